Source: an optimization exercise on an open RTL-to-GDS flow (aim: small area, a short achievable clock period and few clock cycles per item). Production flows keep margins and buffers that such runs may drop.
At most, simulation tests tie the RTL to the original design; equivalence was not proved.
Order is by start time. A run may have started before the one above it ended, and the first run may already hold edits.
The series may have gaps, and a smaller design here may also do less where the tests do not look.
The RTL of run 1 was laid out without a check of its function.

`flow/config.mk`:
```
export PLATFORM = sky130hd
export DESIGN_NAME = Sha3512
export DESIGN_NICKNAME = Sha3512
export VERILOG_FILES = /design/flow/design.v
export SDC_FILE = /design/flow/constraint.sdc
export NUM_CORES = 4
export LEC_CHECK = 0
export CAP_MARGIN = 30
export CORE_MARGIN = 2
export CORE_UTILIZATION = 30
export PLACE_DENSITY = 0.5
export SLEW_MARGIN = 30
```
`flow/constraint.sdc`:
```
create_clock -name core_clock -period 5.0 [get_ports {inClk}]
set_input_delay 1.0000 -clock core_clock [delete_from_list [all_inputs] [get_ports {inClk}]]
set_output_delay 1.0000 -clock core_clock [all_outputs]
set_load 0.01 [all_outputs]
```
`flow/design.v`:
```
module RCfun(
	input wire	[7:0]  inRoundNumber,
	output wire	[63:0] outData
);
assign outData = (inRoundNumber == 8'd1) ? 64'h0000000000000001 :
					  (inRoundNumber == 8'd2) ? 64'h0000000000008082 :
					  (inRoundNumber == 8'd3) ? 64'h800000000000808A :
					  (inRoundNumber == 8'd4) ? 64'h8000000080008000 :
					  (inRoundNumber == 8'd5) ? 64'h000000000000808B :
					  (inRoundNumber == 8'd6) ? 64'h0000000080000001 :
					  (inRoundNumber == 8'd7) ? 64'h8000000080008081 :
					  (inRoundNumber == 8'd8) ? 64'h8000000000008009 :
					  (inRoundNumber == 8'd9) ? 64'h000000000000008A :
					  (inRoundNumber == 8'd10) ? 64'h0000000000000088 :
					  (inRoundNumber == 8'd11) ? 64'h0000000080008009 :
					  (inRoundNumber == 8'd12) ? 64'h000000008000000A :
					  (inRoundNumber == 8'd13) ? 64'h000000008000808B :
					  (inRoundNumber == 8'd14) ? 64'h800000000000008B :
				     (inRoundNumber == 8'd15) ? 64'h8000000000008089 :
					  (inRoundNumber == 8'd16) ? 64'h8000000000008003 :
					  (inRoundNumber == 8'd17) ? 64'h8000000000008002 :
					  (inRoundNumber == 8'd18) ? 64'h8000000000000080 :
					  (inRoundNumber == 8'd19) ? 64'h000000000000800A :
					  (inRoundNumber == 8'd20) ? 64'h800000008000000A :
					  (inRoundNumber == 8'd21) ? 64'h8000000080008081 :
					  (inRoundNumber == 8'd22) ? 64'h8000000000008080 :
					  (inRoundNumber == 8'd23) ? 64'h0000000080000001 : 64'h8000000080008008;  
endmodule
module lotaFun(
	input wire  [7:0]    inRoundNumber,  
	input wire  [1599:0] inData,			 
	output wire [1599:0] outData			 
);
wire [63:0] rcNumber;  
RCfun rcfun(.inRoundNumber(inRoundNumber), .outData(rcNumber));
assign outData[1599:64] = inData[1599:64];
assign outData[63:0] = inData[63:0] ^ rcNumber[63:0];
endmodule
module chiFun (
	input wire  [1599:0] inData,
	output wire [1599:0] outData
);
assign outData[1599:1536] =   inData[1599:1536] ^ ((~inData[1343:1280]) & inData[1407:1344]);
assign outData[1535:1472] =   inData[1535:1472] ^ ((~inData[1599:1536]) & inData[1343:1280]);
assign outData[1471:1408] =   inData[1471:1408] ^ ((~inData[1535:1472]) & inData[1599:1536]);
assign outData[1407:1344] =   inData[1407:1344] ^ ((~inData[1471:1408]) & inData[1535:1472]);
assign outData[1343:1280] =   inData[1343:1280] ^ ((~inData[1407:1344]) & inData[1471:1408]);
assign outData[1279:1216] =   inData[1279:1216] ^ ((~inData[1023:960]) & inData[1087:1024]);
assign outData[1215:1152] =   inData[1215:1152] ^ ((~inData[1279:1216]) & inData[1023:960]);
assign outData[1151:1088] =   inData[1151:1088] ^ ((~inData[1215:1152]) & inData[1279:1216]);
assign outData[1087:1024] =   inData[1087:1024] ^ ((~inData[1151:1088]) & inData[1215:1152]);
assign outData[1023:960]  =   inData[1023:960]  ^ ((~inData[1087:1024]) & inData[1151:1088]);
assign outData[959:896]   =   inData[959:896] ^ ((~inData[703:640]) & inData[767:704]);
assign outData[895:832]   =   inData[895:832] ^ ((~inData[959:896]) & inData[703:640]);
assign outData[831:768]   =   inData[831:768] ^ ((~inData[895:832]) & inData[959:896]);
assign outData[767:704]   =   inData[767:704] ^ ((~inData[831:768]) & inData[895:832]);
assign outData[703:640]   =   inData[703:640] ^ ((~inData[767:704]) & inData[831:768]);
assign outData[639:576]   =   inData[639:576] ^ ((~inData[383:320]) & inData[447:384]);
assign outData[575:512]   =   inData[575:512] ^ ((~inData[639:576]) & inData[383:320]);
assign outData[511:448]   =   inData[511:448] ^ ((~inData[575:512]) & inData[639:576]);
assign outData[447:384]   =   inData[447:384] ^ ((~inData[511:448]) & inData[575:512]);
assign outData[383:320]   =   inData[383:320] ^ ((~inData[447:384]) & inData[511:448]);
assign outData[319:256]   =   inData[319:256] ^ ((~inData[63:0]) & inData[127:64]);
assign outData[255:192]   =   inData[255:192] ^ ((~inData[319:256]) & inData[63:0]);
assign outData[191:128]   =   inData[191:128] ^ ((~inData[255:192]) & inData[319:256]);
assign outData[127:64]    =   inData[127:64]  ^ ((~inData[191:128]) & inData[255:192]);
assign outData[63:0]      =   inData[63:0]    ^ ((~inData[127:64]) & inData[191:128]); 
endmodule
module phiFun (
	input  wire [1599:0] inData,  
	output wire [1599:0] outData  
);
assign outData[1599:1280] = {inData[1407:1344], inData[1023:960], inData[959:896],
									  inData[575:512], inData[191:128]};
assign outData[1279:960]  = {inData[1535:1472], inData[1151:1088], inData[767:704],
									  inData[383:320], inData[319:256]};
assign outData[959:640]   = {inData[1343:1280], inData[1279:1216], inData[895:832],
									  inData[511:448], inData[127:64]};
assign outData[639:320]   = {inData[1471:1408], inData[1087:1024], inData[703:640],
									  inData[639:576], inData[255:192]};
assign outData[319:64]    = {inData[1599:1536], inData[1215:1152], inData[831:768],
								     inData[447:384]};
assign outData[63:0]      =  inData[63:0];
endmodule
module rhoFun (
	input wire  [1599:0]  inData,  
	output wire [1599:0]  outData   
);
assign outData[1599:1536] = {inData[1585:1536], inData[1599:1586]};        
assign outData[1535:1472] = {inData[1479:1472], inData[1535:1480]};        
assign outData[1471:1408] = {inData[1410:1408], inData[1471:1411]};        
assign outData[1407:1344] = {inData[1405:1344], inData[1407:1406]};        
assign outData[1343:1280] = {inData[1325:1280], inData[1343:1326]};        
assign outData[1279:1216] = {inData[1271:1216], inData[1279:1272]};        
assign outData[1215:1152] = {inData[1194:1152], inData[1215:1195]};        
assign outData[1151:1088] = {inData[1136:1088], inData[1151:1137]};        
assign outData[1087:1024] = {inData[1042:1024], inData[1087:1043]};        
assign outData[1023:960] = {inData[982:960], inData[1023:983]};            
assign outData[959:896] = {inData[920:896], inData[959:921]};              
assign outData[895:832] = {inData[870:832], inData[895:871]};              
assign outData[831:768] = {inData[788:768], inData[831:789]};              
assign outData[767:704] = {inData[757:704], inData[767:758]};              
assign outData[703:640] = {inData[700:640], inData[703:701]};              
assign outData[639:576] = {inData[619:576], inData[639:620]};              
assign outData[575:512] = {inData[520:512], inData[575:521]};              
assign outData[511:448] = {inData[505:448], inData[511:506]};              
assign outData[447:384] = {inData[403:384], inData[447:404]};              
assign outData[383:320] = {inData[347:320], inData[383:348]};              
assign outData[319:256] = {inData[292:256], inData[319:293]};              
assign outData[255:192] = {inData[227:192], inData[255:228]};              
assign outData[191:128] = {inData[129:128], inData[191:130]};              
assign outData[127:64] = {inData[126:64], inData[127]}; 
assign outData[63:0] = inData[63:0];   
endmodule
module dFun (
	input wire [319:0] inData,
	output wire [319:0] outData
);
assign outData[319:257] = inData[255:193] ^ inData[62:0];
assign outData[256] = inData[192] ^ inData[63];
assign outData[255:193] = inData[191:129] ^ inData[318:256];
assign outData[192] = inData[128] ^ inData[319];
assign outData[191:129] = inData[127:65] ^ inData[254:192];
assign outData[128] = inData[64] ^ inData[255];
assign outData[127:65] = inData[63:1] ^ inData[190:128];
assign outData[64] = inData[0] ^ inData[191];
assign outData[63:1] = inData[319:257] ^ inData[126:64];
assign outData[0] = inData[256] ^ inData[127];
endmodule
module cFun (                
	input wire [1599:0] inData,  
	output wire [319:0] outData
	);
assign outData = { inData[319:256] ^ inData[639:576] ^ inData[959:896] ^ inData[1279:1216] ^ inData[1599:1536],	 
						 inData[255:192] ^ inData[575:512] ^ inData[895:832] ^ inData[1215:1152] ^ inData[1535:1472],	 
						 inData[191:128] ^ inData[511:448] ^ inData[831:768] ^ inData[1151:1088] ^ inData[1471:1408],	 
						 inData[127:64]  ^ inData[447:384] ^ inData[767:704] ^ inData[1087:1024] ^ inData[1407:1344],    
						 inData[63:0] 	  ^ inData[383:320] ^ inData[703:640] ^ inData[1023:960]  ^ inData[1343:1280] };  
endmodule
module thetaFun (
	input wire [1599:0] inData,   
	output wire [1599:0] outData  
);
wire[319:0] outCData;  
wire[319:0] outDData;  
cFun cfun (.inData(inData), .outData(outCData));
dFun dfun (.inData(outCData), .outData(outDData));
assign outData[1599:1280] = inData[1599:1280] ^ outDData;
assign outData[1279:960]  = inData[1279:960]  ^ outDData;
assign outData[959:640]   = inData[959:640]   ^ outDData;
assign outData[639:320]   = inData[639:320]   ^ outDData;
assign outData[319:0]     = inData[319:0]     ^ outDData;
endmodule
module keccakP (
	input wire  [1599:0]   inData,  
	input wire  [7:0] 	  inRoundNumber,  
	output wire [1599:0]   outData	 
);
wire[1599:0] outTheta;
wire[1599:0] outRho;
wire[1599:0] outPhi;
wire[1599:0] outChi;
thetaFun Thetafun (.inData(inData), .outData(outTheta));
rhoFun Rhofun (.inData(outTheta), .outData(outRho));
phiFun Phifun (.inData(outRho), .outData(outPhi));
chiFun Chifun (.inData(outPhi), .outData(outChi));
lotaFun Lotafun (.inData(outChi), .inRoundNumber(inRoundNumber), .outData(outData));
endmodule
module Sha3512RoundReg(
	input wire 					inClk,
	input wire					inInit,		 
	input wire 					inExtWr,		 
	input wire		[575:0]	inExtData,	 
	input wire 					inIntWr,		 
	input wire		[1599:0] inIntData,	 
   output wire		[1599:0] outData		
);
reg [1599:0] regData;
always @ (posedge(inClk))
begin
    if (inExtWr == 1'b1) begin
		regData[575:0] <=  (regData[575:0] ^ inExtData[575:0]);  
		regData[1599:576] <= regData[1599:576];  
    end
    if (inIntWr == 1'b1) begin										   
        regData <= inIntData[1599:0];
    end
	 if (inInit == 1'b1) begin											   
		  regData <= 1600'b0;
	 end
end
assign outData = regData;
endmodule
module Sha3512DataOutReg(
	input wire 				inClk, 	 
	input wire				inInit,
	input wire 				inWr,		 
	input wire	[1599:0] inData,	 
	output wire	[575:0] 	outData	 
);
reg [575:0] regData;
always @ (posedge(inClk))
begin
    if (inWr == 1'b1) begin
        regData <= {64'b0, inData[511:0]};  
    end												  
	 if (inInit == 1'b1) begin  
		  regData <= 576'b0;
	 end
end
assign outData = regData;
endmodule
module Sha3512Control(
	input wire 			inClk, 				 
	input wire			inInit,				 
	input wire 			inExtDataWr,		 
	output wire 		outIntStateExtWr,	 
	output wire 		outIntStateIntWr,	 
	output wire 		outIntDataOutWr,	 
	output wire 		outBusy,				 
	output wire	[7:0] outRoundNumber,	 
	output wire			outInInit			 
);
reg [7:0] regCounter;
always @ (posedge(inClk))
begin
    if (inInit == 1'b1) begin
        regCounter <= 8'b0;  
    end else if ((inExtDataWr == 1'b1) || (regCounter != 8'b0)) begin
        if (regCounter == 8'd24) begin
            regCounter <= 8'b0;
        end else begin
            regCounter <= regCounter + 8'd1;
        end
    end
end
assign outIntStateExtWr = (regCounter == 8'd0) ? inExtDataWr : 1'b0;
assign outIntStateIntWr = (regCounter == 8'd0) ? 1'b0 : 1'b1;
assign outIntDataOutWr = (regCounter == 8'd24) ? 1'b1 : 1'b0;
assign outBusy = (regCounter == 8'd0) ? 1'b0 : 1'b1;
assign outRoundNumber = regCounter;
assign outInInit = inInit;
endmodule
module Sha3512(
		input wire 				inClk, 		 
		input wire				inInit,		 
		input wire				inDataWr,	 
		input wire	[575:0] 	inData,		 
		output wire	[575:0] 	outData,		 
		output wire 			outBusy		 
);
wire wireControloutIntStateExtWr;
wire wireControloutIntStateIntWr;
wire wireControloutIntDataOutWr;
wire wireControloutInInit;
wire[1599:0] wireKeccakPoutData;
wire[1599:0] wireStateRegoutData;
wire[7:0] wireRoundNumber;
Sha3512Control Sha3512Control(
					.inClk(inClk),
					.inInit(inInit),
					.inExtDataWr(inDataWr),
					.outIntStateExtWr(wireControloutIntStateExtWr),
					.outIntStateIntWr(wireControloutIntStateIntWr),
					.outIntDataOutWr(wireControloutIntDataOutWr),
					.outBusy(outBusy),
					.outRoundNumber(wireRoundNumber),
					.outInInit(wireControloutInInit)
					);
keccakP keccakp(
            .inData(wireStateRegoutData),
				.inRoundNumber(wireRoundNumber),
            .outData(wireKeccakPoutData)
				);
Sha3512RoundReg Sha3512RoundReg(
                .inClk(inClk),
					 .inInit(wireControloutInInit),
                .inExtWr(wireControloutIntStateExtWr),
                .inExtData(inData),
                .inIntWr(wireControloutIntStateIntWr),
                .inIntData(wireKeccakPoutData),
                .outData(wireStateRegoutData)
				);
Sha3512DataOutReg Sha3512DataOutReg(
                .inClk(inClk),
					 .inInit(wireControloutInInit),
                .inWr(wireControloutIntDataOutWr),
                .inData(wireKeccakPoutData),
                .outData(outData)
				);
endmodule
```
`flow/run.sh`:
```
#!/bin/bash
# synth_recipe.tcl (not shown) runs the flow's synth.tcl, then flattens the netlist and writes it again
# the make line also repeats each setting of config.mk as NAME=value (left out here)
make -C /OpenROAD-flow-scripts/flow DESIGN_CONFIG=/design/flow/config.mk WORK_HOME=/design/flow/orfs CLKGATE_MAP_FILE= SYNTH_SCRIPT=/design/flow/synth_recipe.tcl finish
```
==> results of run 1 <==
cell families after synthesis:
family | synth area share [%]
buffers and inverters | 2.621
other | 0.002845
muxes | 0.02373
and+or+nand+nor | 13.40
DFF | 32.20
adders and majority gates | 0.03797
AOI/OAI and AO/OA | 12.27
xor gates and xnor gates | 39.45
final timing paths:
kind / from / end / slack [ps] / depth (start not counted)
setup reg to reg: Sha3512Control.regCounter[4]$_SDFFE_PP0P_ / Sha3512RoundReg.regData[310]$_SDFFE_PP0P_ / 720 / 9
hold / removal: Sha3512DataOutReg.regData[3]$_SDFFE_PP0N_ / Sha3512DataOutReg.regData[3]$_SDFFE_PP0N_ / 450 / 2
setup / recovery: Sha3512Control.regCounter[4]$_SDFFE_PP0P_ / outBusy / 290 / 6
hold reg to reg: Sha3512DataOutReg.regData[3]$_SDFFE_PP0N_ / Sha3512DataOutReg.regData[3]$_SDFFE_PP0N_ / 450 / 2
worst reg2reg max path, delay by kind of cell, from the launching register on:
family	cells	cell delay, ps
buffers and inverters	3	1900
and+or+nand+nor	5	890
DFF	1	690
AOI/OAI and AO/OA	1	660
stage by stage:
| stage | worst slack, ps | hold WS [ps] | util (%) | cells |
|---|---|---|---|---|
| 5_1_grt | 28.83 | 474.1 | 39.40 | 22119 |
| 6_report | 290.7 | 453.5 | 39.44 | 22192 |
| 4_1_cts | 258.9 | 457.2 | 39.34 | 22117 |
| 3_3_place_gp | 649.8 | 444.7 | 36.49 | 21581 |
| 3_5_place_dp | 686.5 | 445.9 | 37.06 | 21597 |
| 2_1_floorplan | 2061 | 464.8 | - | 14632 |
Yosys cell counts (4+ instances only):
| library cell | instances | share of area, % |
|---|---|---|
| xnor2_1 | 3032 | 20 |
| nor2_1 | 2690 | 7.7 |
| dfxtp_1 | 2120 | 32 |
| a211oi_1 | 2103 | 12 |
| xor2_1 | 1309 | 8.7 |
| nand2_1 | 1155 | 3.3 |
| clkbuf_1 | 775 | 2.2 |
| xnor3_1 | 325 | 5.6 |
| nor2b_1 | 310 | 1.5 |
| xnor2_2 | 272 | 3.4 |
| nand2b_1 | 149 | 0.71 |
| xor2_2 | 123 | 1.5 |
| buf_4 | 64 | 0.36 |
| a21oi_1 | 16 | 0.061 |
| and2b_1 | 15 | 0.085 |
| nor3_1 | 15 | 0.057 |
| o21ai_0 | 7 | 0.027 |
| inv_1 | 6 | 0.017 |
| nand3_1 | 6 | 0.023 |
| buf_1 | 5 | 0.014 |
| xor2_4 | 5 | 0.10 |
| buf_2 | 4 | 0.015 |
| ha_1 | 4 | 0.038 |
| xor3_1 | 4 | 0.072 |
registers in the layout, summed over array words and instances (netlist names):
signal	count
Sha3512RoundReg.regData	1600
Sha3512DataOutReg.regData	512
Sha3512Control.regCounter	8
per-layer routing:
layer  wire [um]  global-route usage, %  vias to the layer above
li1            -                      -                    51312
met1      420700                  56.78                    59505
met2      411100                  62.88                     6005
met3      105400                  15.45                     1439
met4       92560                  33.20                       42
met5         284                      0                        -
cell type report:
class	instances	area [um2]	area share (%)
timing repair buffer	2057	18810	10.89
sequential	2120	42440	24.58
tap	5757	7203	4.172
multi-input combinational	11657	94040	54.46
clock buffer	406	8402	4.866
antenna	74	185.2	0.1072
clock inverter	114	1556	0.9014
inverter	7	33.78	0.01956
==> flow_summary.toml, run 1 <==
[cts]
tritoncts = "yes"
post_cts_buffers = 0
cts_hold_buf = 0
clk-insertion-delay-late_ps = 1010
cts_root_buf = "clkbuf_16"
ctsResizeCount = 0
htree_levels = 5
cts_max_path_buffers = 4
clk_pin_slew_ps = 60
cts_buffers = 290
cts_sinks = 2120

[timing]
finalCritPeriodShare_pct = 94.19
period_minus_slack_ps = 4709
finalHoldViolCount = 0
fin_skew_ps = 51.78
rsz0062_at_grt = "false"
maxSlewViolCount = 0
slew_headroom_pct = 15.59
setup_tns_ps = 0
setup_viol = 0
timing.fmax_ghz = 0.2123
worst_slew_pin_slew_ps = 1260

[setup_path]
critPathArrivalTime_ps = 3710
cp_slowest_stage_delay_ps = 570
path_max_fanout = 40
crit_slowest_cell = "clkdlybuf4s50_1"
cp_top_family = "simple AND/OR/NAND/NOR gates"
critPathLaunchType = "register"
crit_required_ps = 4000
worstPathCellList = "nor3_1 > and2_1 > nand2_1 > nor2_1 > inv_8 > clkdlybuf4s50_1"
crit_buf_inv = 2
endpoint_kind = "primary output"
worstSetupPathType = "register to primary output"

[routing]
via_count = 118303
drtAntennaViolNets = 0
viasPerCell = 5.331
avgRoutedWirePerCell_um = 46.42
drc = 0
drt-total-wl_um = 1030000
first_pass_iters = 5
drt_iter0_markers = 15253

[die]
dieHeight_um = 666.8
die_area_um2 = 444700
io_pins = 1156
die_x_um = 666.8
coreArea_um2 = 437800
core.rowCount = 243
start_util_pct = 30.10

[status]
outcome = "complete, no violations"

[logic_synthesis]
synth_flop_cell = "dfxtp_1"
yosysWarnings = 3
async_flop_share_pct = 0
synth.cell_area_um2 = 131800
synth_edf_count = 0
synth.distinct_cells = 59
synthesis.instances = 14569
ys_seq_elements = 2120
synth_area_per_cell_um2 = 9.047
ys_seq_area_share_pct = 32.20

[global_routing]
gr-total-overflow = 0
grt_pass1_wl_um = 1267000
grtUsageTotal_pct = 44.94
grt_start_max_net_pins = 211
grt_pass1_vias = 107724
antenna_found_initial = 124

[worst_hold_path]
hold_path_class = "register to register"

[place]
place_hpwl_um = 902600
port_buffers = 1091
dpl_cell_area_um2 = 162300
place.gp.congestion = 1.130

[layout]
area_delta_synth_final_pct = 31.01
nFillCells = 44048
nets = 16716
stdcell_area_um2 = 172700
final_cell_mix = "nor2_1, xnor2_1, dfxtp_1, a211oi_1, nand2_1"
layout_commonest_cell = "nor2_1"
drive_above_1_share_pct = 16.21

[run]
max_cap_viol_count = 0
Power of run 1 is not shown: default switching activity piles up to over one toggle a cycle in this logic, so the estimate is an artifact.
==> inputs of run 2 (changes only) <==
==> flow/design.v (replaced) <==
module keccakP (
	input  wire [1599:0] inData,
	input  wire [63:0]   inRc,
	output wire [1599:0] outData
);
function integer rhoOff(input integer i);
	case (i)
		0: rhoOff = 0;   1: rhoOff = 1;   2: rhoOff = 62;  3: rhoOff = 28;  4: rhoOff = 27;
		5: rhoOff = 36;  6: rhoOff = 44;  7: rhoOff = 6;   8: rhoOff = 55;  9: rhoOff = 20;
		10: rhoOff = 3;  11: rhoOff = 10; 12: rhoOff = 43; 13: rhoOff = 25; 14: rhoOff = 39;
		15: rhoOff = 41; 16: rhoOff = 45; 17: rhoOff = 15; 18: rhoOff = 21; 19: rhoOff = 8;
		20: rhoOff = 18; 21: rhoOff = 2;  22: rhoOff = 61; 23: rhoOff = 56; default: rhoOff = 14;
	endcase
endfunction
wire [63:0] c [0:4];
wire [63:0] d [0:4];
wire [63:0] b [0:24];
genvar x, y;
generate
	for (x = 0; x < 5; x = x + 1) begin : gc
		assign c[x] = inData[64*x +: 64] ^ inData[64*(x+5) +: 64] ^ inData[64*(x+10) +: 64]
		            ^ inData[64*(x+15) +: 64] ^ inData[64*(x+20) +: 64];
	end
	for (x = 0; x < 5; x = x + 1) begin : gd
		assign d[x] = c[(x+4)%5] ^ {c[(x+1)%5][62:0], c[(x+1)%5][63]};
	end
	for (y = 0; y < 5; y = y + 1) begin : gby
		for (x = 0; x < 5; x = x + 1) begin : gbx
			wire [63:0] t = inData[64*(x+5*y) +: 64] ^ d[x];
			if (rhoOff(x+5*y) == 0)
				assign b[y + 5*((2*x+3*y)%5)] = t;
			else
				assign b[y + 5*((2*x+3*y)%5)] = {t[63-rhoOff(x+5*y):0], t[63:64-rhoOff(x+5*y)]};
		end
	end
	for (y = 0; y < 5; y = y + 1) begin : gcy
		for (x = 0; x < 5; x = x + 1) begin : gcx
			if (x == 0 && y == 0)
				assign outData[0 +: 64] = b[0] ^ (~b[1] & b[2]) ^ inRc;
			else
				assign outData[64*(x+5*y) +: 64] = b[x+5*y] ^ (~b[(x+1)%5+5*y] & b[(x+2)%5+5*y]);
		end
	end
endgenerate
endmodule
module Sha3512(
	input  wire         inClk,
	input  wire         inInit,
	input  wire         inDataWr,
	input  wire [575:0] inData,
	output wire [575:0] outData,
	output wire         outBusy
);
reg  [1599:0] regState;
reg           regBusy;
reg  [4:0]    regRound;
reg  [63:0]   rc;
wire [1599:0] roundOut;
always @(*) begin
	case (regRound)
		5'd0:  rc = 64'h0000000000000001;  5'd1:  rc = 64'h0000000000008082;
		5'd2:  rc = 64'h800000000000808A;  5'd3:  rc = 64'h8000000080008000;
		5'd4:  rc = 64'h000000000000808B;  5'd5:  rc = 64'h0000000080000001;
		5'd6:  rc = 64'h8000000080008081;  5'd7:  rc = 64'h8000000000008009;
		5'd8:  rc = 64'h000000000000008A;  5'd9:  rc = 64'h0000000000000088;
		5'd10: rc = 64'h0000000080008009;  5'd11: rc = 64'h000000008000000A;
		5'd12: rc = 64'h000000008000808B;  5'd13: rc = 64'h800000000000008B;
		5'd14: rc = 64'h8000000000008089;  5'd15: rc = 64'h8000000000008003;
		5'd16: rc = 64'h8000000000008002;  5'd17: rc = 64'h8000000000000080;
		5'd18: rc = 64'h000000000000800A;  5'd19: rc = 64'h800000008000000A;
		5'd20: rc = 64'h8000000080008081;  5'd21: rc = 64'h8000000000008080;
		5'd22: rc = 64'h0000000080000001;  default: rc = 64'h8000000080008008;
	endcase
end
keccakP keccakp (.inData(regState), .inRc(rc), .outData(roundOut));
always @(posedge inClk) begin
	if (inInit) begin
		regState <= 1600'b0;
		regBusy  <= 1'b0;
		regRound <= 5'd0;
	end else if (regBusy) begin
		regState <= roundOut;
		regBusy  <= (regRound != 5'd23);
		regRound <= (regRound == 5'd23) ? 5'd0 : regRound + 5'd1;
	end else if (inDataWr) begin
		regState[575:0] <= regState[575:0] ^ inData;
		regBusy <= 1'b1;
	end
end
assign outData = {64'b0, regState[511:0]};
assign outBusy = regBusy;
endmodule
==> run 2 against run 1 <==
Effect of this change:
- sequential share of layout area fell by 6.0 points
- die area rose by 7.5%
- sequential cell count fell by 507
- highest routed layer unchanged
==> flow_summary.toml, run 2 <==
[status]
outcome = "complete, no violations"

[routing]
via_count = 129491
avgRoutedWirePerCell_um = 57.33
drtAntennaViolNets = 0
drt_iter0_markers = 23090
drt-total-wl_um = 1247000
drc = 0
viasPerCell = 5.954
first_pass_iters = 6

[global_routing]
grt_start_max_net_pins = 152
grt_pass1_wl_um = 1488000
grtUsageTotal_pct = 50.26
grt_pass1_vias = 111124
antenna_found_initial = 218
gr-total-overflow = 0

[worst_hold_path]
hold_start = "inInit"
hold_path_class = "input port to register"

[logic_synthesis]
yosysWarnings = 2
ys_top_cells_by_count = "xnor2_1, nor2_1, dfxtp_1, xnor3_1, a211oi_1"
synth_area_per_cell_um2 = 10.06
synth_top_cell_area_share_pct = 25.46
async_flop_share_pct = 0
ys_seq_area_share_pct = 22.77
synthesis.instances = 14094
synth.cell_area_um2 = 141800
ys_seq_elements = 1613
synth_edf_count = 0
synth.area.top_cells = "xnor3_1, dfxtp_1, xnor2_1, a211oi_1, nor2_1"
post-synth-top-count-cell = "xnor2_1"
synth_area_leader_cell = "xnor3_1"
synth_flop_cell = "dfxtp_1"
synth.distinct_cells = 67

[layout]
regMostFlops = "regState"
final_cell_mix = "nor2_1, xnor2_1, dfxtp_1, xnor3_1, clkdlybuf4s50_1"
largest_reg_flops = 1600
regArea_um2 = 32290
area_delta_synth_final_pct = 22.34
multi_input_comb_area_um2 = 105600
layout_commonest_cell = "nor2_1"
nets = 15772
drive_above_1_share_pct = 13.04
nFillCells = 47301

[timing]
finalCritPeriodShare_pct = 89.91
timing.fmax_ghz = 0.2225
setup_viol = 0
setup_slack_ps = 504.6
worst_slew_pin_slew_ps = 1269
period_minus_slack_ps = 4495
maxSlewViolCount = 0
finalHoldViolCount = 0
slew_headroom_pct = 15.41
setup_tns_ps = 0
rsz0062_at_grt = "false"
fin_skew_ps = 69.09

[die]
io_pins = 1156
die_area_um2 = 478200
dieHeight_um = 691.5
coreArea_um2 = 470700
start_util_pct = 30.12
die_x_um = 691.5
core.rowCount = 252

[setup_path]
cp_slowest_stage_delay_ps = 900
worstSetupPathType = "register to register"
critPathArrivalTime_ps = 5370
critPathLaunch = "regState[1556]$_SDFFE_PP0P_"
crit_buf_inv = 1
worstPathCellList = "xnor3_1 > xnor2_4 > buf_4 > xnor3_1 > nand2_1 > xor2_1 > a211oi_2"
cp_common_cell = "xnor3_1"
critPathLaunchType = "register"
cp_top_family = "XOR/XNOR gates"
endpoint_kind = "register"
crit_required_ps = 5880
crit_slowest_cell = "xnor3_1"
path_max_fanout = 6
timing.rr.start = "regState[1556]$_SDFFE_PP0P_"

[place]
place_hpwl_um = 1088000
dpl_worst_slack_ps = 871.8
port_buffers = 1091
place.gp.congestion = 1.123

[cts]
ctsResizeCount = 0
post_cts_buffers = 0
cts_hold_buf = 0
htree_levels = 4
cts_root_buf = "clkbuf_16"
clk-insertion-delay-late_ps = 1080
cts_buffers = 233
cts_sinks = 1613
cts_max_path_buffers = 4
clk_pin_slew_ps = 70
tritoncts = "yes"

[run]
max_cap_viol_count = 0
## run 2: metrics by stage
stage | cells | hold slack [ps] | utilization, % | area (um2)
6_report | 21748 | 448.8 | 36.85 | 173500
5_1_grt | 21597 | 480.6 | 36.77 | 173100
4_1_cts | 21585 | 472.0 | 36.72 | 172900
3_5_place_dp | 21170 | 493.8 | 35.08 | 165100
3_3_place_gp | 21163 | 493.4 | 34.90 | 164300
2_1_floorplan | 14157 | 474.3 | - | 142000
## run 2: cell type report
cell class	instances	area share, %
timing repair buffer	2151	11.27
antenna	160	0.2308
multi-input combinational	11160	60.88
tap	6223	4.488
inverter	26	0.06058
clock buffer	359	4.009
sequential	1613	18.62
clock inverter	56	0.4464
## run 2: kinds of logic (layout without fill, tap and decap cells)
group / count (synthesis) / in the layout / share of synthesized area (%)
other: 1 / 224 / 0.002645
xor gates and xnor gates: 4678 / 4678 / 46.91
and+or+nand+nor: 4163 / 4163 / 13.25
adders and majority gates: 8 / 8 / 0.07059
DFF: 1613 / 1613 / 22.77
AOI/OAI and AO/OA: 2246 / 2246 / 11.66
buffers and inverters: 1384 / 2592 / 5.332
muxes: 1 / 1 / 0.007059
## run 2: worst reg2reg max path: stages (launching register included)
cell and delay (ps):
dfxtp_1 890, xnor3_1 630, xnor2_4 310, buf_4 380
xnor3_1 910, nand2_1 170, xor2_1 240, a211oi_2 770
## run 2: routing by layer
metal  GRT usage (%)  vias up  part of all wire, %
met5               0        -                0.030
met4           46.17       52                   11
met3           19.11     2171                   12
met2           67.20    10190                   38
met1           61.64    66234                   38
li1                -    50844                    -
## run 2: final timing paths
path / end / slack (ps) / depth (start not counted)
hold reg to reg: regState[1485]$_SDFFE_PP0P_ / 510 / 2
setup / recovery: regState[1469]$_SDFFE_PP0P_ / 500 / 7
setup reg to reg: regState[1469]$_SDFFE_PP0P_ / 500 / 7
hold / removal: regState[120]$_SDFFE_PP0P_ / 450 / 2
Testbench counts for the RTL of run 2, summed over its fixed seeds: cycles 12,417, blocks 489.
Power of run 2 is left out for the same reason.
==> inputs of run 3 (changes only) <==
--- a/flow/design.v
+++ b/flow/design.v
@@ -74,3 +74,4 @@
 end
-keccakP keccakp (.inData(regState), .inRc(rc), .outData(roundOut));
+wire [1599:0] roundIn = {regState[1599:576], regState[575:0] ^ (inData & {576{~regBusy}})};
+keccakP keccakp (.inData(roundIn), .inRc(rc), .outData(roundOut));
 always @(posedge inClk) begin
@@ -80,3 +81,3 @@
 		regRound <= 5'd0;
-	end else if (regBusy) begin
+	end else if (regBusy || inDataWr) begin
 		regState <= roundOut;
@@ -84,5 +85,2 @@
 		regRound <= (regRound == 5'd23) ? 5'd0 : regRound + 5'd1;
-	end else if (inDataWr) begin
-		regState[575:0] <= regState[575:0] ^ inData;
-		regBusy <= 1'b1;
 	end
==> run 3 against run 2 <==
Effect of this change:
- still clean
- via count is 7.8% higher
- sequential cell count stayed put
- routed wire length is 8.1% higher
- die area is 7.5% higher
- non-clock buffer count is 404 higher
- sequential share of layout area is 1.3 points lower
- utilization is 0.059 points higher
- first-iteration DRC count is 5.2% higher
- cell count is 9.2% higher
==> flow_summary.toml, run 3 <==
[status]
outcome = "complete, no violations"

[die]
io_pins = 1156
start_util_pct = 30.14
core.rowCount = 261
die_x_um = 716.9
coreArea_um2 = 505800
die_area_um2 = 513900
dieHeight_um = 716.9

[timing]
setup_tns_ps = 0
slew_headroom_pct = 18.99
worst_slew_pin_slew_ps = 1215
period_minus_slack_ps = 4763
rsz0062_at_grt = "false"
maxSlewViolCount = 0
setup_viol = 0
timing.fmax_ghz = 0.2099
fin_skew_ps = 47.50
finalHoldViolCount = 0
finalCritPeriodShare_pct = 95.26

[logic_synthesis]
ys_top_cells_by_count = "xnor2_1, nor2_1, xnor3_1, dfxtp_1, a211oi_1"
ys_seq_area_share_pct = 21.18
async_flop_share_pct = 0
synth.area.top_cells = "xnor3_1, dfxtp_1, xnor2_1, nor2_1, a211oi_1"
synth_top_cell_area_share_pct = 25.42
synth_flop_cell = "dfxtp_1"
post-synth-top-count-cell = "xnor2_1"
synth.cell_area_um2 = 152500
synth_area_leader_cell = "xnor3_1"
synth_area_per_cell_um2 = 10.08
ys_seq_elements = 1613
synth.distinct_cells = 60
synth_edf_count = 0
synthesis.instances = 15122
yosysWarnings = 2

[routing]
drt-total-wl_um = 1347000
avgRoutedWirePerCell_um = 56.75
first_pass_iters = 8
drtAntennaViolNets = 0
drc = 0
viasPerCell = 5.881
drt_iter0_markers = 24281
via_count = 139627

[cts]
tritoncts = "yes"
cts_max_path_buffers = 4
clk-insertion-delay-late_ps = 1040
post_cts_buffers = 0
cts_root_buf = "clkbuf_16"
cts_hold_buf = 0
ctsResizeCount = 0
cts_sinks = 1613
cts_buffers = 238
htree_levels = 4
clk_pin_slew_ps = 60

[setup_path]
crit_required_ps = 5910
critPathArrivalTime_ps = 5670
worstSetupPathType = "register to register"
critPathLaunchType = "register"
path_max_fanout = 26
endpoint_kind = "register"

[place]
dpl.cell_count = 23179
port_buffers = 1091
place_hpwl_um = 1178000
place.gp.congestion = 1.116

[layout]
nFillCells = 50941
drive_above_1_share_pct = 12.50
layout_commonest_cell = "xnor2_1"
final_cell_count_no_fill = 23743
nets = 17301
final_cell_mix = "xnor2_1, nor2_1, xnor3_1, dfxtp_1, buf_4"
largest_reg_flops = 1600
area_delta_synth_final_pct = 22.46
regMostFlops = "regState"

[global_routing]
grt_pass1_wl_um = 1609000
gr-total-overflow = 0
grt_pass1_vias = 120047
grtUsageTotal_pct = 50.76
grt_start_max_net_pins = 193
antenna_found_initial = 181

[run]
max_cap_viol_count = 0

[worst_hold_path]
hold_path_class = "input port to register"
run 3: layout make-up:
cell class	instances	area, um2	area share [%]
antenna	134	335.3	0.1796
clock buffer	356	7062	3.782
clock inverter	73	968.4	0.5187
inverter	41	161.4	0.08645
multi-input combinational	12265	114300	61.22
sequential	1613	32290	17.30
tap	6706	8391	4.494
timing repair buffer	2555	23190	12.42
run 3: cells by family after synthesis:
kind of cell | count (synthesis) | share of synthesized area, %
simple gates | 5084 | 15.54
compound gates | 1670 | 8.430
flops | 1613 | 21.18
other cells | 1 | 0.002460
buf+inv | 1307 | 4.768
xor+xnor | 5391 | 49.68
fa+ha+maj | 8 | 0.06565
mux | 48 | 0.3315
run 3: through the flow:
stage	worst slack [ps]	instance area (um2)	hold WS [ps]	utilization, %
after CTS	513.1	186300	371.6	36.84
after detailed placement	95.54	178300	489.0	35.25
final	236.9	186700	395.1	36.91
after global placement	-83.94	178100	485.5	35.20
after global routing	471.5	186400	445.2	36.85
after floorplan	1760	152700	452.2	-
run 3: worst paths after layout:
kind / startpoint / to / slack [ps] / cells past startpoint
setup / recovery: regBusy$_SDFFE_PP0N_ / regState[789]$_SDFFE_PP0N_ / 240 / 11
hold / removal: inInit / regRound[1]$_SDFFE_PP0N_ / 400 / 2
setup reg to reg: regBusy$_SDFFE_PP0N_ / regState[789]$_SDFFE_PP0N_ / 240 / 11
hold reg to reg: regState[697]$_SDFFE_PP0N_ / regState[697]$_SDFFE_PP0N_ / 500 / 2
run 3: per-layer routing:
metal  track usage (%)  vias to the layer above  part of all wire (%)
met4             43.94                       90                    11
li1                  -                    54863                     -
met1             64.16                    72276                    39
met5            0.3641                        -                 0.083
met3             19.47                     2100                    13
met2             66.66                    10298                    38
run 3: critical path, stage by stage (launching register included):
cell and delay, ps:
dfxtp_4 460, buf_12 230, buf_12 240, nor2b_1 620, buf_4 340, xnor2_1 180, buf_4 220, xnor3_1 530
xnor3_1 1010, nand2_1 140, xnor2_1 180, a211oi_1 210
Testbench counts for the RTL of run 3, summed over its fixed seeds: cycles 11,928, blocks 489.
Power of run 3 is left out for the same reason.
==> inputs of run 4 (changes only) <==
--- a/flow/design.v
+++ b/flow/design.v
@@ -1 +1,15 @@
+module kXor2 (input wire a, input wire b, output wire y);
+	assign y = a ^ b;
+endmodule
+module kXnor2 (input wire a, input wire b, output wire y);
+	assign y = ~(a ^ b);
+endmodule
+module kOrN (input wire a, input wire b, output wire y);
+	assign y = a | ~b;
+endmodule
+module kChi (input wire a, input wire b, input wire c, output wire y);
+	wire t;
+	kOrN u1 (.a(b), .b(c), .y(t));
+	kXnor2 u2 (.a(a), .b(t), .y(y));
+endmodule
 module keccakP (
@@ -14,2 +28,5 @@
 endfunction
+function isRcBit(input integer z);
+	isRcBit = (z == 0) || (z == 1) || (z == 3) || (z == 7) || (z == 15) || (z == 31) || (z == 63);
+endfunction
 wire [63:0] c [0:4];
@@ -17,10 +34,24 @@
 wire [63:0] b [0:24];
-genvar x, y;
+genvar x, y, z;
 generate
 	for (x = 0; x < 5; x = x + 1) begin : gc
-		assign c[x] = inData[64*x +: 64] ^ inData[64*(x+5) +: 64] ^ inData[64*(x+10) +: 64]
-		            ^ inData[64*(x+15) +: 64] ^ inData[64*(x+20) +: 64];
+		for (z = 0; z < 64; z = z + 1) begin : gz
+			wire t1, t2, t3;
+			if (x < 4) begin : gr
+				kXor2 u1 (.a(inData[64*(x+10)+z]), .b(inData[64*(x+15)+z]), .y(t1));
+				kXor2 u2 (.a(t1), .b(inData[64*(x+20)+z]), .y(t2));
+				kXor2 u3 (.a(inData[64*x+z]), .b(inData[64*(x+5)+z]), .y(t3));
+				kXor2 u4 (.a(t2), .b(t3), .y(c[x][z]));
+			end else begin : gl
+				kXor2 u1 (.a(inData[64*(x+5)+z]), .b(inData[64*(x+10)+z]), .y(t1));
+				kXor2 u2 (.a(inData[64*(x+15)+z]), .b(inData[64*(x+20)+z]), .y(t2));
+				kXor2 u3 (.a(t1), .b(t2), .y(t3));
+				kXor2 u4 (.a(t3), .b(inData[64*x+z]), .y(c[x][z]));
+			end
+		end
 	end
 	for (x = 0; x < 5; x = x + 1) begin : gd
-		assign d[x] = c[(x+4)%5] ^ {c[(x+1)%5][62:0], c[(x+1)%5][63]};
+		for (z = 0; z < 64; z = z + 1) begin : gz
+			kXor2 u (.a(c[(x+4)%5][z]), .b(c[(x+1)%5][(z+63)%64]), .y(d[x][z]));
+		end
 	end
@@ -28,7 +59,6 @@
 		for (x = 0; x < 5; x = x + 1) begin : gbx
-			wire [63:0] t = inData[64*(x+5*y) +: 64] ^ d[x];
-			if (rhoOff(x+5*y) == 0)
-				assign b[y + 5*((2*x+3*y)%5)] = t;
-			else
-				assign b[y + 5*((2*x+3*y)%5)] = {t[63-rhoOff(x+5*y):0], t[63:64-rhoOff(x+5*y)]};
+			for (z = 0; z < 64; z = z + 1) begin : gz
+				kXor2 u (.a(inData[64*(x+5*y)+z]), .b(d[x][z]),
+				         .y(b[y+5*((2*x+3*y)%5)][(z+rhoOff(x+5*y))%64]));
+			end
 		end
@@ -37,6 +67,12 @@
 		for (x = 0; x < 5; x = x + 1) begin : gcx
-			if (x == 0 && y == 0)
-				assign outData[0 +: 64] = b[0] ^ (~b[1] & b[2]) ^ inRc;
-			else
-				assign outData[64*(x+5*y) +: 64] = b[x+5*y] ^ (~b[(x+1)%5+5*y] & b[(x+2)%5+5*y]);
+			for (z = 0; z < 64; z = z + 1) begin : gz
+				if (x == 0 && y == 0 && isRcBit(z)) begin : gi
+					wire a;
+					kXor2 ui (.a(b[0][z]), .b(inRc[z]), .y(a));
+					kChi u (.a(a), .b(b[1][z]), .c(b[2][z]), .y(outData[z]));
+				end else begin : gn
+					kChi u (.a(b[x+5*y][z]), .b(b[(x+1)%5+5*y][z]), .c(b[(x+2)%5+5*y][z]),
+					        .y(outData[64*(x+5*y)+z]));
+				end
+			end
 		end
@@ -74,13 +110,27 @@
 end
-wire [1599:0] roundIn = {regState[1599:576], regState[575:0] ^ (inData & {576{~regBusy}})};
-keccakP keccakp (.inData(roundIn), .inRc(rc), .outData(roundOut));
+wire selRound  = ~inInit & regBusy;
+wire selHold   = ~inInit & ~regBusy;
+wire selAbsorb = ~inInit & ~regBusy & inDataWr;
+wire [1599:0] nextState;
+genvar i;
+generate
+	for (i = 0; i < 576; i = i + 1) begin : gabs
+		kNextAbs u (.r(roundOut[i]), .s(regState[i]), .d(inData[i]), .selR(selRound),
+		            .selS(selHold), .selD(selAbsorb), .y(nextState[i]));
+	end
+	for (i = 576; i < 1600; i = i + 1) begin : gnext
+		kNext u (.r(roundOut[i]), .s(regState[i]), .selR(selRound), .selS(selHold), .y(nextState[i]));
+	end
+endgenerate
+keccakP keccakp (.inData(regState), .inRc(rc), .outData(roundOut));
 always @(posedge inClk) begin
+	regState <= nextState;
 	if (inInit) begin
-		regState <= 1600'b0;
 		regBusy  <= 1'b0;
 		regRound <= 5'd0;
-	end else if (regBusy || inDataWr) begin
-		regState <= roundOut;
+	end else if (regBusy) begin
 		regBusy  <= (regRound != 5'd23);
 		regRound <= (regRound == 5'd23) ? 5'd0 : regRound + 5'd1;
+	end else if (inDataWr) begin
+		regBusy  <= 1'b1;
 	end
@@ -90 +140,8 @@
 endmodule
+module kNextAbs (input wire r, input wire s, input wire d, input wire selR, input wire selS,
+                 input wire selD, output wire y);
+	assign y = (r & selR) | ((s & selS) ^ (d & selD));
+endmodule
+module kNext (input wire r, input wire s, input wire selR, input wire selS, output wire y);
+	assign y = (r & selR) | (s & selS);
+endmodule
--- a/flow/config.mk
+++ b/flow/config.mk
@@ -7,6 +7,8 @@
 export LEC_CHECK = 0
-export CAP_MARGIN = 30
+export CAP_MARGIN = 15
 export CORE_MARGIN = 2
-export CORE_UTILIZATION = 30
-export PLACE_DENSITY = 0.5
-export SLEW_MARGIN = 30
+export CORE_UTILIZATION = 50
+export PLACE_DENSITY = 0.65
+export SLEW_MARGIN = 15
+export SYNTH_HIERARCHICAL = 1
+export SYNTH_MINIMUM_KEEP_SIZE = 0
==> run 4 against run 3 <==
Effect of this change:
- now fails the layout checks on capacitance limit, slew limit
- maximum frequency increased by 8.2%
- first-iteration DRC count shrank 21%
- synthesized cell count decreased by 17%
- register-to-register slack better by 360 ps
- via count is 24% lower
- clock skew down 7.6 ps
- routed wire length fell by 48%
- area after synthesis fell by 26%
- hold slack gained 140 ps
- highest routed layer unchanged
==> flow_summary.toml, run 4 <==
[timing]
rsz0062_at_grt = "false"
slew_headroom_pct = -0.6880
finalHoldViolCount = 0
setup_viol = 0
finalCritPeriodShare_pct = 88.07
worst_slew_pin_slew_ps = 1509
period_minus_slack_ps = 4404
timing.fmax_ghz = 0.2271
holdWs_ps = 535.8
setup_slack_ps = 596.5
maxSlewViolCount = 8
setup_tns_ps = 0
fin_skew_ps = 39.92

[die]
die_area_um2 = 227900
io_pins = 1156
core.rowCount = 173
start_util_pct = 50.36
die_x_um = 477.4
dieHeight_um = 477.4
coreArea_um2 = 222500

[logic_synthesis]
synthesis.instances = 12591
synth.cell_area_um2 = 112100
synth_area_per_cell_um2 = 8.901
synth_top_cell_area_share_pct = 28.81
synth.area.top_cells = "dfxtp_1, xor2_1, xnor2_1, nand2b_1, a22o_1"
ys_seq_elements = 1613
synth_flop_cell = "dfxtp_1"
ys_top_cells_by_count = "xor2_1, nand2_1, xnor2_1, dfxtp_1, nand2b_1"
synth.distinct_cells = 51
yosysWarnings = 8
synth_edf_count = 0
synth_area_leader_cell = "dfxtp_1"
async_flop_share_pct = 0
ys_seq_area_share_pct = 28.81
post-synth-top-count-cell = "xor2_1"

[setup_path]
crit_required_ps = 5770
critPathArrivalTime_ps = 5170
critPathLaunchType = "register"
worstSetupPathType = "register to register"
path_max_fanout = 5
endpoint_kind = "register"

[status]
failed_checks = "capacitance limit, slew limit"
outcome = "finished with violations"

[layout]
stdcell_area_um2 = 136900
final_cell_mix = "xor2_1, nand2_1, xnor2_1, dfxtp_1, nand2b_1"
regMostFlops = "regState"
drive_above_1_share_pct = 8.464
area_delta_synth_final_pct = 22.12
largest_reg_flops = 1600
nets = 14634
nFillCells = 18689
layout_commonest_cell = "xor2_1"

[cts]
cts_root_buf = "clkbuf_16"
cts_hold_buf = 0
ctsResizeCount = 0
htree_levels = 4
post_cts_buffers = 0
clk_pin_slew_ps = 60
cts_sinks = 1613
clk-insertion-delay-late_ps = 900
tritoncts = "yes"
cts_max_path_buffers = 3
cts_buffers = 190

[routing]
first_pass_iters = 9
avgRoutedWirePerCell_um = 40.58
drt-total-wl_um = 701200
viasPerCell = 6.164
drc = 0
via_count = 106527
drtAntennaViolNets = 0
drt_iter0_markers = 19258

[global_routing]
grt_pass1_wl_um = 899000
grtUsageTotal_pct = 59.00
gr-total-overflow = 0
antenna_found_initial = 76
grt_start_max_net_pins = 166
grt_pass1_vias = 96898

[place]
place.gp.congestion = 1.233
port_buffers = 1091
dpl_worst_slack_ps = 715.4
dpl_cell_area_um2 = 129300
place_hpwl_um = 593800

[worst_hold_path]
hold_path_class = "register to register"

[run]
max_cap_viol_count = 3
## run 4: layout make-up
type	count	area [um2]	share of cell area, %
Multi-Input combinational cell	10452	76990	56.25
Tap cell	2975	3722	2.720
Timing Repair Buffer	1783	16700	12.20
Clock inverter	97	1328	0.9700
Sequential cell	1613	32290	23.59
Clock buffer	261	5560	4.063
Inverter	7	32.53	0.02377
Antenna cell	93	232.7	0.1700
## run 4: worst paths after layout
check,startpoint,to,slack (ps),depth (start not counted)
setup reg to reg,regState[1139]$_DFF_P_,regState[591]$_DFF_P_,600,9
hold reg to reg,regState[812]$_DFF_P_,regState[812]$_DFF_P_,540,1
hold / removal,regState[812]$_DFF_P_,regState[812]$_DFF_P_,540,1
setup / recovery,regState[1139]$_DFF_P_,regState[591]$_DFF_P_,600,9
## run 4: through the flow
stage	util (%)	std cells
floorplan	-	12654
global placement	58.05	16815
detailed placement	58.11	16819
CTS	61.20	17177
global route	61.41	17194
finish	61.50	17281
## run 4: per-module statistics from Yosys, one instance, submodules excluded, excerpt
module    times used  cells inside  flops+latches
kNextAbs         576             5              0
kOrN            1600             1              0
Sha3512            1          2280           1613
kNext           1024             1              0
kXnor2          1600             1              0
kXor2           3207             1              0
## run 4: worst max-delay path: stages, from the launching register on
cell	delay [ps]
dfxtp_1	450
xor2_1	200
xor2_1	200
xor2_1	1050
xor2_1	890
xor2_1	730
buf_4	280
nand2b_1	130
xnor2_1	90
a22o_1	260
## run 4: layer usage
metal | part of all wire [%] | global-route usage [%]
met1 | 34 | 65.74
met2 | 37 | 77.37
met3 | 16 | 31.14
met4 | 13 | 59.73
met5 | 0.097 | 2.311
## run 4: cell families (layout without fill, tap and decap cells)
kind of cell	count (synthesis)	count (layout)	synth area share, %
xor gates and xnor gates	5386	5386	42.10
AOI/OAI and AO/OA	1051	1051	8.187
buffers and inverters	589	2148	3.947
DFF	1613	1613	28.81
and+or+nand+nor	3939	3939	16.81
other	1	157	0.003346
muxes	4	4	0.04578
adders and majority gates	8	8	0.08932
Testbench counts for the RTL of run 4, summed over its fixed seeds: cycles 12,417, blocks 489.
Power of run 4 is left out for the same reason.
==> inputs of run 5 (changes only) <==
--- a/flow/config.mk
+++ b/flow/config.mk
@@ -7,3 +7,3 @@
 export LEC_CHECK = 0
-export CAP_MARGIN = 15
+export CAP_MARGIN = 30
 export CORE_MARGIN = 2
@@ -11,3 +11,4 @@
 export PLACE_DENSITY = 0.65
-export SLEW_MARGIN = 15
+export SETUP_SLACK_MARGIN = 2.0
+export SLEW_MARGIN = 30
 export SYNTH_HIERARCHICAL = 1
==> run 5 against run 4 <==
Effect of this change:
- now clean on timing, DRC and antenna
- critical path depth unchanged
- hold slack gained 1.2 ps
- design area rose by 18%
- non-clock buffer count up 583
- die area unchanged
- via count grew 3.8%
- sequential share of layout area shrank 3.4 points
- synthesized cell count unchanged
- critical path type unchanged
- critical endpoint is now regState[1163]$_DFF_P_
- largest cell class unchanged
==> flow_summary.toml, run 5 <==
[timing]
fin_skew_ps = 41.66
holdWs_ps = 536.9
rsz0062_at_grt = "true"
period_minus_slack_ps = 3367
worst_slew_pin_slew_ps = 1193
slew_headroom_pct = 20.45
maxSlewViolCount = 0
setup_slack_ps = 1633
timing.fmax_ghz = 0.2970
setup_viol = 0
finalCritPeriodShare_pct = 67.35
setup_tns_ps = 0
finalHoldViolCount = 0

[place]
place.gp.congestion = 1.233
dpl_worst_slack_ps = 705.6
place_hpwl_um = 593500
port_buffers = 1091

[logic_synthesis]
synth_edf_count = 0
post-synth-top-count-cell = "xor2_1"
synth.cell_area_um2 = 112100
yosysWarnings = 8
ys_seq_elements = 1613
synthesis.instances = 12591
synth_area_leader_cell = "dfxtp_1"
async_flop_share_pct = 0
synth_top_cell_area_share_pct = 28.81
synth.area.top_cells = "dfxtp_1, xor2_1, xnor2_1, nand2b_1, a22o_1"
synth_flop_cell = "dfxtp_1"
ys_top_cells_by_count = "xor2_1, nand2_1, xnor2_1, dfxtp_1, nand2b_1"
ys_seq_area_share_pct = 28.81
synth_area_per_cell_um2 = 8.901
synth.distinct_cells = 51

[routing]
drt-total-wl_um = 725100
avgRoutedWirePerCell_um = 40.71
drc = 0
drt_iter0_markers = 18908
via_count = 110546
first_pass_iters = 7
drtAntennaViolNets = 0
viasPerCell = 6.206

[die]
die_x_um = 477.4
io_pins = 1156
core.rowCount = 173
start_util_pct = 50.36
die_area_um2 = 227900
dieHeight_um = 477.4
coreArea_um2 = 222500

[cts]
cts_max_path_buffers = 3
cts_sinks = 1613
clk-insertion-delay-late_ps = 900
cts_hold_buf = 0
cts_buffers = 192
clk_pin_slew_ps = 60
cts_root_buf = "clkbuf_16"
tritoncts = "yes"
htree_levels = 4

[global_routing]
grtUsageTotal_pct = 60.43
gr-total-overflow = 0
grt_start_max_net_pins = 166
grt_pass1_wl_um = 918900
grt_pass1_vias = 100702
antenna_found_initial = 66

[layout]
drive_above_1_share_pct = 23.13
layout_commonest_cell = "nand2_1"
area_delta_synth_final_pct = 44.51
nets = 15219
fin_util_pct = 72.78
largest_reg_flops = 1600
regMostFlops = "regState"
nFillCells = 15411
final_cell_mix = "nand2_1, xnor2_1, xor2_1, nand2b_1, dfxtp_1"

[setup_path]
reg2reg_slack_ps = 1630
worstSetupPathType = "register to register"
crit_buf_inv = 1
crit_slowest_cell = "xnor2_2"
critPathLaunchType = "register"
endpoint_kind = "register"
path_max_fanout = 5
worstPathCellList = "xor2_1 > xor2_1 > xor2_4 > xor2_4 > xor2_2 > buf_4 > nand2b_1 > xnor2_2 > a22o_1"
crit_required_ps = 5840
critPathArrivalTime_ps = 4210
cp_slowest_stage_delay_ps = 630
cp_top_family = "XOR/XNOR gates"

[run]
max_cap_viol_count = 0

[worst_hold_path]
hold_path_class = "register to register"

[status]
outcome = "complete, no violations"
==> run 5: cell counts after synthesis <==
Identical to the previous run, type by type.
==> run 5: layer usage <==
layer / routed length, um / global-route usage (%)
met1: 228900 / 64.97
met2: 268900 / 79.37
met3: 126700 / 35.00
met4: 98600 / 62.06
met5: 1969 / 3.277
==> run 5: logic make-up after synthesis <==
family	Yosys count	share of synthesized area [%]
xor gates and xnor gates	5386	42.10
and+or+nand+nor	3939	16.81
DFF	1613	28.81
AOI/OAI and AO/OA	1051	8.187
buffers and inverters	589	3.947
adders and majority gates	8	0.08932
muxes	4	0.04578
other	1	0.003346
==> run 5: through the flow <==
stage / cells / instance area (um2)
after floorplan: 12654 / 112300
after global placement: 16815 / 129200
after detailed placement: 16819 / 130000
after CTS: 17353 / 152100
after global routing: 17768 / 161800
final: 17812 / 161900
==> run 5: worst paths after layout <==
path	from	depth (start not counted)	to
setup / recovery	regState[1107]$_DFF_P_	9	regState[1163]$_DFF_P_
hold / removal	regState[812]$_DFF_P_	1	regState[812]$_DFF_P_
setup reg to reg	regState[1107]$_DFF_P_	9	regState[1163]$_DFF_P_
hold reg to reg	regState[812]$_DFF_P_	1	regState[812]$_DFF_P_
==> run 5: Yosys stat by module (local to each module, per instance), excerpt <==
module,times used,flip-flops and latches,cell area (um2),cells inside
Sha3512,1,1613,37290,2280
kOrN,1600,0,6.256,1
kNextAbs,576,0,23.77,5
kXnor2,1600,0,8.758,1
kXor2,3207,0,8.758,1
kNext,1024,0,8.758,1
==> run 5: what timing repair did <==
action	4_1_cts	5_1_grt
pin swaps	110	169
endpoints found under the setup margin	1676	1202
gates cloned	1	1
resized for setup	1737	621
setup buffers	183	409
==> run 5: final cells by class <==
cell class	instances	area [um2]	area share, %
diodes	49	122.6	0.07571
flip-flops and latches	1613	32720	20.20
well taps	2975	3722	2.298
clock buffers	264	5647	3.487
multi-input cells	10452	94660	58.45
repair buffers	2366	23940	14.78
clock inverters	86	1109	0.6845
inverters	7	32.53	0.02009
Power of run 5 is left out for the same reason.
==> inputs of run 6 (changes only) <==
--- a/flow/config.mk
+++ b/flow/config.mk
@@ -11,3 +11,3 @@
 export PLACE_DENSITY = 0.65
-export SETUP_SLACK_MARGIN = 2.0
+export SETUP_SLACK_MARGIN = 1.0
 export SLEW_MARGIN = 30
==> run 6 against run 5 <==
Effect of this change:
- die area did not move
- sequential share of layout area increased by 3.2 points
- register-to-register slack worse by 880 ps
- clock skew is 11 ps lower
- global-route usage fell by 1.4 points
- worst setup slack lost 880 ps
- non-clock buffer count down 591
- area after synthesis unchanged
- highest routed layer unchanged
==> flow_summary.toml, run 6 <==
[cts]
tritoncts = "yes"
cts_buffers = 192
cts_sinks = 1613
cts_hold_buf = 0
cts_root_buf = "clkbuf_16"
clk-insertion-delay-late_ps = 900
htree_levels = 4
cts_max_path_buffers = 3
clk_pin_slew_ps = 60

[place]
place.gp.congestion = 1.233
dpl.cell_count = 16819
port_buffers = 1091
place_hpwl_um = 593500

[timing]
timing.fmax_ghz = 0.2357
worst_slew_pin_slew_ps = 1415
slew_headroom_pct = 5.372
period_minus_slack_ps = 4243
finalHoldViolCount = 0
fin_skew_ps = 30.42
setup_tns_ps = 0
finalCritPeriodShare_pct = 84.85
maxSlewViolCount = 0
setup_viol = 0
rsz0062_at_grt = "false"

[worst_hold_path]
hold_path_class = "register to register"

[logic_synthesis]
ys_top_cells_by_count = "xor2_1, nand2_1, xnor2_1, dfxtp_1, nand2b_1"
ys_seq_area_share_pct = 28.81
synth_flop_cell = "dfxtp_1"
synth_edf_count = 0
synthesis.instances = 12591
synth_area_leader_cell = "dfxtp_1"
synth_area_per_cell_um2 = 8.901
synth.distinct_cells = 51
synth.cell_area_um2 = 112100
synth.area.top_cells = "dfxtp_1, xor2_1, xnor2_1, nand2b_1, a22o_1"
yosysWarnings = 8
ys_seq_elements = 1613
async_flop_share_pct = 0
post-synth-top-count-cell = "xor2_1"
synth_top_cell_area_share_pct = 28.81

[global_routing]
grt_start_max_net_pins = 166
grt_pass1_vias = 97314
grtUsageMet3_pct = 32.34
grtUsageTotal_pct = 59.07
grt_pass1_wl_um = 900800
grt-busiest-layer = "met2"
antenna_found_initial = 61
met2_usage_pct = 77.48
grtUsageMet1_pct = 64.84
gr-total-overflow = 0

[routing]
drc = 0
drt_iter0_markers = 17919
avgRoutedWirePerCell_um = 40.75
first_pass_iters = 8
viasPerCell = 6.160
drtAntennaViolNets = 0
via_count = 106253
drt-total-wl_um = 702900

[setup_path]
worstSetupPathType = "register to register"
endpoint_kind = "register"
critPathLaunchType = "register"
path_max_fanout = 5
crit_required_ps = 5830
critPathArrivalTime_ps = 5070

[layout]
regArea_um2 = 32290
drive_above_1_share_pct = 8.917
multi_input_comb_area_um2 = 78140
final_cell_count_no_fill = 17250
nets = 14628
regMostFlops = "regState"
layout_commonest_cell = "xor2_1"
largest_reg_flops = 1600
fin_util_pct = 61.92
nFillCells = 18600
area_delta_synth_final_pct = 22.94
final_cell_mix = "xor2_1, nand2_1, xnor2_1, dfxtp_1, nand2b_1"

[die]
die_x_um = 477.4
dieHeight_um = 477.4
io_pins = 1156
die_area_um2 = 227900
core.rowCount = 173
start_util_pct = 50.36
coreArea_um2 = 222500

[status]
outcome = "complete, no violations"

[run]
max_cap_viol_count = 0
==> run 6: routing by layer <==
metal  vias up  share of wire, %
met2      9574                37
met4        22                13
li1      42499                 -
met3      2662                17
met1     51496                33
met5         -              0.16
==> run 6: timing repair <==
item                                    in CTS  in global routing
endpoints found under the setup margin       2                  7
gates resized for setup                      1                  4
hold endpoints to repair                     0                  0
buffers inserted                             0                  0
==> run 6: layout make-up <==
cell class,instances,share of cell area (%)
well taps,2975,2.702
inverters,7,0.02361
clock buffers,264,4.098
clock inverters,86,0.8046
flip-flops and latches,1613,23.44
repair buffers,1775,12.08
diodes,78,0.1417
multi-input cells,10452,56.72
==> run 6: worst paths after layout <==
check | slack (ps) | cells after the start | from | end
worst min-delay path | 540 | 1 | regState[1370]$_DFF_P_ | regState[1370]$_DFF_P_
worst max-delay path | 760 | 8 | regState[882]$_DFF_P_ | regState[1026]$_DFF_P_
worst min register to register | 540 | 1 | regState[1370]$_DFF_P_ | regState[1370]$_DFF_P_
worst max register to register | 760 | 8 | regState[882]$_DFF_P_ | regState[1026]$_DFF_P_
==> run 6: per-module statistics from Yosys, one instance, submodules excluded, a selection <==
| module | cells inside | area [um2] |
|---|---|---|
| Sha3512 | 2280 | 37290 |
| kNext | 1 | 8.758 |
| kNextAbs | 5 | 23.77 |
| kOrN | 1 | 6.256 |
| kXnor2 | 1 | 8.758 |
| kXor2 | 1 | 8.758 |
==> run 6: kinds of logic after synthesis <==
| group | Yosys count | synth area share, % |
|---|---|---|
| AO/OA/AOI/OAI | 1051 | 8.187 |
| XOR/XNOR | 5386 | 42.10 |
| adder cells (fa/ha/maj) | 8 | 0.08932 |
| buffers and inverters | 589 | 3.947 |
| flip-flops | 1613 | 28.81 |
| multiplexers | 4 | 0.04578 |
| other | 1 | 0.003346 |
| AND/OR/NAND/NOR | 3939 | 16.81 |
==> run 6: per-stage QoR <==
stage                     setup slack, ps  area, um2  hold WS, ps
after floorplan                    -19130     112300        502.5
after global placement              320.7     129200        516.3
after detailed placement            705.6     130000        519.8
after CTS                           985.4     136700        537.3
after global routing                 1011     137600        553.4
final                               757.3     137800        536.5
==> run 6: worst max-delay path: stages, from the launching register on <==
cell,delay [ps]
dfxtp_1,390
xor2_1,190
xor2_1,190
xor2_1,760
xor2_1,530
xor2_1,960
nand2b_1,210
xnor2_1,700
a22o_1,250
Power of run 6 is left out for the same reason.
==> inputs of run 7 (changes only) <==
--- a/flow/design.v
+++ b/flow/design.v
@@ -112,3 +112,2 @@
 wire selHold   = ~inInit & ~regBusy;
-wire selAbsorb = ~inInit & ~regBusy & inDataWr;
 wire [1599:0] nextState;
@@ -118,3 +117,3 @@
 		kNextAbs u (.r(roundOut[i]), .s(regState[i]), .d(inData[i]), .selR(selRound),
-		            .selS(selHold), .selD(selAbsorb), .y(nextState[i]));
+		            .selS(selHold), .wr(inDataWr), .y(nextState[i]));
 	end
@@ -141,4 +140,9 @@
 module kNextAbs (input wire r, input wire s, input wire d, input wire selR, input wire selS,
-                 input wire selD, output wire y);
-	assign y = (r & selR) | ((s & selS) ^ (d & selD));
+                 input wire wr, output wire y);
+	wire t;
+	kAbsorb u1 (.s(s), .d(d), .en(wr), .y(t));
+	kNext u2 (.r(r), .s(t), .selR(selR), .selS(selS), .y(y));
+endmodule
+module kAbsorb (input wire s, input wire d, input wire en, output wire y);
+	assign y = s ^ (d & en);
 endmodule
==> flow/flow/run.sh (new file) <==
#!/bin/bash
# Standard ORFS layout, except that the port buffers are buf_2 cells rather
# than the delay buffers buffer_ports picks by default.
set -euo pipefail
export BUFFER_PORTS_ARGS="-buffer_cell sky130_fd_sc_hd__buf_2"
bash standard.sh > flow_make.log 2>&1
==> flow/standard.sh (new file) <==
#!/bin/bash
# synth_recipe.tcl (not shown) runs the flow's synth.tcl, then flattens the netlist and writes it again
# the make line also repeats each setting of config.mk as NAME=value (left out here)
make -C /OpenROAD-flow-scripts/flow DESIGN_CONFIG=/design/flow/config.mk WORK_HOME=/design/flow/orfs CLKGATE_MAP_FILE= SYNTH_SCRIPT=/design/flow/synth_recipe.tcl "${@:-finish}"
--- a/flow/config.mk
+++ b/flow/config.mk
@@ -11,3 +11,3 @@
 export PLACE_DENSITY = 0.65
-export SETUP_SLACK_MARGIN = 1.0
+export SETUP_SLACK_MARGIN = 2.5
 export SLEW_MARGIN = 30
removed: flow/run.sh
==> run 7 against run 6 <==
Effect of this change:
- the run now fails in global routing (5_1_grt)
- area after synthesis decreased by 1.3%
- synthesized cell count fell by 9.2%
==> flow_summary.toml, run 7 <==
[global_routing]
grt_start_max_net_pins = 182
grtUsageTotal_pct = 76.80
gr-total-overflow = 294
grt_pass1_wl_um = 1189000
grt_pass1_vias = 129596

[logic_synthesis]
ys_seq_area_share_pct = 29.20
ys_seq_elements = 1613
synth.cell_area_um2 = 110600
async_flop_share_pct = 0
synth_area_leader_cell = "dfxtp_1"
ys_top_cells_by_count = "xor2_1, xnor2_1, dfxtp_1, nand2b_1, a22o_1"
synth.area.top_cells = "dfxtp_1, xor2_1, xnor2_1, a22o_1, nand2b_1"
synth.distinct_cells = 43
synth_edf_count = 0
synthesis.instances = 11433
synth_top_cell_area_share_pct = 29.20
yosysWarnings = 8
post-synth-top-count-cell = "xor2_1"
synth_flop_cell = "dfxtp_1"
synth_area_per_cell_um2 = 9.671

[cts]
htree_levels = 4
cts_root_buf = "clkbuf_16"
cts_sinks = 1613
cts_max_path_buffers = 3
cts_hold_buf = 0
cts_buffers = 190

[die]
die_x_um = 474.3
dieHeight_um = 474.3
core.rowCount = 172
start_util_pct = 50.32
io_pins = 1156

[status]
outcome = "did not finish"
haltStage = "global routing (5_1_grt)"
tool.error = "[ERROR GRT-0116] Global routing finished with congestion. Check the congestion regions in the DRC Viewer."

[place]
place.gp.congestion = 1.238
port_buffers = 1091
place_hpwl_um = 589800
-- run 7: cell count changes after synthesis, sizes merged, moves of 3 or more --
cell    before   now
a211oi       1     4
a22o      1024  1600
nand2     2314   586
o211ai       6     0
-- run 7: repair_timing --
| action | CTS |
|---|---|
| setup endpoints to repair | 2037 |
| gates resized for setup | 6290 |
| setup buffers | 1958 |
| pin swaps | 981 |
-- run 7: worst max path at each step --
stage / to / cells past startpoint
2_1_floorplan: regState[0]$_DFF_P_ / 3
3_3_place_gp: regState[1177]$_DFF_P_ / 9
3_5_place_dp: regState[1177]$_DFF_P_ / 9
4_1_cts: regState[1177]$_DFF_P_ / 11
-- run 7: per-layer routing --
metal | overflow | track usage (%)
met4 | 120 | 77.61
met3 | 2 | 61.62
met5 | 0 | 28.68
met2 | 171 | 93.04
met1 | 1 | 76.62
-- run 7: stage by stage --
step / area, um2 / hold WS [ps] / std cells / setup WS, ps
3_5_place_dp: 122600 / 518.8 / 15611 / 1072
4_1_cts: 190700 / 501.5 / 17916 / 2337
2_1_floorplan: 110800 / 502.0 / 11496 / -14110
3_3_place_gp: 121800 / 516.9 / 15606 / 719.8
-- run 7: modules after synthesis, one instance, submodules excluded, excerpt --
module   times used  flops+latches
kXnor2         1600              0
kNext          1600              0
Sha3512           1           1613
kXor2          3207              0
kOrN           1600              0
kAbsorb         576              0
-- run 7: kinds of logic after synthesis --
| group | after synthesis | synth area share, % |
|---|---|---|
| xor+xnor | 5386 | 42.67 |
| flops | 1613 | 29.20 |
| simple gates | 2210 | 11.17 |
| mux | 5 | 0.05884 |
| compound gates | 1623 | 12.83 |
| buf+inv | 587 | 3.966 |
| fa+ha+maj | 8 | 0.09053 |
| other cells | 1 | 0.003392 |
Testbench counts for the RTL of run 7, summed over its fixed seeds: cycles 12,417, blocks 489.
==> inputs of run 8 (changes only) <==
==> flow/run.sh (new file) <==
#!/bin/bash
# synth_recipe.tcl (not shown) runs the flow's synth.tcl, then flattens the netlist and writes it again
# the make line also repeats each setting of config.mk as NAME=value (left out here)
make -C /OpenROAD-flow-scripts/flow DESIGN_CONFIG=/design/flow/config.mk WORK_HOME=/design/flow/orfs CLKGATE_MAP_FILE= SYNTH_SCRIPT=/design/flow/synth_recipe.tcl finish
removed: flow/flow/run.sh
removed: flow/standard.sh
==> run 8 against run 7 <==
Effect of this change:
- the run again fails in global routing (5_1_grt)
- area after synthesis stayed put
- synthesized cell count unchanged
==> flow_summary.toml, run 8 <==
[place]
port_buffers = 1091
dpl.cell_count = 15628
dpl_cell_area_um2 = 128400
place_hpwl_um = 585100
place.gp.congestion = 1.231
dpl_worst_slack_ps = 1060

[logic_synthesis]
synth_area_per_cell_um2 = 9.671
yosysWarnings = 8
synth_area_leader_cell = "dfxtp_1"
synth_edf_count = 0
ys_seq_area_share_pct = 29.20
synth_top_cell_area_share_pct = 29.20
ys_seq_elements = 1613
synth.cell_area_um2 = 110600
synth.area.top_cells = "dfxtp_1, xor2_1, xnor2_1, a22o_1, nand2b_1"
ys_top_cells_by_count = "xor2_1, xnor2_1, dfxtp_1, nand2b_1, a22o_1"
synthesis.instances = 11433
async_flop_share_pct = 0
post-synth-top-count-cell = "xor2_1"
synth.distinct_cells = 43
synth_flop_cell = "dfxtp_1"

[cts]
cts_max_path_buffers = 3
cts_sinks = 1613
cts_buffers = 188
cts_root_buf = "clkbuf_16"
htree_levels = 4

[status]
haltStage = "global routing (5_1_grt)"
tool.error = "[ERROR GRT-0116] Global routing finished with congestion. Check the congestion regions in the DRC Viewer."
outcome = "did not finish"

[die]
core.rowCount = 172
start_util_pct = 50.32
io_pins = 1156
die_x_um = 474.3
dieHeight_um = 474.3

[global_routing]
grt_pass1_vias = 140234
grt_pass1_wl_um = 1291000
gr-total-overflow = 783
grt_start_max_net_pins = 145
grtUsageTotal_pct = 80.91
-- run 8: cell families after synthesis --
kind of cell,synth area share (%)
AND/OR/NAND/NOR,11.17
buffers and inverters,3.966
adder cells (fa/ha/maj),0.09053
multiplexers,0.05884
other,0.003392
AO/OA/AOI/OAI,12.83
flip-flops,29.20
XOR/XNOR,42.67
-- run 8: per-module statistics from Yosys, one instance, submodules excluded, excerpt --
module / flip-flops and latches / cells / cell area, um2
kXor2: 0 / 1 / 8.758
kOrN: 0 / 1 / 6.256
kAbsorb: 0 / 2 / 12.51
kNext: 0 / 1 / 8.758
kXnor2: 0 / 1 / 8.758
Sha3512: 1613 / 2274 / 37240
-- run 8: stage by stage --
step / util, % / hold WS [ps]
detailed placement: 58.44 / 519.5
global placement: 58.07 / 516.6
CTS: 89.03 / 501.0
floorplan: - / 502.0
-- run 8: worst min-delay path by stage --
stage	start	to	slack (ps)	cells past startpoint
after floorplan	regState[1216]$_DFF_P_	regState[1216]$_DFF_P_	500	1
after global placement	regState[1106]$_DFF_P_	regState[1106]$_DFF_P_	520	1
after detailed placement	regState[1106]$_DFF_P_	regState[1106]$_DFF_P_	520	1
after CTS	regState[827]$_DFF_P_	regState[827]$_DFF_P_	500	1
-- run 8: routing by layer --
metal,GRT overflow,GRT usage (%)
met5,2,43.63
met3,3,70.52
met1,4,79.31
met4,360,80.32
met2,414,94.70
-- run 8: repair_timing --
item                        CTS
setup endpoints to repair  2119
hold buffers                  0
setup buffers              2347
gates resized for setup    7843
pin swaps                   977
==> inputs of run 9 (changes only) <==
==> flow/flow/run.sh (new file) <==
#!/bin/bash
# Standard ORFS layout, except that the port buffers are buf_2 cells rather
# than the delay buffers buffer_ports picks by default.
set -euo pipefail
export BUFFER_PORTS_ARGS="-buffer_cell sky130_fd_sc_hd__buf_2"
bash standard.sh > flow_make.log 2>&1
==> flow/standard.sh (new file) <==
#!/bin/bash
# synth_recipe.tcl (not shown) runs the flow's synth.tcl, then flattens the netlist and writes it again
# the make line also repeats each setting of config.mk as NAME=value (left out here)
make -C /OpenROAD-flow-scripts/flow DESIGN_CONFIG=/design/flow/config.mk WORK_HOME=/design/flow/orfs CLKGATE_MAP_FILE= SYNTH_SCRIPT=/design/flow/synth_recipe.tcl "${@:-finish}"
--- a/flow/config.mk
+++ b/flow/config.mk
@@ -9,5 +9,5 @@
 export CORE_MARGIN = 2
-export CORE_UTILIZATION = 50
-export PLACE_DENSITY = 0.65
-export SETUP_SLACK_MARGIN = 2.5
+export CORE_UTILIZATION = 45
+export PLACE_DENSITY = 0.6
+export SETUP_SLACK_MARGIN = 2.25
 export SLEW_MARGIN = 30
removed: flow/run.sh
==> run 9 against run 8 <==
Effect of this change:
- now clean on timing, DRC and antenna
- synthesized cell count stayed put
- area after synthesis stayed put
==> flow_summary.toml, run 9 <==
[worst_hold_path]
hold_start = "inData[91]"
hold_path_class = "input port to register"
worstHoldPathCells = 4
min_to = "regState[91]$_DFF_P_"

[setup_path]
crit_required_ps = 5800
cp_slowest_stage_delay_ps = 550
cp_top_family = "XOR/XNOR gates"
worstPathCellList = "xor2_1 > xor2_1 > xor2_2 > buf_4 > xor2_4 > buf_4 > xor2_2 > nand2b_1 > xnor2_1 > a22o_1"
critPathArrivalTime_ps = 3860
path_max_fanout = 4
timing.rr.end = "regState[860]$_DFF_P_"
timing.rr.start = "regState[906]$_DFF_P_"
cp.depth = 10
crit_buf_inv = 2
rr_worst_depth = 10
critPathLaunchType = "register"
endpoint_kind = "register"
reg2reg_slack_ps = 1940
crit_slowest_cell = "xor2_2"
worstSetupPathType = "register to register"

[timing]
finalCritPeriodShare_pct = 61.23
fin_skew_ps = 60.72
finalHoldViolCount = 0
worst_slew_pin_slew_ps = 1219
setup_tns_ps = 0
period_minus_slack_ps = 3061
setup_slack_ps = 1939
timing.fmax_ghz = 0.3266
setup_viol = 0
slew_headroom_pct = 18.74
maxSlewViolCount = 0
rsz0062_at_grt = "true"

[routing]
avgRoutedWirePerCell_um = 43.83
viasPerCell = 6.240
drt_iter0_markers = 17957
via_count = 110805
drt-total-wl_um = 778200
first_pass_iters = 9
drc = 0
drtAntennaViolNets = 0

[layout]
layout_commonest_cell = "xnor2_1"
drive_above_1_share_pct = 46.17
largest_reg_flops = 1600
final_cell_mix = "xnor2_1, a22o_1, nand2b_1, buf_4, xor2_2"
final_cell_count_no_fill = 17757
regMostFlops = "regState"
area_delta_synth_final_pct = 60.09
fin_util_pct = 72.64
nets = 14900

[die]
dieHeight_um = 499.7
coreArea_um2 = 243700
die_x_um = 499.7
die_area_um2 = 249700
io_pins = 1156
start_util_pct = 45.38
core.rowCount = 181

[global_routing]
grt_pass1_vias = 101235
gr-total-overflow = 0
grtUsageTotal_pct = 59.06
antenna_found_initial = 58
grt_pass1_wl_um = 971500
grt_start_max_net_pins = 149

[logic_synthesis]
synth_area_per_cell_um2 = 9.671
synth_simple_gate_area_share_pct = 11.17
synthesis.instances = 11433
synth_flop_cell = "dfxtp_1"
ys_seq_elements = 1613
ys_seq_area_share_pct = 29.20
yosysWarnings = 8
synth_top_cell_area_share_pct = 29.20
synth_top_family_by_area = "XOR/XNOR gates"
async_flop_share_pct = 0
ys_top_cells_by_count = "xor2_1, xnor2_1, dfxtp_1, nand2b_1, a22o_1"
synth_mux_area_share_pct = 0.05884
synth_area_leader_cell = "dfxtp_1"
synth_compound_area_share_pct = 12.83
synth_edf_count = 0
yosys.area_share.adder_pct = 0.09053
synth.cell_area_um2 = 110600
synth.area.top_cells = "dfxtp_1, xor2_1, xnor2_1, a22o_1, nand2b_1"
synth_xor_area_share_pct = 42.67
synth.distinct_cells = 43
post-synth-top-count-cell = "xor2_1"

[cts]
cts_sinks = 1613
tritoncts = "yes"
cts_root_buf = "clkbuf_16"
htree_levels = 4
clk_pin_slew_ps = 70
clk-insertion-delay-late_ps = 940
cts_max_path_buffers = 3
cts_buffers = 198

[place]
place.gp.congestion = 1.180
place_hpwl_um = 626700
dpl.cell_count = 15998
dpl_worst_slack_ps = 1101
port_buffers = 1091

[status]
outcome = "complete, no violations"

[run]
max_cap_viol_count = 0
==> run 9: final cells by class <==
type | instances | area (um2)
Antenna cell | 79 | 197.7
Clock buffer | 280 | 5791
Clock inverter | 83 | 1104
Fill cell | 16300 | 66670
Inverter | 6 | 25.02
Multi-Input combinational cell | 9296 | 103300
Sequential cell | 1613 | 33650
Tap cell | 3202 | 4006
Timing Repair Buffer | 3198 | 28900
==> run 9: kinds of logic after synthesis <==
| logic type | count (synthesis) |
|---|---|
| fa+ha+maj | 8 |
| other cells | 1 |
| simple gates | 2210 |
| buf+inv | 587 |
| flops | 1613 |
| compound gates | 1623 |
| xor+xnor | 5386 |
| mux | 5 |
==> run 9: modules after synthesis (local to each module, per instance), excerpt <==
module | area (um2) | copies in the design
kXnor2 | 8.758 | 1600
kNext | 8.758 | 1600
Sha3512 | 37240 | 1
kXor2 | 8.758 | 3207
kOrN | 6.256 | 1600
kAbsorb | 12.51 | 576
==> run 9: worst max-delay path by stage <==
stage	startpoint	end	slack [ps]
6_report	regState[906]$_DFF_P_	regState[860]$_DFF_P_	1940
5_1_grt	regState[1073]$_DFF_P_	regState[1024]$_DFF_P_	1930
4_1_cts	regState[288]$_DFF_P_	outData[288]	2110
3_5_place_dp	regState[1133]$_DFF_P_	regState[66]$_DFF_P_	1100
3_3_place_gp	regState[1066]$_DFF_P_	regState[1145]$_DFF_P_	770
2_1_floorplan	inInit	regState[0]$_DFF_P_	-14110
==> run 9: per-layer routing <==
layer / share of wire, % / up-vias / GRT usage (%)
met5: 0.25 / - / 2.431
met2: 37 / 10576 / 77.52
met4: 14 / 36 / 60.85
li1: - / 41644 / -
met1: 32 / 55036 / 65.82
met3: 17 / 3513 / 30.72
==> run 9: what timing repair did <==
| item | CTS | global route |
|---|---|---|
| setup buffers | 928 | 389 |
| cloned | 0 | 0 |
| hold buffers | 0 | 0 |
| pin swaps | 370 | 276 |
| resized for setup | 2709 | 1729 |
| endpoints found under the setup margin | 1637 | 1526 |
==> run 9: metrics by stage <==
step / hold WS [ps] / cell area [um2]
global route: 493.6 / 176800
finish: 464.3 / 177000
CTS: 447.7 / 163300
global placement: 516.3 / 123600
detailed placement: 519.2 / 124300
floorplan: 502.0 / 110800
==> run 9: worst min-delay path: stages <==
cell	delay [ps]
buf_2	70
nand2_1	50
xnor2_1	130
a22o_1	110
Power of run 9 is left out for the same reason.
==> inputs of run 10 (changes only) <==
--- a/flow/config.mk
+++ b/flow/config.mk
@@ -9,5 +9,5 @@
 export CORE_MARGIN = 2
-export CORE_UTILIZATION = 45
-export PLACE_DENSITY = 0.6
-export SETUP_SLACK_MARGIN = 2.25
+export CORE_UTILIZATION = 50
+export PLACE_DENSITY = 0.65
+export SETUP_SLACK_MARGIN = 2.0
 export SLEW_MARGIN = 30
==> run 10 against run 9 <==
Effect of this change:
- sequential cell count stayed put
- clock-buffer cell count down 10
- clock skew decreased by 19 ps
- routed wire length is 7.9% lower
- non-clock buffer count shrank 788
- critical path depth stayed put
- area after synthesis unchanged
- maximum frequency is 4.7% lower
- first-iteration DRC count is 4.7% lower
- global-route usage grew 1.9 points
==> flow_summary.toml, run 10 <==
[logic_synthesis]
synth.cell_area_um2 = 110600
ys_seq_elements = 1613
ys_seq_area_share_pct = 29.20
synth_edf_count = 0
async_flop_share_pct = 0
synth_top_cell_area_share_pct = 29.20
ys_top_cells_by_count = "xor2_1, xnor2_1, dfxtp_1, nand2b_1, a22o_1"
synth.area.top_cells = "dfxtp_1, xor2_1, xnor2_1, a22o_1, nand2b_1"
synth_area_per_cell_um2 = 9.671
synth.distinct_cells = 43
synthesis.instances = 11433
yosysWarnings = 8
post-synth-top-count-cell = "xor2_1"
synth_flop_cell = "dfxtp_1"
synth_area_leader_cell = "dfxtp_1"

[timing]
holdWs_ps = 501.1
finalCritPeriodShare_pct = 64.23
slew_headroom_pct = 31.39
period_minus_slack_ps = 3212
rsz0062_at_grt = "true"
fin_skew_ps = 41.47
setup_viol = 0
setup_tns_ps = 0
finalHoldViolCount = 0
maxSlewViolCount = 0
timing.fmax_ghz = 0.3114
worst_slew_pin_slew_ps = 1029

[die]
coreArea_um2 = 219700
core.rowCount = 172
dieHeight_um = 474.3
die_area_um2 = 224900
io_pins = 1156
start_util_pct = 50.32
die_x_um = 474.3

[cts]
tritoncts = "yes"
clk-insertion-delay-late_ps = 890
cts_root_buf = "clkbuf_16"
cts_max_path_buffers = 3
cts_hold_buf = 0
htree_levels = 4
cts_sinks = 1613
clk_pin_slew_ps = 60
cts_buffers = 190

[layout]
largest_reg_flops = 1600
regMostFlops = "regState"
stdcell_area_um2 = 155100
drive_above_1_share_pct = 32.15
nets = 14104
final_cell_mix = "xnor2_1, xor2_1, nand2b_1, a22o_1, dfxtp_1"
nFillCells = 15924
fin_util_pct = 70.61
area_delta_synth_final_pct = 40.31
layout_commonest_cell = "xnor2_1"

[global_routing]
gr-total-overflow = 0
grt_pass1_vias = 94881
grtUsageTotal_pct = 60.91
grt_pass1_wl_um = 900700
antenna_found_initial = 80
grt_start_max_net_pins = 182

[setup_path]
timing.rr.end = "regState[328]$_DFF_P_"
endpoint_kind = "register"
rr_worst_depth = 10
critPathArrivalTime_ps = 3990
cp.depth = 10
crit_slowest_cell = "xor2_4"
reg2reg_slack_ps = 1790
crit_buf_inv = 3
worstPathCellList = "xor2_1 > xor2_1 > xor2_2 > buf_4 > xor2_4 > buf_12 > buf_4 > xor2_4 > xnor2_1 > a22o_1"
critPathLaunch = "regState[1132]$_DFF_P_"
crit_path_end = "regState[328]$_DFF_P_"
timing.rr.start = "regState[1132]$_DFF_P_"
cp_top_family = "XOR/XNOR gates"
path_max_fanout = 5
crit_required_ps = 5770
critPathLaunchType = "register"
cp_slowest_stage_delay_ps = 650
worstSetupPathType = "register to register"

[routing]
avgRoutedWirePerCell_um = 42.94
drt-total-wl_um = 716900
drc = 0
drt_iter0_markers = 17120
first_pass_iters = 8
via_count = 106142
drtAntennaViolNets = 0
viasPerCell = 6.357

[run]
max_cap_viol_count = 0

[place]
dpl_cell_area_um2 = 122600
place_hpwl_um = 589800
place.gp.congestion = 1.238
port_buffers = 1091

[status]
outcome = "complete, no violations"

[worst_hold_path]
hold_path_class = "input port to register"
run 10: cell counts after synthesis:
Identical to the previous run, type by type.
run 10: layout make-up:
class	instances	area, um2	share of cell area, %
Clock buffer	270	5643	3.637
Multi-Input combinational cell	9296	93520	60.28
Tap cell	2958	3701	2.386
Sequential cell	1613	32400	20.89
Clock inverter	77	1132	0.7299
Antenna cell	66	165.2	0.1065
Timing Repair Buffer	2410	18550	11.96
Inverter	6	25.02	0.01613
run 10: logic make-up after synthesis:
logic type / Yosys count / share of synthesized area, %
multiplexers: 5 / 0.05884
AND/OR/NAND/NOR: 2210 / 11.17
AO/OA/AOI/OAI: 1623 / 12.83
other: 1 / 0.003392
adder cells (fa/ha/maj): 8 / 0.09053
flip-flops: 1613 / 29.20
XOR/XNOR: 5386 / 42.67
buffers and inverters: 587 / 3.966
run 10: timing repair:
action / CTS / global route
buffers inserted: 248 / 422
pin swaps: 135 / 167
resized for setup: 1622 / 507
endpoints found under the setup margin: 1550 / 1233
run 10: routing by layer:
layer / GRT usage (%) / part of all wire [%] / wire length [um] / vias to the layer above
li1: - / - / - / 40489
met1: 66.73 / 32 / 230500 / 52180
met2: 80.15 / 37 / 267600 / 10347
met3: 34.62 / 17 / 123100 / 3074
met4: 60.04 / 13 / 93540 / 52
met5: 3.223 / 0.30 / 2146 / -
run 10: Yosys stat by module, one instance, submodules excluded, excerpt:
module / flops+latches / cells
kOrN: 0 / 1
Sha3512: 1613 / 2274
kNext: 0 / 1
kXor2: 0 / 1
kAbsorb: 0 / 2
kXnor2: 0 / 1
run 10: through the flow:
stage | cells | setup WS [ps]
after floorplan | 11496 | -14110
after global placement | 15606 | 719.8
after detailed placement | 15611 | 1072
after CTS | 16206 | 1770
after global routing | 16634 | 1789
final | 16696 | 1788
run 10: worst reg2reg max path, stage by stage, from the launching register on:
cell     delay (ps)
dfxtp_1         530
xor2_1          210
xor2_1          320
xor2_2          160
buf_4           200
xor2_4          170
buf_12          150
buf_4           150
xor2_4          650
xnor2_1         290
a22o_1          280
run 10: worst min path at each step:
stage                      startpoint                      to  slack, ps  depth (start not counted)
2_1_floorplan  regState[1216]$_DFF_P_  regState[1216]$_DFF_P_        500                          1
3_3_place_gp    regState[843]$_DFF_P_   regState[843]$_DFF_P_        520                          1
3_5_place_dp   regState[1200]$_DFF_P_  regState[1200]$_DFF_P_        520                          1
4_1_cts                   inData[165]   regState[165]$_DFF_P_        510                          4
5_1_grt                   inData[165]   regState[165]$_DFF_P_        530                          4
6_report                  inData[253]   regState[253]$_DFF_P_        500                          4
Power of run 10 is left out for the same reason.
==> inputs of run 11 (changes only) <==
--- a/flow/design.v
+++ b/flow/design.v
@@ -9,6 +9,29 @@
 endmodule
-module kChi (input wire a, input wire b, input wire c, output wire y);
-	wire t;
-	kOrN u1 (.a(b), .b(c), .y(t));
-	kXnor2 u2 (.a(a), .b(t), .y(y));
+module kNand2 (input wire a, input wire b, output wire y);
+	assign y = ~(a & b);
+endmodule
+module kNor2 (input wire a, input wire b, output wire y);
+	assign y = ~(a | b);
+endmodule
+module kChi #(parameter PA = 0, parameter PB = 0, parameter PC = 0) (
+	input wire a, input wire b, input wire c, output wire y
+);
+	wire g;  
+	localparam GI = (PB == 0 && PC == 1) ? 0 : 1;
+	generate
+		if (PB == 1 && PC == 0) begin : gnand
+			kNand2 u1 (.a(b), .b(c), .y(g));
+		end else if (PB == 0 && PC == 1) begin : gnor
+			kNor2 u1 (.a(b), .b(c), .y(g));
+		end else if (PB == 0) begin : gorn0
+			kOrN u1 (.a(b), .b(c), .y(g));
+		end else begin : gorn1
+			kOrN u1 (.a(c), .b(b), .y(g));
+		end
+		if ((PA ^ GI) == 0) begin : gx
+			kXor2 u2 (.a(a), .b(g), .y(y));
+		end else begin : gxn
+			kXnor2 u2 (.a(a), .b(g), .y(y));
+		end
+	endgenerate
 endmodule
@@ -27,2 +50,5 @@
 	endcase
+endfunction
+function integer inv(input integer xx);
+	inv = (xx == 1 || xx == 3 || xx == 4) ? 1 : 0;
 endfunction
@@ -60,4 +86,9 @@
 			for (z = 0; z < 64; z = z + 1) begin : gz
-				kXor2 u (.a(inData[64*(x+5*y)+z]), .b(d[x][z]),
-				         .y(b[y+5*((2*x+3*y)%5)][(z+rhoOff(x+5*y))%64]));
+				if (inv(y)) begin : gn
+					kXnor2 u (.a(inData[64*(x+5*y)+z]), .b(d[x][z]),
+					          .y(b[y+5*((2*x+3*y)%5)][(z+rhoOff(x+5*y))%64]));
+				end else begin : gp
+					kXor2 u (.a(inData[64*(x+5*y)+z]), .b(d[x][z]),
+					         .y(b[y+5*((2*x+3*y)%5)][(z+rhoOff(x+5*y))%64]));
+				end
 			end
@@ -71,6 +102,8 @@
 					kXor2 ui (.a(b[0][z]), .b(inRc[z]), .y(a));
-					kChi u (.a(a), .b(b[1][z]), .c(b[2][z]), .y(outData[z]));
+					kChi #(.PA(inv(0)), .PB(inv(1)), .PC(inv(2)))
+						u (.a(a), .b(b[1][z]), .c(b[2][z]), .y(outData[z]));
 				end else begin : gn
-					kChi u (.a(b[x+5*y][z]), .b(b[(x+1)%5+5*y][z]), .c(b[(x+2)%5+5*y][z]),
-					        .y(outData[64*(x+5*y)+z]));
+					kChi #(.PA(inv(x)), .PB(inv((x+1)%5)), .PC(inv((x+2)%5)))
+						u (.a(b[x+5*y][z]), .b(b[(x+1)%5+5*y][z]), .c(b[(x+2)%5+5*y][z]),
+						   .y(outData[64*(x+5*y)+z]));
 				end
==> run 11 against run 10 <==
Effect of this change:
- still clean on timing, DRC and antenna
- routed wire length down 2.4%
- sequential cell count stayed put
- global-route usage is 0.097 points higher
- first-iteration DRC count grew 2.5%
- register-to-register slack worse by 80 ps
- critical path depth shrank 1
- die area fell by 2.9%
- critical path type unchanged
- largest cell class unchanged
==> flow_summary.toml, run 11 <==
[layout]
largest_reg_flops = 1600
regArea_um2 = 32370
layout_commonest_cell = "xnor2_1"
nets = 13959
drive_above_1_share_pct = 31.79
final_cell_mix = "xnor2_1, a22o_1, dfxtp_1, xor2_1, nand2_1"
regMostFlops = "regState"
nFillCells = 15352
multi_input_comb_area_um2 = 91720
area_delta_synth_final_pct = 41.40

[setup_path]
cp.depth = 9
cp_common_cell = "xor2_1"
endpoint_kind = "register"
timing.rr.start = "regState[1098]$_DFF_P_"
worstSetupPathType = "register to register"
worstPathCellList = "xor2_1 > xor2_1 > xor2_2 > xor2_1 > buf_4 > xnor2_4 > nor2_1 > xnor2_1 > a22o_1"
crit_required_ps = 5760
timing.rr.end = "regState[1537]$_DFF_P_"
rr_worst_depth = 9
critPathArrivalTime_ps = 4050
crit_slowest_cell = "xnor2_4"
reg2reg_slack_ps = 1710
cp_top_family = "XOR/XNOR gates"
crit_buf_inv = 1
path_max_fanout = 5
critPathLaunchType = "register"
cp_slowest_stage_delay_ps = 840
critPathLaunch = "regState[1098]$_DFF_P_"

[logic_synthesis]
ys_seq_elements = 1613
ys_top_cells_by_count = "xnor2_1, xor2_1, dfxtp_1, a22o_1, nand2_1"
post-synth-top-count-cell = "xnor2_1"
synth_area_per_cell_um2 = 9.391
async_flop_share_pct = 0
synth.area.top_cells = "dfxtp_1, xnor2_1, xor2_1, a22o_1, nand2_1"
synth_flop_cell = "dfxtp_1"
yosysWarnings = 8
ys_seq_area_share_pct = 30.08
synth_area_leader_cell = "dfxtp_1"
synth_top_cell_area_share_pct = 30.08
synth_edf_count = 0
synth.cell_area_um2 = 107400
synthesis.instances = 11433
synth.distinct_cells = 43

[timing]
rsz0062_at_grt = "true"
setup_tns_ps = 0
maxSlewViolCount = 0
setup_viol = 0
timing.fmax_ghz = 0.3042
finalCritPeriodShare_pct = 65.74
slew_headroom_pct = 27.61
period_minus_slack_ps = 3287
fin_skew_ps = 45.03
finalHoldViolCount = 0
worst_slew_pin_slew_ps = 1086

[status]
outcome = "complete, no violations"

[global_routing]
grt_pass1_wl_um = 879200
grt_start_max_net_pins = 183
grt_pass1_vias = 92980
gr-total-overflow = 0
antenna_found_initial = 46
grtUsageTotal_pct = 61.00

[cts]
tritoncts = "yes"
cts_sinks = 1613
clk-insertion-delay-late_ps = 910
cts_hold_buf = 0
htree_levels = 4
clk_pin_slew_ps = 60
cts_root_buf = "clkbuf_16"
cts_buffers = 188
cts_max_path_buffers = 3

[routing]
drtAntennaViolNets = 0
first_pass_iters = 10
avgRoutedWirePerCell_um = 42.61
viasPerCell = 6.463
via_count = 106085
drc = 0
drt_iter0_markers = 17543
drt-total-wl_um = 699500

[die]
io_pins = 1156
die_x_um = 467.4
die_area_um2 = 218500
coreArea_um2 = 214000
core.rowCount = 170
dieHeight_um = 467.4
start_util_pct = 50.18

[place]
place.gp.congestion = 1.221
port_buffers = 1091
place_hpwl_um = 573100

[run]
max_cap_viol_count = 0

[worst_hold_path]
hold_path_class = "input port to register"
hold_start = "inInit"
worstHoldPathCells = 2
min_to = "regRound[1]$_SDFFE_PP0P_"
[run 11: timing repair]
item | 4_1_cts | 5_1_grt
setup endpoints to repair | 1537 | 1234
resized for setup | 1553 | 560
pin swaps | 122 | 211
buffers inserted | 187 | 452
[run 11: cells by family after synthesis]
group / after synthesis / share of synthesized area (%)
xor+xnor: 5386 / 43.94
fa+ha+maj: 8 / 0.09323
buf+inv: 587 / 4.085
other cells: 1 / 0.003493
mux: 5 / 0.06060
flops: 1613 / 30.08
compound gates: 1623 / 13.22
simple gates: 2210 / 8.523
[run 11: layout make-up]
class	instances	area share, %
Clock buffer	273	3.644
Antenna cell	54	0.08901
Sequential cell	1613	21.32
Clock inverter	68	0.6115
Multi-Input combinational cell	9296	60.42
Timing Repair Buffer	2267	11.56
Inverter	6	0.01648
Tap cell	2838	2.339
[run 11: stage by stage]
stage | hold slack [ps] | instance area, um2 | std cells | util [%] | setup WS (ps)
2_1_floorplan | 502.5 | 107600 | 11496 | - | -14110
3_3_place_gp | 516.7 | 118200 | 15373 | 55.23 | 724.3
3_5_place_dp | 520.2 | 119600 | 15380 | 55.91 | 1072
4_1_cts | 458.4 | 141800 | 15908 | 66.26 | 1764
5_1_grt | 520.2 | 151700 | 16364 | 70.89 | 1724
6_report | 486.2 | 151800 | 16415 | 70.95 | 1713
[run 11: routing by layer]
| layer | GRT usage (%) | share of wire, % | vias to the layer above |
|---|---|---|---|
| li1 | - | - | 40580 |
| met1 | 66.48 | 32 | 51934 |
| met2 | 79.35 | 37 | 10349 |
| met3 | 35.20 | 17 | 3188 |
| met4 | 61.64 | 13 | 34 |
| met5 | 6.126 | 0.36 | - |
[run 11: worst register-to-register path, cell delays in order, from the launching register on]
cell and delay [ps]:
dfxtp_2 470, xor2_1 230, xor2_1 310, xor2_2 360
xor2_1 110, buf_4 230, xnor2_4 840, nor2_1 160
xnor2_1 190, a22o_1 250
[run 11: how the worst max path moves through the flow]
stage	to	slack, ps
after global placement	regState[1148]$_DFF_P_	720
final	regState[1537]$_DFF_P_	1710
after floorplan	regState[0]$_DFF_P_	-14110
after CTS	regState[991]$_DFF_P_	1760
after detailed placement	regState[348]$_DFF_P_	1070
after global routing	regState[1537]$_DFF_P_	1720
[run 11: Yosys stat by module (local to each module, per instance), a selection]
module | cells | cell area, um2 | flip-flops and latches
Sha3512 | 2274 | 37240 | 1613
kAbsorb | 2 | 12.51 | 0
kNand2 | 1 | 3.754 | 0
kNext | 1 | 8.758 | 0
kNor2 | 1 | 3.754 | 0
kOrN | 1 | 6.256 | 0
kXnor2 | 1 | 8.758 | 0
kXor2 | 1 | 8.758 | 0
Testbench counts for the RTL of run 11, summed over its fixed seeds: cycles 12,417, blocks 489.
Power of run 11 is left out for the same reason.
--- run 12: outline of the changes from run 11 ---
flow/design.v: 184 -> 4944 lines; modules unchanged: 9
  kChi000: new, 5 lines
  kChi001: new, 5 lines
  kChi010: new, 5 lines
  kChi011: new, 5 lines
  kChi100: new, 5 lines
  kChi101: new, 5 lines
  kChi110: new, 5 lines
  kChi111: new, 5 lines
  keccakP: edited, 77 -> 4819 lines, shown in part
  removed: kChi
==> module kChi000 as of run 12 <==
module kChi000 (input wire a, input wire b, input wire c, output wire y);
	wire g;
	kOrN u1 (.a(b), .b(c), .y(g));
	kXnor2 u2 (.a(a), .b(g), .y(y));
endmodule
==> module kChi001 as of run 12 <==
module kChi001 (input wire a, input wire b, input wire c, output wire y);
	wire g;
	kNor2 u1 (.a(b), .b(c), .y(g));
	kXor2 u2 (.a(a), .b(g), .y(y));
endmodule
==> module kChi010 as of run 12 <==
module kChi010 (input wire a, input wire b, input wire c, output wire y);
	wire g;
	kNand2 u1 (.a(b), .b(c), .y(g));
	kXnor2 u2 (.a(a), .b(g), .y(y));
endmodule
==> module kChi011 as of run 12 <==
module kChi011 (input wire a, input wire b, input wire c, output wire y);
	wire g;
	kOrN u1 (.a(c), .b(b), .y(g));
	kXnor2 u2 (.a(a), .b(g), .y(y));
endmodule
==> module kChi100 as of run 12 <==
module kChi100 (input wire a, input wire b, input wire c, output wire y);
	wire g;
	kOrN u1 (.a(b), .b(c), .y(g));
	kXor2 u2 (.a(a), .b(g), .y(y));
endmodule
==> module kChi101 as of run 12 <==
module kChi101 (input wire a, input wire b, input wire c, output wire y);
	wire g;
	kNor2 u1 (.a(b), .b(c), .y(g));
	kXnor2 u2 (.a(a), .b(g), .y(y));
endmodule
==> module kChi110 as of run 12 <==
module kChi110 (input wire a, input wire b, input wire c, output wire y);
	wire g;
	kNand2 u1 (.a(b), .b(c), .y(g));
	kXor2 u2 (.a(a), .b(g), .y(y));
endmodule
==> module kChi111 as of run 12 <==
module kChi111 (input wire a, input wire b, input wire c, output wire y);
	wire g;
	kOrN u1 (.a(c), .b(b), .y(g));
	kXor2 u2 (.a(a), .b(g), .y(y));
endmodule
==> module keccakP as of run 12, first 41 of 4819 lines <==
module keccakP (
	input  wire [1599:0] inData,
	input  wire [63:0]   inRc,
	output wire [1599:0] outData
);
wire [319:0] c;   
wire [319:0] d;   
wire [1599:0] b;  
wire [255:0] t1, t2, t3;
wire [63:0] c4a, c4b, c4c;
wire [6:0] ia;
kXor2 u0 (.a(inData[640]), .b(inData[960]), .y(t1[0]));
kXor2 u1 (.a(t1[0]), .b(inData[1280]), .y(t2[0]));
kXor2 u2 (.a(inData[0]), .b(inData[320]), .y(t3[0]));
kXor2 u3 (.a(t2[0]), .b(t3[0]), .y(c[0]));
kXor2 u4 (.a(inData[641]), .b(inData[961]), .y(t1[1]));
kXor2 u5 (.a(t1[1]), .b(inData[1281]), .y(t2[1]));
kXor2 u6 (.a(inData[1]), .b(inData[321]), .y(t3[1]));
kXor2 u7 (.a(t2[1]), .b(t3[1]), .y(c[1]));
kXor2 u8 (.a(inData[642]), .b(inData[962]), .y(t1[2]));
kXor2 u9 (.a(t1[2]), .b(inData[1282]), .y(t2[2]));
kXor2 u10 (.a(inData[2]), .b(inData[322]), .y(t3[2]));
kXor2 u11 (.a(t2[2]), .b(t3[2]), .y(c[2]));
kXor2 u12 (.a(inData[643]), .b(inData[963]), .y(t1[3]));
kXor2 u13 (.a(t1[3]), .b(inData[1283]), .y(t2[3]));
kXor2 u14 (.a(inData[3]), .b(inData[323]), .y(t3[3]));
kXor2 u15 (.a(t2[3]), .b(t3[3]), .y(c[3]));
kXor2 u16 (.a(inData[644]), .b(inData[964]), .y(t1[4]));
kXor2 u17 (.a(t1[4]), .b(inData[1284]), .y(t2[4]));
kXor2 u18 (.a(inData[4]), .b(inData[324]), .y(t3[4]));
kXor2 u19 (.a(t2[4]), .b(t3[4]), .y(c[4]));
kXor2 u20 (.a(inData[645]), .b(inData[965]), .y(t1[5]));
kXor2 u21 (.a(t1[5]), .b(inData[1285]), .y(t2[5]));
kXor2 u22 (.a(inData[5]), .b(inData[325]), .y(t3[5]));
kXor2 u23 (.a(t2[5]), .b(t3[5]), .y(c[5]));
kXor2 u24 (.a(inData[646]), .b(inData[966]), .y(t1[6]));
kXor2 u25 (.a(t1[6]), .b(inData[1286]), .y(t2[6]));
kXor2 u26 (.a(inData[6]), .b(inData[326]), .y(t3[6]));
kXor2 u27 (.a(t2[6]), .b(t3[6]), .y(c[6]));
kXor2 u28 (.a(inData[647]), .b(inData[967]), .y(t1[7]));
kXor2 u29 (.a(t1[7]), .b(inData[1287]), .y(t2[7]));
==> run 12 against run 11 <==
Effect of this change:
- still clean on timing, DRC and antenna
- hold slack better by 9.1 ps
- maximum frequency down 4.9%
- critical path depth unchanged
- register-to-register slack worse by 170 ps
- sequential share of layout area up 0.15 points
- non-clock buffer count down 26
- area after synthesis unchanged
==> flow_summary.toml, run 12 <==
[status]
outcome = "complete, no violations"

[timing]
maxSlewViolCount = 0
finalHoldViolCount = 0
period_minus_slack_ps = 3455
setup_slack_ps = 1545
setup_viol = 0
setup_tns_ps = 0
rsz0062_at_grt = "true"
fin_skew_ps = 39.57
finalCritPeriodShare_pct = 69.11
worst_slew_pin_slew_ps = 1225
slew_headroom_pct = 17.72
timing.fmax_ghz = 0.2894

[setup_path]
cp_top_family = "XOR/XNOR gates"
worstSetupPathType = "register to register"
cp_common_cell = "xor2_1"
timing.rr.end = "regState[563]$_DFF_P_"
crit_required_ps = 5770
rr_worst_depth = 9
endpoint_kind = "register"
timing.rr.start = "regState[1238]$_DFF_P_"
critPathLaunchType = "register"
path_max_fanout = 5
worstPathCellList = "xor2_1 > xor2_1 > xor2_2 > xor2_4 > buf_12 > xor2_4 > nand2_1 > xor2_1 > a22o_1"
critPathArrivalTime_ps = 4230
crit_buf_inv = 1
crit_slowest_cell = "xor2_4"
reg2reg_slack_ps = 1540
cp_slowest_stage_delay_ps = 710

[cts]
cts_hold_buf = 0
cts_sinks = 1613
clk_pin_slew_ps = 60
tritoncts = "yes"
cts_max_path_buffers = 3
cts_buffers = 190
htree_levels = 4
clk-insertion-delay-late_ps = 900
cts_root_buf = "clkbuf_16"

[routing]
drtAntennaViolNets = 0
first_pass_iters = 9
drt_iter0_markers = 17703
viasPerCell = 6.448
drt-total-wl_um = 706200
via_count = 105681
avgRoutedWirePerCell_um = 43.09
drc = 0

[global_routing]
antenna_found_initial = 46
grt_pass1_wl_um = 883000
grt_pass1_vias = 92806
grt_start_max_net_pins = 160
gr-total-overflow = 0
grtUsageTotal_pct = 61.51

[logic_synthesis]
synth_top_cell_area_share_pct = 30.08
synth.distinct_cells = 43
synthesis.instances = 11433
yosysWarnings = 7
synth_edf_count = 0
ys_seq_elements = 1613
synth.cell_area_um2 = 107400
synth_area_per_cell_um2 = 9.391
synth_area_leader_cell = "dfxtp_1"
async_flop_share_pct = 0
post-synth-top-count-cell = "xnor2_1"
synth.area.top_cells = "dfxtp_1, xnor2_1, xor2_1, a22o_1, nand2_1"
ys_seq_area_share_pct = 30.08
synth_flop_cell = "dfxtp_1"
ys_top_cells_by_count = "xnor2_1, xor2_1, dfxtp_1, a22o_1, nand2_1"

[die]
io_pins = 1156
die_x_um = 467.4
coreArea_um2 = 214000
core.rowCount = 170
die_area_um2 = 218500
dieHeight_um = 467.4
start_util_pct = 50.18

[place]
dpl_worst_slack_ps = 1077
place_hpwl_um = 580800
place.gp.congestion = 1.266
port_buffers = 1091

[layout]
area_delta_synth_final_pct = 40.44
layout_commonest_cell = "xnor2_1"
largest_reg_flops = 1600
regArea_um2 = 32370
regMostFlops = "regState"
nets = 13935
nFillCells = 15737
drive_above_1_share_pct = 31.23
multi_input_comb_area_um2 = 90750
final_cell_mix = "xnor2_1, a22o_1, xor2_1, dfxtp_1, nand2_1"

[run]
max_cap_viol_count = 0

[worst_hold_path]
min_to = "regState[305]$_DFF_P_"
hold_start = "inData[305]"
hold_path_class = "input port to register"
worstHoldPathCells = 4
## run 12: cell counts after synthesis
No cell type changed its count.
## run 12: Yosys stat by module, one instance, submodules excluded, a selection
module   copies in the design  cell area [um2]  cells
kAbsorb                   576            12.51      2
kOrN                      320            6.256      1
kXor2                    2567            8.758      1
kNor2                     640            3.754      1
kNext                    1600            8.758      1
Sha3512                     1            37240   2274
kXnor2                   2240            8.758      1
kNand2                    640            3.754      1
## run 12: timing repair
| item | CTS | global route |
|---|---|---|
| resized for setup | 1484 | 494 |
| gates cloned | 0 | 0 |
| endpoints found under the setup margin | 1545 | 1207 |
| setup buffers | 207 | 417 |
| hold endpoints to repair | 0 | 0 |
| pin swaps | 126 | 205 |
## run 12: worst register-to-register path, delay by kind of cell (launching register included)
kind	cells	cell delay [ps]
flip-flops	1	410
XOR/XNOR	6	2340
buffers and inverters	1	160
AO/OA/AOI/OAI	1	250
AND/OR/NAND/NOR	1	200
## run 12: area by class of cell
class | count | share of cell area (%)
Tap cell | 2838 | 2.355
Inverter | 6 | 0.01660
Antenna cell | 43 | 0.07136
Multi-Input combinational cell | 9296 | 60.18
Sequential cell | 1613 | 21.47
Timing Repair Buffer | 2241 | 11.44
Clock buffer | 264 | 3.702
Clock inverter | 88 | 0.7651
## run 12: layer usage
layer | global-route usage, % | part of all wire (%) | vias to the layer above
li1 | - | - | 40531
met1 | 66.70 | 32 | 51557
met2 | 80.15 | 37 | 10372
met3 | 35.43 | 17 | 3187
met4 | 63.40 | 13 | 34
met5 | 3.623 | 0.22 | -
## run 12: kinds of logic (layout without fill, tap and decap cells)
kind of cell             Yosys count  after routing  synth area share (%)
AO/OA/AOI/OAI                   1623           1623                 13.22
adder cells (fa/ha/maj)            8              8               0.09323
other                              1            107              0.003493
flip-flops                      1613           1613                 30.08
AND/OR/NAND/NOR                 2210           2210                 8.523
XOR/XNOR                        5386           5386                 43.94
buffers and inverters            587           2599                 4.085
multiplexers                       5              5               0.06060
## run 12: how the worst max path moves through the flow
stage | end | from | slack [ps] | cells after the start
5_1_grt | regState[868]$_DFF_P_ | regState[1041]$_DFF_P_ | 1630 | 9
3_5_place_dp | regState[649]$_DFF_P_ | regState[1027]$_DFF_P_ | 1080 | 8
3_3_place_gp | regState[90]$_DFF_P_ | regState[1093]$_DFF_P_ | 560 | 8
6_report | regState[563]$_DFF_P_ | regState[1238]$_DFF_P_ | 1540 | 9
4_1_cts | regState[426]$_DFF_P_ | regState[701]$_DFF_P_ | 1730 | 8
2_1_floorplan | regState[0]$_DFF_P_ | inInit | -14110 | 3
## run 12: per-stage QoR
step | instances | utilization (%) | instance area (um2) | hold WS [ps]
after floorplan | 11496 | - | 107600 | 502.5
after global placement | 15357 | 55.19 | 118100 | 516.1
after detailed placement | 15370 | 55.99 | 119800 | 518.1
after CTS | 15929 | 66.15 | 141500 | 459.8
after global routing | 16348 | 70.42 | 150700 | 534.2
final | 16389 | 70.47 | 150800 | 495.3
Testbench counts for the RTL of run 12, summed over its fixed seeds: cycles 12,417, blocks 489.
Power of run 12 is left out for the same reason.
==> inputs of run 13 (changes only) <==
--- a/flow/config.mk
+++ b/flow/config.mk
@@ -11,3 +11,3 @@
 export PLACE_DENSITY = 0.65
-export SETUP_SLACK_MARGIN = 2.0
+export SETUP_SLACK_MARGIN = 1.8
 export SLEW_MARGIN = 30
==> run 13 against run 12 <==
Effect of this change:
- first-iteration DRC count is 0.15% lower
- still clean
- routed wire length shrank 1.6%
- critical endpoint is now regState[1057]$_DFF_P_
- largest cell class unchanged
- sequential share of layout area increased by 1.7 points
==> flow_summary.toml, run 13 <==
[status]
outcome = "complete, no violations"

[logic_synthesis]
yosysWarnings = 7
post-synth-top-count-cell = "xnor2_1"
ys_seq_area_share_pct = 30.08
async_flop_share_pct = 0
synth_area_per_cell_um2 = 9.391
synth_top_cell_area_share_pct = 30.08
synth.area.top_cells = "dfxtp_1, xnor2_1, xor2_1, a22o_1, nand2_1"
synth.cell_area_um2 = 107400
synth_area_leader_cell = "dfxtp_1"
synth_edf_count = 0
ys_top_cells_by_count = "xnor2_1, xor2_1, dfxtp_1, a22o_1, nand2_1"
ys_seq_elements = 1613
synth_flop_cell = "dfxtp_1"
synthesis.instances = 11433
synth.distinct_cells = 43

[timing]
setup_viol = 0
holdWs_ps = 468.3
setup_tns_ps = 0
maxSlewViolCount = 0
finalHoldViolCount = 0
rsz0062_at_grt = "true"
fin_skew_ps = 41.53
finalCritPeriodShare_pct = 74.93
setup_slack_ps = 1254
timing.fmax_ghz = 0.2669
period_minus_slack_ps = 3746
worst_slew_pin_slew_ps = 1208
slew_headroom_pct = 18.85

[cts]
clk-insertion-delay-late_ps = 930
clk_pin_slew_ps = 60
htree_levels = 4
cts_sinks = 1613
cts_buffers = 190
cts_root_buf = "clkbuf_16"
tritoncts = "yes"
cts_max_path_buffers = 3

[routing]
drt_iter0_markers = 17676
drc = 0
avgRoutedWirePerCell_um = 43.82
viasPerCell = 6.469
first_pass_iters = 8
via_count = 102618
drtAntennaViolNets = 0
drt-total-wl_um = 695200

[setup_path]
timing.rr.start = "regState[1042]$_DFF_P_"
rr_worst_depth = 8
timing.rr.end = "regState[1057]$_DFF_P_"
crit_slowest_cell = "xnor2_1"
crit_required_ps = 5850
worstPathCellList = "xor2_1 > xor2_1 > xor2_1 > xor2_2 > xnor2_1 > nor2_1 > xnor2_1 > a22o_1"
critPathLaunchType = "register"
worstSetupPathType = "register to register"
cp_slowest_stage_delay_ps = 1030
reg2reg_slack_ps = 1250
critPathArrivalTime_ps = 4600
endpoint_kind = "register"
cp_common_cell = "xor2_1"
critPathLaunch = "regState[1042]$_DFF_P_"
path_max_fanout = 5

[global_routing]
antenna_found_initial = 49
gr-total-overflow = 0
grt_pass1_vias = 91082
grt_pass1_wl_um = 876500
grtUsageTotal_pct = 61.00
grt_start_max_net_pins = 160

[place]
dpl_worst_slack_ps = 1077
place_hpwl_um = 580800
port_buffers = 1091
dpl_cell_area_um2 = 119800
place.gp.congestion = 1.266

[worst_hold_path]
worstHoldPathCells = 4
hold_path_class = "input port to register"
min_to = "regState[475]$_DFF_P_"
hold_start = "inData[475]"

[die]
core.rowCount = 170
die_area_um2 = 218500
die_x_um = 467.4
io_pins = 1156
start_util_pct = 50.18
coreArea_um2 = 214000
dieHeight_um = 467.4

[layout]
nets = 13404
stdcell_area_um2 = 139500
area_delta_synth_final_pct = 29.94
largest_reg_flops = 1600
final_cell_mix = "xnor2_1, xor2_1, a22o_1, dfxtp_1, nand2_1"
drive_above_1_share_pct = 25.51
regMostFlops = "regState"
layout_commonest_cell = "xnor2_1"

[run]
max_cap_viol_count = 0
-- run 13: cell counts after synthesis --
No cell type changed its count.
-- run 13: kinds of logic after synthesis --
family	share of synthesized area, %
buffers and inverters	4.085
XOR/XNOR	43.94
adder cells (fa/ha/maj)	0.09323
AO/OA/AOI/OAI	13.22
other	0.003493
AND/OR/NAND/NOR	8.523
multiplexers	0.06060
flip-flops	30.08
-- run 13: Yosys stat by module (local to each module, per instance), excerpt --
module   area, um2  flops+latches  copies in the design  cells inside
kNext        8.758              0                  1600             1
kXor2        8.758              0                  2567             1
kNor2        3.754              0                   640             1
kOrN         6.256              0                   320             1
kXnor2       8.758              0                  2240             1
kNand2       3.754              0                   640             1
Sha3512      37240           1613                     1          2274
kAbsorb      12.51              0                   576             2
-- run 13: critical path: cells and delay by family, from the launching register on --
family          cells  cell delay [ps]
compound gates      1              210
xor+xnor            6             2830
flops               1              470
simple gates        1              150
-- run 13: worst max-delay path by stage --
stage                                        end  slack [ps]
after floorplan              regState[0]$_DFF_P_      -14110
after global placement      regState[90]$_DFF_P_         560
after detailed placement   regState[649]$_DFF_P_        1080
after CTS                 regState[1304]$_DFF_P_        1560
after global routing      regState[1057]$_DFF_P_        1490
final                     regState[1057]$_DFF_P_        1250
-- run 13: routing by layer --
metal	track usage, %	up-vias	routed length [um]
li1	-	39650	-
met1	67.04	50256	227100
met2	79.14	9863	256800
met3	34.28	2821	117900
met4	62.36	28	91440
met5	4.414	-	1888
-- run 13: layout make-up --
| cell class | instances | area [um2] |
|---|---|---|
| tap | 2838 | 3551 |
| clock inverter | 88 | 1154 |
| fill | 17095 | 74470 |
| multi-input combinational | 9296 | 85400 |
| sequential | 1613 | 32310 |
| clock buffer | 264 | 5583 |
| inverter | 6 | 25.02 |
| timing repair buffer | 1710 | 11370 |
| antenna | 49 | 122.6 |
-- run 13: metrics by stage --
step | std cells | util [%]
after CTS | 15733 | 62.21
after global placement | 15357 | 55.19
after floorplan | 11496 | -
final | 15864 | 65.20
after detailed placement | 15370 | 55.99
after global routing | 15824 | 65.15
-- run 13: what timing repair did --
| item | 4_1_cts | 5_1_grt |
|---|---|---|
| pin swaps | 20 | 82 |
| setup buffers | 11 | 81 |
| gates resized for setup | 763 | 568 |
| hold buffers | 0 | 0 |
| endpoints found under the setup margin | 1126 | 967 |
Power of run 13 is left out for the same reason.
==> inputs of run 14 (changes only) <==
--- a/flow/config.mk
+++ b/flow/config.mk
@@ -10,4 +10,5 @@
 export CORE_UTILIZATION = 50
+export CTS_BUF_LIST = sky130_fd_sc_hd__clkbuf_8
 export PLACE_DENSITY = 0.65
-export SETUP_SLACK_MARGIN = 1.8
+export SETUP_SLACK_MARGIN = 2.0
 export SLEW_MARGIN = 30
==> run 14 against run 13 <==
Effect of this change:
- sequential share of layout area decreased by 1.7 points
- global-route usage increased by 0.70 points
- hold slack got worse by 210 ps
- area after synthesis unchanged
- worst setup slack improved by 460 ps
- still clean
==> flow_summary.toml, run 14 <==
[status]
outcome = "complete, no violations"

[timing]
fin_skew_ps = 62.73
timing.fmax_ghz = 0.3039
maxSlewViolCount = 0
slew_headroom_pct = 16.00
finalHoldViolCount = 0
finalCritPeriodShare_pct = 65.82
period_minus_slack_ps = 3291
rsz0062_at_grt = "true"
setup_viol = 0
worst_slew_pin_slew_ps = 1260
setup_tns_ps = 0

[routing]
route.met2.wl_um = 260000
first_pass_iters = 7
viasPerCell = 6.431
via_count = 106679
drc = 0
drtAntennaViolNets = 0
routed.top_layer = "met5"
drt_iter0_markers = 18316
drt-total-wl_um = 708000
routedLengthMet1_um = 226100
wl_met3_um = 124600
avgRoutedWirePerCell_um = 42.68

[layout]
largest_reg_flops = 1600
regMostFlops = "regState"
final_cell_mix = "xnor2_1, a22o_1, xor2_1, dfxtp_1, nand2_1"
area_delta_synth_final_pct = 40.57
drive_above_1_share_pct = 32.11
layout_commonest_cell = "xnor2_1"
regArea_um2 = 32420
nFillCells = 15763
multi_input_comb_area_um2 = 91390
nets = 14068

[die]
core.rowCount = 170
start_util_pct = 50.18
coreArea_um2 = 214000
dieHeight_um = 467.4
io_pins = 1156
die_area_um2 = 218500
die_x_um = 467.4

[cts]
cts_hold_buf = 0
cts_sinks = 1613
cts_max_path_buffers = 4
cts_buffers = 319
tritoncts = "yes"
cts_root_buf = "clkbuf_8"
clk_pin_slew_ps = 60
clk-insertion-delay-late_ps = 1140
htree_levels = 5

[setup_path]
critPathLaunchType = "register"
cp_common_cell = "xor2_2"
worstPathCellList = "xor2_1 > xor2_2 > buf_4 > xor2_4 > xor2_2 > nand2_1 > xnor2_1 > a22o_1"
crit_slowest_cell = "xor2_2"
rr_worst_depth = 8
reg2reg_slack_ps = 1710
timing.rr.end = "regState[1314]$_DFF_P_"
critPathArrivalTime_ps = 4300
timing.rr.start = "regState[571]$_DFF_P_"
crit_required_ps = 6010
path_max_fanout = 5
crit_buf_inv = 1
cp_top_family = "XOR/XNOR gates"
cp_slowest_stage_delay_ps = 680
worstSetupPathType = "register to register"
endpoint_kind = "register"

[global_routing]
antenna_found_initial = 50
grt_pass1_vias = 93653
gr-total-overflow = 0
grt_start_max_net_pins = 160
grt_pass1_wl_um = 885600
grtUsageTotal_pct = 61.70

[worst_hold_path]
min_to = "regState[305]$_DFF_P_"
hold_start = "inData[305]"
hold_path_class = "input port to register"
worstHoldPathCells = 4

[logic_synthesis]
post-synth-top-count-cell = "xnor2_1"
synth_flop_cell = "dfxtp_1"
async_flop_share_pct = 0
synth_area_per_cell_um2 = 9.391
synth_area_leader_cell = "dfxtp_1"
synth.cell_area_um2 = 107400
synth_top_cell_area_share_pct = 30.08
synth.area.top_cells = "dfxtp_1, xnor2_1, xor2_1, a22o_1, nand2_1"
ys_seq_area_share_pct = 30.08
synthesis.instances = 11433
synth_edf_count = 0
ys_top_cells_by_count = "xnor2_1, xor2_1, dfxtp_1, a22o_1, nand2_1"
yosysWarnings = 7
ys_seq_elements = 1613
synth.distinct_cells = 43

[place]
place_hpwl_um = 580800
port_buffers = 1091
place.gp.congestion = 1.266

[run]
max_cap_viol_count = 0
==> run 14: cell counts after synthesis <==
Identical to the previous run, type by type.
==> run 14: how the worst max path moves through the flow <==
stage / start / end / slack, ps / depth (start not counted)
finish: regState[571]$_DFF_P_ / regState[1314]$_DFF_P_ / 1710 / 8
global route: regState[833]$_DFF_P_ / regState[777]$_DFF_P_ / 1770 / 8
CTS: regState[762]$_DFF_P_ / regState[446]$_DFF_P_ / 1760 / 8
detailed placement: regState[1027]$_DFF_P_ / regState[649]$_DFF_P_ / 1080 / 8
global placement: regState[1093]$_DFF_P_ / regState[90]$_DFF_P_ / 560 / 8
floorplan: inInit / regState[0]$_DFF_P_ / -14110 / 3
==> run 14: worst register-to-register path, delay by kind of cell, from the launching register on <==
| family | cells | cell delay [ps] |
|---|---|---|
| xor gates and xnor gates | 5 | 1960 |
| DFF | 1 | 620 |
| AOI/OAI and AO/OA | 1 | 260 |
| buffers and inverters | 1 | 170 |
| and+or+nand+nor | 1 | 150 |
==> run 14: what timing repair did <==
item | CTS | global route
endpoints found under the setup margin | 1574 | 1198
gates resized for setup | 1516 | 560
buffers inserted | 197 | 431
pin swaps | 132 | 218
==> run 14: stage by stage <==
| step | instance area [um2] | hold slack [ps] | setup WS (ps) | util [%] | cells |
|---|---|---|---|---|---|
| 6_report | 150900 | 254.6 | 1709 | 70.53 | 16588 |
| 5_1_grt | 150800 | 299.5 | 1771 | 70.48 | 16540 |
| 4_1_cts | 141000 | 201.0 | 1761 | 65.92 | 16105 |
| 3_5_place_dp | 119800 | 518.1 | 1077 | 55.99 | 15370 |
| 3_3_place_gp | 118100 | 516.1 | 559.2 | 55.19 | 15357 |
| 2_1_floorplan | 107600 | 502.5 | -14110 | - | 11496 |
==> run 14: final cells by class <==
cell class | count | area share (%)
multi-input combinational | 9296 | 60.55
sequential | 1613 | 21.48
timing repair buffer | 2245 | 11.43
clock buffer | 390 | 3.557
tap | 2838 | 2.353
clock inverter | 148 | 0.5298
antenna | 52 | 0.08622
inverter | 6 | 0.01658
==> run 14: kinds of logic (layout without fill, tap and decap cells) <==
logic type / count (synthesis) / in the layout / share of synthesized area, %
other: 1 / 116 / 0.003493
adder cells (fa/ha/maj): 8 / 8 / 0.09323
XOR/XNOR: 5386 / 5386 / 43.94
flip-flops: 1613 / 1613 / 30.08
buffers and inverters: 587 / 2789 / 4.085
multiplexers: 5 / 5 / 0.06060
AND/OR/NAND/NOR: 2210 / 2210 / 8.523
AO/OA/AOI/OAI: 1623 / 1623 / 13.22
==> run 14: routing by layer <==
layer | GRT usage, % | up-vias
li1 | - | 40842
met4 | 64.27 | 38
met1 | 66.48 | 51862
met2 | 79.71 | 10775
met3 | 36.76 | 3162
met5 | 3.052 | -
==> run 14: per-module statistics from Yosys (local to each module, per instance), a selection <==
module / cells / times used / flip-flops and latches / area [um2]
Sha3512: 2274 / 1 / 1613 / 37240
kNor2: 1 / 640 / 0 / 3.754
kNext: 1 / 1600 / 0 / 8.758
kXnor2: 1 / 2240 / 0 / 8.758
kAbsorb: 2 / 576 / 0 / 12.51
kOrN: 1 / 320 / 0 / 6.256
Power of run 14 is left out for the same reason.

## port drivers added, routing unchanged
The results above use ideal ports. As a check the final layouts listed here were re-extracted and re-timed, cells and wires unchanged. Step 1: set_driving_cell puts a clkbuf_16 on inClk and a buf_2 on each other input, an assumption about the parent block. Step 2 also shifts input and output timing later by t, the mid clock arrival at the registers, as if the neighbouring blocks saw the same clock. Slacks: no drivers / after step 1 / after step 2; pairs: no drivers / after step 1.
run	t (ns)	setup WS [ns]	slew at the worst register clock pin (ns)
run 1	1.115	0.291 / 0.156 / 0.715	0.07 / 0.07
run 2	1.144	0.505 / 0.505 / 0.505	0.07 / 0.07
run 3	1.158	0.237 / 0.237 / -0.149	0.07 / 0.07
run 4	0.992	0.596 / 0.596 / 0.518	0.07 / 0.07
run 5	1.004	1.633 / 1.633 / 1.325	0.07 / 0.07
run 6	0.997	0.757 / 0.757 / 0.350	0.07 / 0.07
run 9	1.035	1.939 / 1.939 / 1.534	0.07 / 0.07
run 10	0.986	1.788 / 1.788 / 1.720	0.07 / 0.07
run 11	1.003	1.713 / 1.713 / 1.602	0.07 / 0.07
run 12	0.996	1.545 / 1.545 / 1.545	0.08 / 0.08
run 13	1.022	1.254 / 1.254 / 1.254	0.07 / 0.07
run 14	1.225	1.709 / 1.709 / 1.675	0.08 / 0.08
With both steps, setup timing fails in run 3, where it was met with ideal ports. For run 6, which loses most, drivers alone change the setup slack by 0.000 ns; drivers and shift together by -0.407 ns.
